Background: an optimization exercise with open tools, aiming at small area. Do not read the settings as production practice.
Function was checked by simulation only, so behaviour that the tests miss may differ from the original.
Runs are listed by start time; runs that overlapped did not see each other's results, and the first one shown may already differ from the original design.
Not every run is shown, and edits may drop behaviour that the tests do not exercise.
No activity file was given, so power comes from the tool's default toggle rates.

File: design/flow/design.v
module sync_reset (
    input   wire    i_clk,
    input   wire    i_res_n,
    output  wire    o_res_n
);
    reg r_ff1;
    reg r_ff2;
    always @(posedge i_clk or negedge i_res_n) begin
        if (~i_res_n) begin
            r_ff1 <= 1'b0;
            r_ff2 <= 1'b0;
        end else begin
            r_ff1 <= 1'b1;
            r_ff2 <= r_ff1;
        end
    end
    assign o_res_n = r_ff2;
endmodule
module uart_rx (
    input           i_clk,
    input           i_rst_n,
    input           i_uart_mosi,
    output  [7:0]   o_data,
    output          o_dataen
    );
    parameter   DIV_WID = 10;        
    parameter   DIV_CNT = 10'd520;   
    reg     [2:0]   mosi_ff;         
    wire            start;           
    wire            fin;             
    reg             busy;
    reg     [DIV_WID-1:0]   div;     
    reg     [3:0]   bitCnt;          
    wire            dt_latch;        
    reg     [9:0]   sp;              
    reg     [7:0]   data;            
    reg             dataen;          
    reg             chk_trg;         
    always @(posedge i_clk or negedge i_rst_n) begin
        if (~i_rst_n)
            mosi_ff <= 3'b111;
        else
            mosi_ff <= { mosi_ff[1:0], i_uart_mosi };
    end
    assign start = (mosi_ff[2:1] == 2'b10) & (busy == 1'b0) ? 1'b1 : 1'b0;
    assign fin = (bitCnt == 4'd9) & (dt_latch) ? 1'b1 : 1'b0;
    always @(posedge i_clk or negedge i_rst_n) begin
        if (~i_rst_n)
            busy <= 1'b0;
        else if (start)
            busy <= 1'b1;
        else if (fin)
            busy <= 1'b0;
    end
    always @(posedge i_clk or negedge i_rst_n) begin
        if (~i_rst_n)
            div <= {DIV_WID{1'b0}};
        else if (start)
            div <= { 1'b0, DIV_CNT[DIV_WID-1:1] };   
        else if (busy) begin
            if (div == {DIV_WID{1'b0}}) begin
                div <= DIV_CNT;
            end else begin
                div <= div - {{(DIV_WID-1){1'b0}},1'b1};
            end
        end else begin
            div <= {DIV_WID{1'b0}};
        end
    end
    always @(posedge i_clk or negedge i_rst_n) begin
        if (~i_rst_n) begin
            bitCnt <= 0;
        end else if (start) begin
            bitCnt <= 0;
        end else if (dt_latch) begin
            bitCnt <= bitCnt + 4'd1;
        end
    end
    assign dt_latch = (busy) & (div == {DIV_WID{1'b0}}) ? 1'b1 : 1'b0;
    always @(posedge i_clk or negedge i_rst_n) begin
        if (~i_rst_n) begin
            sp <= 10'h3FF;
        end else if (dt_latch) begin
            sp <= { mosi_ff[2], sp[9:1] };  
        end
    end
     always @(posedge i_clk or negedge i_rst_n) begin
        if (~i_rst_n) begin
            chk_trg <= 1'b0;
        end else begin
            chk_trg <= fin;
        end
    end
    always @(posedge i_clk or negedge i_rst_n) begin
        if (~i_rst_n) begin
            data <= 8'h00;
            dataen <= 1'b0;
        end else if (chk_trg & ~sp[0] & sp[9]) begin
            data <= sp[8:1];
            dataen <= 1'b1;
        end else begin
            dataen <= 1'b0;
        end
    end
    assign o_data = data;
    assign o_dataen = dataen;
endmodule
module uart_tx (
    input           i_clk,
    input           i_rst_n,
    input   [7:0]   i_data,
    input           i_txen,
    output          o_uart_miso,
    output          o_txempty
    );
    parameter   DIV_WID = 10;        
    parameter   DIV_CNT = 10'd520;   
    reg     [9:0]       data;        
    reg                 txempty;
    reg                 miso;
    reg     [DIV_WID-1:0]   div;
    wire                start;
    wire                fin;
    wire                dt_txpls;
    reg     [3:0]       bitCnt;
    assign start = (txempty & i_txen);
    assign fin  = (bitCnt == 4'd10 & div == {DIV_WID{1'b0}});
    assign dt_txpls = (~txempty & div == DIV_CNT);
    always @(posedge i_clk or negedge i_rst_n) begin
        if (~i_rst_n)
            div <= {DIV_WID{1'b0}};
        else if (start)
            div <= DIV_CNT;
        else if (~txempty) begin
            if (div == {DIV_WID{1'b0}})
                div <= DIV_CNT;
            else
                div <= div - {{(DIV_WID-1){1'b0}},1'b1};
        end else
            div <= {DIV_WID{1'b0}};
    end
    always @(posedge i_clk or negedge i_rst_n) begin
        if (~i_rst_n)
            txempty <= 1'b1;
        else if (start)
            txempty <= 1'b0;
        else if (fin)
            txempty <= 1'b1;
    end
    always @(posedge i_clk or negedge i_rst_n) begin
        if (~i_rst_n)
            data <= 10'b1_00000000_0;
        else if (start)
            data <= { 1'b1, i_data[7:0], 1'b0 };
        else if (dt_txpls)
            data <= { 1'd0, data[9:1] };
    end
    always @(posedge i_clk or negedge i_rst_n) begin
        if (~i_rst_n)
            bitCnt <= 4'd0;
        else if (start)
            bitCnt <= 4'd0;
        else if (dt_txpls)
            bitCnt <= bitCnt + 4'd1;
    end
    always @(posedge i_clk or negedge i_rst_n) begin
        if (~i_rst_n)
            miso <= 1'b1;
        else if (dt_txpls) begin
            miso <= data[0];     
        end
    end
    assign o_uart_miso = miso;
    assign o_txempty = txempty;
endmodule
module uart2reg_if (
    input           i_clk,
    input           i_rst_n,
    input   [15:0]  i_rdata,
    input           i_uart_mosi,
    output  [15:0]  o_rwaddr,
    output  [15:0]  o_wdata,
    output          o_wen,
    output          o_uart_miso
    );
    wire    [ 7:0]  uart_rx_data;
    wire    [ 7:0]  uart_tx_data;
    wire            dataen;
    reg             ReadByteCmp;
    reg     [ 3:0]  readByteCnt;
    reg     [ 3:0]  writeByteCnt;
    reg     [47:0]  uartReadBuf;
    reg     [47:0]  uartWriteBuf;
    reg     [15:0]  rwaddr;
    reg     [15:0]  wdata;
    reg             wen;
    reg             uart_tx_ready;
    reg     [ 3:0]  read_trg;        
    wire            uartTxDataLatch_pls;
    wire            uartTxStart_pls;
    reg             uartTxBusy;
    reg             uartTxen;
    wire            tx_empty;
    always @(posedge i_clk or negedge i_rst_n) begin
        if (~i_rst_n)
            readByteCnt <= 4'd0;
        else if (dataen)
            readByteCnt <= readByteCnt + 4'd1;
        else if (ReadByteCmp)
            readByteCnt <= 4'd0;
    end
    always @(posedge i_clk or negedge i_rst_n) begin
        if (~i_rst_n) begin
            uartReadBuf <= 48'd0;
            ReadByteCmp <= 0;
        end else if (dataen) begin
            if (readByteCnt == 4'd0)
                uartReadBuf[47:40] <= uart_rx_data;
            else if (readByteCnt == 4'd1)
                uartReadBuf[39:32] <= uart_rx_data;
            else if (readByteCnt == 4'd2)
                uartReadBuf[31:24] <= uart_rx_data;
            else if (readByteCnt == 4'd3)
                uartReadBuf[23:16] <= uart_rx_data;
            else if (readByteCnt == 4'd4)
                uartReadBuf[15:8] <= uart_rx_data;
            else if (readByteCnt == 4'd5) begin
                uartReadBuf[7:0] <= uart_rx_data;
                ReadByteCmp <= 1'b1;
            end
        end else begin
            ReadByteCmp <= 1'b0;
        end
    end
    always @(posedge i_clk or negedge i_rst_n) begin
        if (~i_rst_n) begin
            wen <= 1'b0;
            rwaddr <= 16'd0;
            wdata <= 16'd0;
            read_trg <= 4'd0;
        end else if (ReadByteCmp) begin
            if (uartReadBuf[47:40] == 8'h01) begin
                wen <= 1'b1;
                rwaddr <= uartReadBuf[39:24];    
                wdata <= uartReadBuf[23:8];      
                read_trg <= 4'b0001;
            end else if (uartReadBuf[47:40] == 8'h00) begin
                wen <= 1'b0;
                rwaddr <= uartReadBuf[39:24];    
                read_trg <= 4'b0001;
            end
        end else begin
            read_trg <= { read_trg[2:0] , 1'b0 };
        end
    end
    assign uartTxDataLatch_pls = read_trg[2];
    assign uartTxStart_pls = read_trg[3];
    assign o_wen = wen;
    assign o_rwaddr = rwaddr;
    assign o_wdata = wdata;
    always @(posedge i_clk or negedge i_rst_n) begin
        if (~i_rst_n) begin
            writeByteCnt <= 4'd0;
            uartTxBusy <= 1'b0;
            uartTxen <= 1'b0;
        end else if (uartTxStart_pls) begin
            uartTxBusy <= 1'b1;
        end else if (uartTxBusy & tx_empty) begin
            uartTxen <= 1'b1;
        end else if (uartTxen) begin
            writeByteCnt <= writeByteCnt + 4'd1;
            uartTxen <= 1'b0;
            if (writeByteCnt == 4'd5) begin
                writeByteCnt <= 4'd0;
                uartTxBusy <= 1'b0;
            end
        end
    end
    always @(posedge i_clk or negedge i_rst_n) begin
        if (~i_rst_n) begin
            uartWriteBuf <= 48'd0;
        end else if (uartTxDataLatch_pls) begin
            uartWriteBuf[47:40] <= 8'hFF;    
            uartWriteBuf[39:24] <= i_rdata;  
            uartWriteBuf[23:8] <= 16'h0000;  
            uartWriteBuf[7:0] <= 8'h0;       
        end
    end
    assign uart_tx_data =   (writeByteCnt == 4'd0) ? uartWriteBuf[47:40] :
                            (writeByteCnt == 4'd1) ? uartWriteBuf[39:32] :
                            (writeByteCnt == 4'd2) ? uartWriteBuf[31:24] :
                            (writeByteCnt == 4'd3) ? uartWriteBuf[23:16] :
                            (writeByteCnt == 4'd4) ? uartWriteBuf[15:8]  :
                            uartWriteBuf[7:0];
    uart_rx uart_rx_inst (
        .i_clk ( i_clk ),
        .i_rst_n ( i_rst_n ),
        .i_uart_mosi ( i_uart_mosi ),
        .o_data ( uart_rx_data ),
        .o_dataen ( dataen )
    );
    uart_tx uart_tx_inst (
        .i_clk ( i_clk ),
        .i_rst_n ( i_rst_n ),
        .i_data ( uart_tx_data ),
        .i_txen ( uartTxen ),
        .o_uart_miso ( o_uart_miso ),
        .o_txempty ( tx_empty )
    );
endmodule
module reg_map (
    input               i_clk,
    input               i_rst_n,
    input       [15:0]  i_addr,
    input       [15:0]  i_wdata,
    input               i_wen,
    output  reg [15:0]  o_q,
    output  reg [15:0]  o_reg0000,
    output  reg [15:0]  o_reg0002,
    output  reg [15:0]  o_reg0004,
    output  reg [15:0]  o_reg0006,
    output  reg [15:0]  o_reg0008,
    output  reg [15:0]  o_reg000A,
    output  reg [15:0]  o_reg000C,
    output  reg [15:0]  o_reg000E,
    output  reg [15:0]  o_reg0010
    );
    wire        [15:0]  tmp_rdata;
    always @(posedge i_clk or negedge i_rst_n) begin
        if (~i_rst_n)
            o_reg0000 <= 16'h0000;
        else if (decode_0x0000 && i_wen)
            o_reg0000 <= i_wdata[15:0];
    end
    always @(posedge i_clk or negedge i_rst_n) begin
        if (~i_rst_n)
            o_reg0002 <= 16'h0000;
        else if (decode_0x0002 && i_wen)
            o_reg0002 <= i_wdata[15:0];
    end
    always @(posedge i_clk or negedge i_rst_n) begin
        if (~i_rst_n)
            o_reg0004 <= 16'h0000;
        else if (decode_0x0004 && i_wen)
            o_reg0004 <= i_wdata[15:0];
    end
    always @(posedge i_clk or negedge i_rst_n) begin
        if (~i_rst_n)
            o_reg0006 <= 16'h0000;
        else if (decode_0x0006 && i_wen)
            o_reg0006 <= i_wdata[15:0];
    end
    always @(posedge i_clk or negedge i_rst_n) begin
        if (~i_rst_n)
            o_reg0008 <= 16'h0000;
        else if (decode_0x0008 && i_wen)
            o_reg0008 <= i_wdata[15:0];
    end
    always @(posedge i_clk or negedge i_rst_n) begin
        if (~i_rst_n)
            o_reg000A <= 16'h0000;
        else if (decode_0x000A && i_wen)
            o_reg000A <= i_wdata[15:0];
    end
    always @(posedge i_clk or negedge i_rst_n) begin
        if (~i_rst_n)
            o_reg000C <= 16'h0000;
        else if (decode_0x000C && i_wen)
            o_reg000C <= i_wdata[15:0];
    end
    always @(posedge i_clk or negedge i_rst_n) begin
        if (~i_rst_n)
            o_reg000E <= 16'h0000;
        else if (decode_0x000E && i_wen)
            o_reg000E <= i_wdata[15:0];
    end
    always @(posedge i_clk or negedge i_rst_n) begin
        if (~i_rst_n)
            o_reg0010 <= 16'h0000;
        else if (decode_0x0010 && i_wen)
            o_reg0010 <= i_wdata[15:0];
    end
    wire    decode_0x0000 = (i_addr[15:0] == 16'h0000) ? 1'b1 : 1'b0;
    wire    decode_0x0002 = (i_addr[15:0] == 16'h0002) ? 1'b1 : 1'b0;
    wire    decode_0x0004 = (i_addr[15:0] == 16'h0004) ? 1'b1 : 1'b0;
    wire    decode_0x0006 = (i_addr[15:0] == 16'h0006) ? 1'b1 : 1'b0;
    wire    decode_0x0008 = (i_addr[15:0] == 16'h0008) ? 1'b1 : 1'b0;
    wire    decode_0x000A = (i_addr[15:0] == 16'h000A) ? 1'b1 : 1'b0;
    wire    decode_0x000C = (i_addr[15:0] == 16'h000C) ? 1'b1 : 1'b0;
    wire    decode_0x000E = (i_addr[15:0] == 16'h000E) ? 1'b1 : 1'b0;
    wire    decode_0x0010 = (i_addr[15:0] == 16'h0010) ? 1'b1 : 1'b0;
    assign  tmp_rdata[15:0] =   (decode_0x0000) ? o_reg0000 :
                                (decode_0x0002) ? o_reg0002 :
                                (decode_0x0004) ? o_reg0004 :
                                (decode_0x0006) ? o_reg0006 :
                                (decode_0x0008) ? o_reg0008 :
                                (decode_0x000A) ? o_reg000A :
                                (decode_0x000C) ? o_reg000C :
                                (decode_0x000E) ? o_reg000E :
                                (decode_0x0010) ? o_reg0010 :
                                16'd0;
    always @(posedge i_clk or negedge i_rst_n) begin
        if (~i_rst_n) begin
            o_q[15:0] <= 16'h0000;
        end else if (~i_wen) begin
            o_q[15:0] <= tmp_rdata[15:0];
        end
    end
endmodule
module period_counter (
    input   wire            i_clk,
    input   wire            i_res_n,
    input   wire    [23:0]  i_period,
    output  reg     [23:0]  o_cnt
);
    wire    w_top_en = (o_cnt == i_period);
    always @(posedge i_clk or negedge i_res_n) begin
        if (~i_res_n) begin
            o_cnt <= 24'd0;
        end else begin
            if (w_top_en) begin
                o_cnt <= 24'd0;
            end else begin
                o_cnt <= o_cnt + 24'd1;
            end
        end
    end
endmodule
module pg_oneshot (
    input   wire            i_clk,
    input   wire            i_res_n,
    input   wire    [23:0]  i_cnt,
    input   wire    [23:0]  i_st,
    input   wire    [23:0]  i_end,
    output  reg             o_pulse
);
    always @(posedge i_clk or negedge i_res_n) begin
        if (~i_res_n) begin
            o_pulse <= 1'b0;
        end else begin
            if (i_cnt == i_st) begin
                o_pulse <= 1'b1;
            end else if (i_cnt == i_end) begin
                o_pulse <= 1'b0;
            end
        end
    end
endmodule
module led_tikatika (
    input   wire    i_clk,
    input   wire    i_res_n,
    input   wire    i_en,
    output  reg     o_led
);
    reg     [23:0]  r_cnt;
    wire            w_cnt_top = (r_cnt == 24'd4999999);     
    always @(posedge i_clk or negedge i_res_n) begin
        if (~i_res_n) begin
            r_cnt <= 24'd0;
            o_led <= 1'b0;
        end else begin
            if (~i_en) begin
                r_cnt <= 24'd0;
                o_led <= 1'b0;
            end else if (w_cnt_top) begin
                r_cnt <= 24'd0;
                o_led <= ~o_led;
            end else begin
                r_cnt <= r_cnt + 24'd1;
            end
        end
    end
endmodule
module pg_top
(
    input   wire            clk,         
    input   wire            res_n,       
    input   wire            btn_b_n,     
    input   wire            uart_rx,     
    output  wire            uart_tx,     
    output  wire    [2:0]   led_rgb_n,   
    output  wire            pout0,       
    output  wire            pout1,       
    output  wire            pout2,       
    output  wire            pout3        
);
    wire            w_sync_res_n;
    wire    [23:0]  w_period_cnt;
    wire    [15:0]  w_regmap_addr;
    wire    [15:0]  w_regmap_rdata;
    wire    [15:0]  w_regmap_wdata;
    wire            w_regmap_wen;
    wire    [15:0]  w_reg0000;
    wire    [15:0]  w_reg0002;
    wire    [15:0]  w_reg0004;
    wire    [15:0]  w_reg0006;
    wire    [15:0]  w_reg0008;
    wire    [15:0]  w_reg000A;
    wire    [15:0]  w_reg000C;
    wire    [15:0]  w_reg000E;
    wire    [15:0]  w_reg0010;
    sync_reset sync_reset (
        .i_clk          ( clk                   ),
        .i_res_n        ( res_n                 ),
        .o_res_n        ( w_sync_res_n          )
    );
    led_tikatika l_tika (
        .i_clk          ( clk                   ),
        .i_res_n        ( w_sync_res_n          ),
        .i_en           ( 1'b1                  ),
        .o_led          ( led_rgb_n[1]          )
    );
    assign led_rgb_n[0] = 1'b1;
    assign led_rgb_n[2] = 1'b1;
    uart2reg_if uart2reg (
        .i_clk          ( clk                   ),
        .i_rst_n        ( w_sync_res_n          ),
        .i_rdata        ( w_regmap_rdata[15:0]  ),
        .i_uart_mosi    ( uart_rx               ),
        .o_rwaddr       ( w_regmap_addr[15:0]   ),
        .o_wdata        ( w_regmap_wdata[15:0]  ),
        .o_wen          ( w_regmap_wen          ),
        .o_uart_miso    ( uart_tx               )
    );
    reg_map reg_map (
        .i_clk          ( clk                   ),
        .i_rst_n        ( w_sync_res_n          ),
        .i_addr         ( w_regmap_addr[15:0]   ),
        .i_wdata        ( w_regmap_wdata[15:0]  ),
        .i_wen          ( w_regmap_wen          ),
        .o_q            ( w_regmap_rdata[15:0]  ),
        .o_reg0000      ( w_reg0000[15:0]       ),
        .o_reg0002      ( w_reg0002[15:0]       ),
        .o_reg0004      ( w_reg0004[15:0]       ),
        .o_reg0006      ( w_reg0006[15:0]       ),
        .o_reg0008      ( w_reg0008[15:0]       ),
        .o_reg000A      ( w_reg000A[15:0]       ),
        .o_reg000C      ( w_reg000C[15:0]       ),
        .o_reg000E      ( w_reg000E[15:0]       ),
        .o_reg0010      ( w_reg0010[15:0]       )
    );
    period_counter period_counter (
        .i_clk          ( clk                   ),
        .i_res_n        ( w_sync_res_n          ),
        .i_period       ( {8'd0, w_reg0000[15:0]} ),
        .o_cnt          ( w_period_cnt[23:0]    )
    );
    pg_oneshot pgo0 (
        .i_clk          ( clk                   ),
        .i_res_n        ( w_sync_res_n          ),
        .i_cnt          ( w_period_cnt[23:0]    ),
        .i_st           ( {8'd0, w_reg0002[15:0]} ),
        .i_end          ( {8'd0, w_reg0004[15:0]} ),
        .o_pulse        ( pout0                 )
    );
    pg_oneshot pgo1 (
        .i_clk          ( clk                   ),
        .i_res_n        ( w_sync_res_n          ),
        .i_cnt          ( w_period_cnt[23:0]    ),
        .i_st           ( {8'd0, w_reg0006[15:0]} ),
        .i_end          ( {8'd0, w_reg0008[15:0]} ),
        .o_pulse        ( pout1                 )
    );
    pg_oneshot pgo2 (
        .i_clk          ( clk                   ),
        .i_res_n        ( w_sync_res_n          ),
        .i_cnt          ( w_period_cnt[23:0]    ),
        .i_st           ( {8'd0, w_reg000A[15:0]} ),
        .i_end          ( {8'd0, w_reg000C[15:0]} ),
        .o_pulse        ( pout2                 )
    );
    pg_oneshot pgo3 (
        .i_clk          ( clk                   ),
        .i_res_n        ( w_sync_res_n          ),
        .i_cnt          ( w_period_cnt[23:0]    ),
        .i_st           ( {8'd0, w_reg000E[15:0]} ),
        .i_end          ( {8'd0, w_reg0010[15:0]} ),
        .o_pulse        ( pout3                 )
    );
endmodule
File: design/flow/config.mk
export PLATFORM = sky130hd
export DESIGN_NAME = pg_top
export DESIGN_NICKNAME = pg_top
export VERILOG_FILES = /design/flow/design.v
export SDC_FILE = /design/flow/constraint.sdc
export NUM_CORES = 4
export LEC_CHECK = 0
export CAP_MARGIN = 20
export CORE_MARGIN = 2
export CORE_UTILIZATION = 40
export SLEW_MARGIN = 20
File: design/flow/constraint.sdc
create_clock -name core_clock -period 10.0 [get_ports {clk}]
set_input_delay 2.0000 -clock core_clock [delete_from_list [all_inputs] [get_ports {clk}]]
set_output_delay 2.0000 -clock core_clock [all_outputs]
set_load 0.01 [all_outputs]
File: design/flow/run.sh
#!/bin/bash
# synth_recipe.tcl (not shown) runs the flow's synth.tcl, then flattens the netlist and writes it again
# the make line also repeats each setting of config.mk as NAME=value (left out here)
make -C /OpenROAD-flow-scripts/flow DESIGN_CONFIG=/design/flow/config.mk WORK_HOME=/design/flow/orfs CLKGATE_MAP_FILE= SYNTH_SCRIPT=/design/flow/synth_recipe.tcl finish
==> metrics.md, run 1 <==
| Metric | Value |
|---|---|
| Outcome | complete, no violations |
| Reg power frac | 48.6% |
| Crit. End Element | output pin |
| TritonCTS Buffers | between 40 and 50 |
| Finish-stage setup viols | 0 |
| Clock Sinks | 384 |
| Final Skew | about 21 ps |
| Post-route worst setup slack | around 6400 ps |
| Cells after synthesis | 1585 |
| Row count | between 70 and 80 |
| Synthesized area per cell | approximately 12 um2 |
| Share of the synthesized area in the top cell type | ~50% |
| DR WL/cell | about 20 um |
| Fin cells | 2206 |
| Async set-reset flop share out of synthesis | 100.0% |
| Die width | approximately 220 um |
| EDFF count, synth | 0 |
| First-pass GRT wire length | a little over 70 mm |
| Clock latency (worst-skew pair) | 570 ps |
| Via Count | approximately 12k |
| WL met3 | between 2 and 2.5 mm |
| Worst slew pin tran | approximately 1100 ps |
| H-Tree Depth | 2 |
| Fin. max-slew vios | 0 |
| Area growth, synth to finish | 11.43% |
| Period minus WS final | roughly 3600 ps |
| Highest metal used | met4 |
| Drt drc | 0 |
| Critical path class | reg2out |
| Initial DRC Count | between 700 and 800 |
| Hold Fails Final Rpt | 0 |
| Max FO, Critical Path | 2 |
| Layout cells sized above 1 | a little under a quarter |
| Initial Utilization | 40.57% |
| Largest net degree at the start of global routing | 165 |
| Worst Path Required | 8000 ps |
| Slew HR | ~27% |
| DRT Wirelength | 45.00 mm |
| CTS tree | yes |
| Post-Synthesis Cell Area | approximately 18000 um2 |
| Gr ovfl total | 0 |
| Final net count | between 1.5k and 2k |
| Reg clk slew, reported paths | 60 ps |
| Initial antenna violation count | 2 |
| Post-DR vias/cell | ~5.5 |
| Maximum vdd drop | 0.1445 mV |
| Area leader, netlist | dfrtp_1 |
| Post-Route Setup TNS | 0 ps |
| N_diodes | 0 |
| DP Cell Count | roughly 2.1k |
| CP max-delay cell | clkdlybuf4s50_1 |
| CP startpoint kind | flop |
| Sw Pwr | about 730 uW |
| Max clock buf depth | 3 |
| Top cells by area, synth | dfrtp_1 50%, mux2_2 14%, xor2_1 6.2% |
| Hold-fix buffers, CTS | 0 |
| Met1 WL | about 21 mm |
| Synth warn | 8 |
| Input/output buffers | 8 |
| Net Sw Frac | a little over a fifth |
| Cell-internal power | approximately 2600 uW |
| Part of the power in the clock network | between 40% and 50% |
| Post_cts resized | 0 |
| Pleak | between 0.01 and 0.015 uW |
| Die Span Y | 218.5 um |
| Distinct cells, synth | 70 |
| Post-DRT Antenna Nets | 0 |
| Root Buffer Master | clkbuf_16 |
| First-pass DRT Iterations | 5 |
| Die area | around 48000 um2 |
| RSZ-0062 raised after global routing | false |
| Top delay family on crit path | buffers and inverters |
| Total GRT Usage | about 20% |
| Post-CTS Setup Inserts | 0 |
| Logic gate share of total power | 2.9% |
| Core Area | around 45000 um2 |
| Register area share after synthesis | a little over half |
| I/O pin total | 12 |
| Vias in the first global route | between 10k and 15k |
| Min-Delay Path Class | reg2async |
| CP bufs+invs | 1 |
| PD cells | 162.2 nW/um2 |
| Routed length on met2 | about 20 mm |
| Slowest stage delay, CP | between 500 and 600 ps |
| GP Congestion | a little under 0.9 |
| Worst slack at placement | ~6500 ps |
| Number of max-cap violations | 0 |
| Max Freq | 276.5 MHz |
| Register bit total from synthesis | 384 |
| Cells along the critical path | clkdlybuf4s50_1 |
| Detailed placement HPWL | slightly below 30 mm |
| Post-synth top flop | dfrtp_1 |
| Tcrit/Tclk final | a little over a third |
| Crit path arrival time | between 1500 and 2000 ps |
[stage by stage]
stage / cell area, um2 / hold slack (ps) / util (%) / total power (uW)
floorplan: 18420 / 331.1 / - / 1717
global route: 20520 / 242.0 / 45.21 / 3456
CTS: 20500 / 221.5 / 45.18 / 3375
detailed placement: 19060 / 218.6 / 42.00 / 1746
finish: 20520 / 211.3 / 45.21 / 3327
global placement: 19040 / 213.8 / 41.97 / 1740
[cells in the final DEF (no fill, tap or decap), drive strengths merged, types with 7 or more instances in the layout]
| cell type | instances |
|---|---|
| a21o | 10 |
| a21oi | 38 |
| a221o | 9 |
| a221oi | 7 |
| and2 | 7 |
| and3 | 17 |
| and4 | 10 |
| buf | 26 |
| clkbuf | 68 |
| clkdlybuf4s50 | 8 |
| dfrtp | 368 |
| dfstp | 16 |
| ha | 13 |
| inv | 24 |
| mux2 | 234 |
| mux2i | 26 |
| nand2 | 133 |
| nand3 | 45 |
| nand4 | 21 |
| nor2 | 67 |
| nor2b | 8 |
| nor3 | 30 |
| nor4 | 37 |
| o21a | 10 |
| o21ai | 40 |
| o22ai | 23 |
| o2bb2ai | 9 |
| o31ai | 10 |
| or3 | 13 |
| xnor2 | 69 |
| xor2 | 131 |
[per-layer routing]
layer | track usage, % | vias up
met1 | 27.81 | 6235
met5 | 0 | -
li1 | - | 5574
met3 | 3.535 | 74
met2 | 30.00 | 292
met4 | 5.692 | 0
[flip-flops by register name (all words and copies together), names as in the netlist, 17 cells and up]
signal	count
uart2reg.uartReadBuf	40
l_tika.r_cnt	24
period_counter.o_cnt	24
uart2reg.uartWriteBuf	17
[cell usage after synthesis, drive strengths merged, types with 4 or more instances]
master and n:
dfrtp 368, mux2 234, nand2 133, xor2 131, xnor2 69, nor2 67
buf 53, nand3 45, clkbuf 41, o21ai 40, a21oi 38, nor4 37
nor3 30, mux2i 26, o22ai 23, inv 22, nand4 21, and3 17
dfstp 16, ha 13, or3 13, a21o 10, and4 10, o21a 10
o31ai 10, a221o 9, o2bb2ai 9, nor2b 8, a221oi 7, and2 7
a22oi 6, nand2b 6, o22a 6, o32ai 6, or2 6, or4 5
nand3b 4, nor3b 4
[final timing paths]
check                                           startpoint                              end  slack (ps)  cells after the start
max in group asynchronous                 sync_reset.r_ff2  uart2reg.uart_tx_inst.bitCnt[1]        7620                      2
worst max-delay path            uart2reg.uart_tx_inst.miso                          uart_tx        6380                      1
worst max register to register         uart2reg.rwaddr[14]                   reg_map.o_q[5]        6570                      6
min in group core_clock                   sync_reset.r_ff1                 sync_reset.r_ff2         350                      0
worst min register to register            sync_reset.r_ff2     uart2reg.uart_rx_inst.div[5]         210                      0
worst min-delay path                      sync_reset.r_ff2     uart2reg.uart_rx_inst.div[5]         210                      0
[cell type report]
class | instances | area (um2)
well taps | 600 | 750.7
inverters | 23 | 86.33
clock buffers | 68 | 1303
multi-input cells | 1086 | 8300
fillers | 4187 | 24870
clock inverters | 11 | 142.6
repair buffers | 34 | 299.0
flip-flops and latches | 384 | 9634
[power groups by stage]
stage	Combinational, uW	Sequential, uW	Clock [uW]
3_5_place_dp	100	1650	0
6_report	96.4	1620	1610
4_1_cts	101	1620	1660
5_1_grt	117	1620	1720
2_1_floorplan	58.6	1660	0
3_3_place_gp	97.0	1640	0
[kinds of logic (layout without fill, tap and decap cells)]
group           count (synthesis)  count (layout)  synth area share [%]
simple gates                  424             424                 12.12
flops                         384             384                 52.30
mux                           260             260                 15.73
xor+xnor                      200             200                 9.514
compound gates                186             186                 6.714
buf+inv                       117             136                 2.718
fa+ha+maj                      13              13                0.8835
other cells                     1               3               0.02037
==> inputs of run 2 (changes only) <==
==> design/flow/design.v (replaced) <==
module pg_top
(
    input   wire            clk,
    input   wire            res_n,
    input   wire            btn_b_n,
    input   wire            uart_rx,
    output  wire            uart_tx,
    output  wire    [2:0]   led_rgb_n,
    output  wire            pout0,
    output  wire            pout1,
    output  wire            pout2,
    output  wire            pout3
);
    reg r_ff1, r_ff2;
    always @(posedge clk or negedge res_n) begin
        if (~res_n) begin
            r_ff1 <= 1'b0;
            r_ff2 <= 1'b0;
        end else begin
            r_ff1 <= 1'b1;
            r_ff2 <= r_ff1;
        end
    end
    wire rst_n = r_ff2;
    reg  [22:0] led_lfsr;
    reg         led;
    wire        led_top = (led_lfsr == 23'h209829);    
    always @(posedge clk) begin
        if (~rst_n | led_top)
            led_lfsr <= 23'd0;
        else
            led_lfsr <= {led_lfsr[21:0], ~(led_lfsr[22] ^ led_lfsr[17])};
    end
    always @(posedge clk or negedge rst_n) begin
        if (~rst_n)
            led <= 1'b0;
        else if (led_top)
            led <= ~led;
    end
    assign led_rgb_n = {1'b1, led, 1'b1};
    reg  [15:0] reg_q [0:8];
    reg         wr_en;           
    reg  [3:0]  cmd_idx;         
    reg  [15:0] cmd_data;        
    wire [15:0] wr_data = rst_n ? cmd_data : 16'd0;
    genvar gi;
    generate
        for (gi = 0; gi < 9; gi = gi + 1) begin : g_reg
            always @(posedge clk) begin
                if (~rst_n | (wr_en & (cmd_idx == gi)))
                    reg_q[gi] <= wr_data;
            end
        end
    endgenerate
    reg  [23:0] cnt;
    wire        cnt_hz = (cnt[23:16] == 8'd0);
    wire        cnt_top = cnt_hz & (cnt[15:0] == reg_q[0]);
    always @(posedge clk) begin
        if (~rst_n | cnt_top)
            cnt <= 24'd0;
        else
            cnt <= cnt + 24'd1;
    end
    reg [3:0] pout;
    generate
        for (gi = 0; gi < 4; gi = gi + 1) begin : g_pout
            always @(posedge clk or negedge rst_n) begin
                if (~rst_n)
                    pout[gi] <= 1'b0;
                else if (cnt_hz & (cnt[15:0] == reg_q[2*gi+1]))
                    pout[gi] <= 1'b1;
                else if (cnt_hz & (cnt[15:0] == reg_q[2*gi+2]))
                    pout[gi] <= 1'b0;
            end
        end
    endgenerate
    assign pout0 = pout[0];
    assign pout1 = pout[1];
    assign pout2 = pout[2];
    assign pout3 = pout[3];
    reg  [2:0]  mosi_ff;
    always @(posedge clk or negedge rst_n) begin
        if (~rst_n)
            mosi_ff <= 3'b111;
        else
            mosi_ff <= {mosi_ff[1:0], uart_rx};
    end
    reg         rx_busy;
    reg  [9:0]  rx_div;          
    reg  [9:0]  rx_sr;           
    wire        rx_start = mosi_ff[2] & ~mosi_ff[1] & ~rx_busy;
    wire        rx_zero  = (rx_div == 10'd1000);
    wire        rx_smp   = rx_busy & rx_zero;
    wire        rx_fin   = rx_smp & rx_sr[9];
    wire        rx_byte  = rx_fin & ~rx_sr[8] & mosi_ff[2];
    wire [7:0]  rx_data  = {rx_sr[0], rx_sr[1], rx_sr[2], rx_sr[3],
                            rx_sr[4], rx_sr[5], rx_sr[6], rx_sr[7]};
    always @(posedge clk or negedge rst_n) begin
        if (~rst_n)
            rx_busy <= 1'b0;
        else if (rx_start)
            rx_busy <= 1'b1;
        else if (rx_fin)
            rx_busy <= 1'b0;
    end
    always @(posedge clk) begin
        if (rx_start)
            rx_div <= 10'd496;
        else if (rx_zero)
            rx_div <= 10'd368;
        else
            rx_div <= {rx_div[8:0], ~(rx_div[9] ^ rx_div[6])};
    end
    always @(posedge clk) begin
        if (rx_start)
            rx_sr <= 10'd1;
        else if (rx_smp)
            rx_sr <= {rx_sr[8:0], mosi_ff[2]};
    end
    reg  [3:0]  byte_cnt;
    reg         cmd_rd, cmd_wr, cmd_av;
    wire        pipe = byte_cnt[3] | (byte_cnt[2] & byte_cnt[1]);
    always @(posedge clk) begin
        if (~rst_n | (byte_cnt == 4'd12))
            byte_cnt <= 4'd0;
        else if (rx_byte | pipe)
            byte_cnt <= byte_cnt + 4'd1;
    end
    always @(posedge clk) begin
        if (rx_byte) begin
            case (byte_cnt)
                4'd0: begin
                    cmd_rd <= (rx_data == 8'h00);
                    cmd_wr <= (rx_data == 8'h01);
                end
                4'd1: cmd_av <= (rx_data == 8'h00);
                4'd2: begin
                    cmd_av  <= cmd_av & (rx_data[7:5] == 3'd0) & ~rx_data[0]
                               & (~rx_data[4] | (rx_data[3:1] == 3'd0));
                    cmd_idx <= rx_data[4:1];
                end
                4'd3: cmd_data[15:8] <= rx_data;
                4'd4: cmd_data[7:0]  <= rx_data;
                default: ;
            endcase
        end
    end
    always @(posedge clk or negedge rst_n) begin
        if (~rst_n)
            wr_en <= 1'b0;
        else
            wr_en <= (byte_cnt == 4'd8) & cmd_wr & cmd_av;
    end
    reg  [15:0] resp;
    wire        resp_ld = (byte_cnt == 4'd11) & cmd_rd;
    wire [15:0] rd_data = (cmd_av & rst_n) ? reg_q[cmd_idx] : 16'd0;
    always @(posedge clk) begin
        if (~rst_n | resp_ld)
            resp <= rd_data;
    end
    wire        tx_req = (byte_cnt == 4'd12) & (cmd_rd | cmd_wr);
    reg  [2:0]  wbc;
    reg         tx_busy;
    reg         tx_en;
    reg         txempty;
    always @(posedge clk or negedge rst_n) begin
        if (~rst_n) begin
            wbc     <= 3'd0;
            tx_busy <= 1'b0;
            tx_en   <= 1'b0;
        end else if (tx_req) begin
            tx_busy <= 1'b1;
        end else if (tx_busy & txempty) begin
            tx_en <= 1'b1;
        end else if (tx_en) begin
            tx_en <= 1'b0;
            if (wbc == 3'd5) begin
                wbc     <= 3'd0;
                tx_busy <= 1'b0;
            end else begin
                wbc <= wbc + 3'd1;
            end
        end
    end
    reg  [9:0]  tx_div;          
    reg  [9:0]  tx_sr;           
    reg         miso;
    wire        tx_start = txempty & tx_en;
    wire        tx_term  = (tx_div == 10'd99);
    wire        tx_last  = (tx_sr[9:1] == 9'd0);
    wire        tx_done  = tx_last & ~tx_sr[0];
    wire        tx_stop  = tx_last & tx_sr[0];
    wire        tx_shift = ~txempty & tx_term & ~tx_done;
    reg  [7:0]  tx_byte;
    always @(*) begin
        case (wbc)
            3'd0:    tx_byte = 8'hFF;
            3'd1:    tx_byte = resp[15:8];
            3'd2:    tx_byte = resp[7:0];
            default: tx_byte = 8'h00;
        endcase
    end
    always @(posedge clk) begin
        if (tx_start)
            tx_div <= 10'd99;
        else if (tx_term)
            tx_div <= tx_stop ? 10'd1 : 10'd0;
        else
            tx_div <= {tx_div[8:0], ~(tx_div[9] ^ tx_div[6])};
    end
    always @(posedge clk) begin
        if (tx_start)
            tx_sr <= {1'b1, tx_byte, 1'b0};
        else if (tx_shift)
            tx_sr <= {1'b0, tx_sr[9:1]};
    end
    always @(posedge clk or negedge rst_n) begin
        if (~rst_n)
            txempty <= 1'b1;
        else if (tx_start)
            txempty <= 1'b0;
        else if (tx_term & tx_done)
            txempty <= 1'b1;
    end
    always @(posedge clk or negedge rst_n) begin
        if (~rst_n)
            miso <= 1'b1;
        else if (tx_shift)
            miso <= tx_sr[0];
    end
    assign uart_tx = miso;
endmodule
==> run 2 against run 1 <==
- design area fell by 28%
- setup slack got worse by 3.7 ps
- utilization rose by 0.36 points
- synthesized cell count fell by 32%
- routed wire length fell by 22%
- sequential share of layout area rose by 6.3 points
- count of clock-buffer cells in the layout fell by 32
- critical path type unchanged
- critical endpoint unchanged
- largest power group unchanged
==> metrics.md, run 2 <==
| Metric | Value |
|---|---|
| H-Tree Depth | 1 (was 2) |
| Detailed placement HPWL | 23.89 mm (was 29.79 mm) |
| Area leader, netlist | edfxtp_1 (was dfrtp_1) |
| Post-CTS Setup Inserts | 0 (unchanged) |
| Register area share after synthesis | 59.99% (was 52.30%) |
| First-pass DRT Iterations | 5 (unchanged) |
| N_diodes | 0 (unchanged) |
| Tcrit/Tclk final | 36.20% (was 36.16%) |
| Via Count | 8617 (was 12.18k) |
| Total GRT Usage | 20.78% (was 19.42%) |
| Synth warn | 2 (was 8) |
| Maximum vdd drop | 0.1474 mV (was 0.1445 mV) |
| Crit path arrival time | 1620 ps (about the same) |
| Min-Delay Path Class | reg2reg (was reg2async) |
| Post-DR vias/cell | 5.567 (was 5.519) |
| Core Area | 32450 um2 (was 45380 um2) |
| Crit. End Element | output pin (unchanged) |
| Finish-stage setup viols | 0 (unchanged) |
| RSZ-0062 raised after global routing | false (unchanged) |
| Number of max-cap violations | 0 (unchanged) |
| Gr ovfl total | 0 (unchanged) |
| Worst slew pin tran | 1023 ps (was 1096 ps) |
| Most frequent cell after synthesis | edfxtp_1 (was dfrtp_1) |
| DRT Wirelength | 34.92 mm (was 45.00 mm) |
| Share of the synthesized area in the top cell type | 43.67% (was 50.02%) |
| Clock Sinks | 293 (was 384) |
| Vias in the first global route | 8370 (was 12.53k) |
| Largest reg by FF count | reg_q (was uart2reg.uartReadBuf) |
| Critical path class | reg2out (unchanged) |
| Slowest stage delay, CP | 530 ps (was 540 ps) |
| Largest net degree at the start of global routing | 55 (was 165) |
| Post-Route Setup TNS | 0 ps (unchanged) |
| Register bit total from synthesis | 293 (was 384) |
| Max FO, Critical Path | 2 (unchanged) |
| Initial DRC Count | 849 (was 763) |
| Die Span Y | 185.2 um (was 218.5 um) |
| Max FFs per register | 144 (was 40) |
| Row count | 66 (was 78) |
| Async set-reset flop share out of synthesis | 6.485% (was 100.0%) |
| Pleak | 0.005644 uW (was 0.01019 uW) |
| Cells after synthesis | 1076 (was 1585) |
| Post_cts resized | 0 (unchanged) |
| CTS tree | yes (unchanged) |
| Period minus WS final | 3620 ps (was 3616 ps) |
| Max Freq | 276.2 MHz (was 276.5 MHz) |
| Fin. max-slew vios | 0 (unchanged) |
| GP Congestion | 0.8756 (was 0.8679) |
| Placed inst area | 13710 um2 (was 19060 um2) |
| Largest regs | reg_q (144), cnt (24), led_lfsr (23) (was uart2reg.uartReadBuf (40), l_tika.r_cnt (24), period_counter.o_cnt (24)) |
| Outcome | complete, no violations (unchanged) |
| I/O pin total | 12 (unchanged) |
| Final net count | 1094 (was 1590) |
| Final Cell Area | 14790 um2 (was 20520 um2) |
| Top cells by area, synth | edfxtp_1 44%, dfxtp_1 13%, xor2_1 8.0% (was dfrtp_1 50%, mux2_2 14%, xor2_1 6.2%) |
| Commonest cells in the netlist | 191 x edfxtp_1, 120 x xor2_1, 83 x dfxtp_1, 64 x nand2_1, 62 x nor2_1 (was 368 x dfrtp_1, 232 x mux2_2, 132 x nand2_1, 131 x xor2_1, 69 x xnor2_1) |
| Layout cells sized above 1 | 10.40% (was 22.85%) |
| TritonCTS Buffers | 31 (was 44) |
| Post-DRT Antenna Nets | 0 (unchanged) |
| Initial antenna violation count | 0 (was 2) |
| PD cells | 184.1 nW/um2 (was 162.2 nW/um2) |
| Commonest non-fill, non-tap cells in the layout | 191 x edfxtp_1, 120 x xor2_1, 83 x dfxtp_1 (was 366 x dfrtp_1, 232 x mux2_2, 132 x nand2_1) |
| Area growth, synth to finish | 12.61% (was 11.43%) |
| CP max-delay cell | dfstp_2 (was clkdlybuf4s50_1) |
| Top delay family on crit path | flip-flops (was buffers and inverters) |
| EDFF count, synth | 191 (was 0) |
| Reg clk slew, reported paths | 60 ps (about the same) |
| Die area | 34300 um2 (was 47760 um2) |
| DR WL/cell | 22.56 um (was 20.40 um) |
| CP startpoint kind | flop (unchanged) |
| Clock latency (worst-skew pair) | 570 ps (about the same) |
| Cells along the critical path | clkdlybuf4s50_1 (unchanged) |
| Post-Synthesis Cell Area | 13130 um2 (was 18410 um2) |
| Max clock buf depth | 3 (unchanged) |
| Root Buffer Master | clkbuf_16 (unchanged) |
| Worst Path Required | 8000 ps (about the same) |
| Slew HR | 31.80% (was 26.88%) |
| Initial Utilization | 40.47% (was 40.57%) |
| Hold-fix buffers, CTS | 0 (unchanged) |
| Distinct cells, synth | 75 (was 70) |
| Hold Fails Final Rpt | 0 (unchanged) |
| First-pass GRT wire length | 52.75 mm (was 72.17 mm) |
| Drt drc | 0 (unchanged) |
| Leading cell type in the layout, fill and taps excluded | edfxtp_1 (was dfrtp_1) |
| Final Skew | 16.32 ps (was 21.39 ps) |
| Post-synth top flop | edfxtp_1 (was dfrtp_1) |
| Synthesized area per cell | 12.21 um2 (was 11.62 um2) |
| Die width | 185.2 um (was 218.5 um) |
| Input/output buffers | 8 (unchanged) |
| CP bufs+invs | 1 (unchanged) |
==> run 2: cell count changes after synthesis, sizes merged, moves of 19 or more <==
cell / before / now
nand2: 133 / 65
mux2: 234 / 12
dfxtp: 0 / 83
buf: 53 / 34
and2: 7 / 47
dfrtp: 368 / 14
edfxtp: 0 / 191
o22ai: 23 / 4
==> run 2: worst paths after layout <==
kind | endpoint | slack [ps] | from | cells past startpoint
max in group asynchronous | r_ff2 | 8270 | res_n | 1
worst min-delay path | mosi_ff[1] | 360 | mosi_ff[0] | 0
worst max-delay path | uart_tx | 6380 | miso | 1
worst min register to register | mosi_ff[1] | 360 | mosi_ff[0] | 0
worst max register to register | resp[10] | 7040 | cmd_idx[0] | 7
min in group asynchronous | tx_busy | 370 | r_ff2 | 1
==> run 2: final cells by class <==
type / instances / area, um2
Clock buffer: 36 / 814.5
Clock inverter: 22 / 254.0
Fill cell: 2921 / 17660
Inverter: 22 / 82.58
Multi-Input combinational cell: 704 / 4964
Sequential cell: 293 / 7880
Tap cell: 442 / 553.0
Timing Repair Buffer: 29 / 241.5
==> run 2: cell families (layout without fill, tap and decap cells) <==
group	Yosys count	count (layout)	share of synthesized area, %
muxes	35	35	2.877
xor gates and xnor gates	172	172	11.47
DFF	293	293	59.99
buffers and inverters	81	109	2.744
AOI/OAI and AO/OA	147	147	7.956
adders and majority gates	9	9	0.8575
other	1	3	0.02855
and+or+nand+nor	338	338	14.07
==> run 2: routing by layer <==
metal,up-vias,GRT usage (%),part of all wire (%)
met5,-,0,0
met4,0,9.365,4.8
met3,82,3.225,8.1
met2,409,31.90,44
met1,4210,29.10,43
li1,3916,-,-
==> run 2: metrics by stage <==
stage	power (uW)	hold WS (ps)	util [%]	instances	setup WS, ps
final	2723	356.6	45.57	1548	6380
after global routing	2805	358.3	45.57	1548	6337
after CTS	2742	357.8	45.53	1548	6352
after detailed placement	1549	347.0	42.24	1490	6950
after global placement	1546	336.7	42.16	1489	6949
after floorplan	1496	217.4	-	1078	7251
==> run 2: where the power goes <==
part | internal [uW] | total (uW) | switching (uW) | leakage [uW]
combinational | 53.1 | 136 | 83.1 | 0.00232
clock | 713 | 1200 | 484 | 0.000512
sequential | 1350 | 1390 | 39.1 | 0.00281
==> inputs of run 3 (changes only) <==
--- a/design/flow/design.v
+++ b/design/flow/design.v
@@ -154,2 +154,3 @@
     reg  [15:0] resp;
+    reg         txempty;
     wire        resp_ld = (byte_cnt == 4'd11) & cmd_rd;
@@ -164,3 +165,2 @@
     reg         tx_en;
-    reg         txempty;
     always @(posedge clk or negedge rst_n) begin
@@ -185,3 +185,3 @@
     reg  [9:0]  tx_div;          
-    reg  [9:0]  tx_sr;           
+    reg  [3:0]  tx_bit;
     reg         miso;
@@ -189,15 +189,9 @@
     wire        tx_term  = (tx_div == 10'd99);
-    wire        tx_last  = (tx_sr[9:1] == 9'd0);
-    wire        tx_done  = tx_last & ~tx_sr[0];
-    wire        tx_stop  = tx_last & tx_sr[0];
+    wire        tx_stop  = ~tx_bit[3] & ~tx_bit[0];
+    wire        tx_done  = ~tx_bit[3] & tx_bit[0] & ~tx_bit[1];
     wire        tx_shift = ~txempty & tx_term & ~tx_done;
-    reg  [7:0]  tx_byte;
-    always @(*) begin
-        case (wbc)
-            3'd0:    tx_byte = 8'hFF;
-            3'd1:    tx_byte = resp[15:8];
-            3'd2:    tx_byte = resp[7:0];
-            default: tx_byte = 8'h00;
-        endcase
-    end
+    wire [7:0]  tx_rbyte = (wbc == 3'd2) ? resp[15:8] : resp[7:0];
+    wire        tx_dbit  = (wbc == 3'd1) |
+                           (((wbc == 3'd2) | (wbc == 3'd3)) & tx_rbyte[tx_bit[2:0]]);
+    wire        tx_nbit  = tx_bit[3] ? tx_dbit : ~tx_bit[0];
     always @(posedge clk) begin
@@ -212,5 +206,5 @@
         if (tx_start)
-            tx_sr <= {1'b1, tx_byte, 1'b0};
+            tx_bit <= 4'd7;
         else if (tx_shift)
-            tx_sr <= {1'b0, tx_sr[9:1]};
+            tx_bit <= tx_bit + 4'd1;
     end
@@ -228,3 +222,3 @@
         else if (tx_shift)
-            miso <= tx_sr[0];
+            miso <= tx_nbit;
     end
--- a/design/flow/config.mk
+++ b/design/flow/config.mk
@@ -9,3 +9,6 @@
 export CORE_MARGIN = 2
-export CORE_UTILIZATION = 40
+export CORE_UTILIZATION = 60
+export CTS_BUF_LIST = sky130_fd_sc_hd__clkbuf_16
+export CTS_CLUSTER_DIAMETER = 150
+export CTS_CLUSTER_SIZE = 30
 export SLEW_MARGIN = 20
==> run 3 against run 2 <==
- count of clock-buffer cells in the layout decreased by 23
- combinational power about the same
- synthesized area is 2.7% lower
- hold slack improved by 5.8 ps
- critical path depth unchanged
- global-route usage up 8.9 points
- still clean on timing, DRC and antenna
==> metrics.md, run 3 <==
| Metric | Value |
|---|---|
| Root Buffer Master | clkbuf_16 (unchanged) |
| CP bufs+invs | 1 (unchanged) |
| Finish-stage setup viols | 0 (unchanged) |
| Initial Utilization | 60.96% (was 40.47%) |
| Post-CTS Setup Inserts | 0 (unchanged) |
| Most frequent cell after synthesis | edfxtp_1 (unchanged) |
| Largest reg by FF count | reg_q (unchanged) |
| Post-DRT Antenna Nets | 0 (unchanged) |
| DR WL/cell | 24.81 um (was 22.56 um) |
| Top delay family on crit path | flip-flops (unchanged) |
| Max FFs per register | 144 (unchanged) |
| Layout cells sized above 1 | 7.094% (was 10.40%) |
| N_diodes | 0 (unchanged) |
| Leading cell type in the layout, fill and taps excluded | edfxtp_1 (unchanged) |
| Initial antenna violation count | 1 (was 0) |
| Max Freq | 279.9 MHz (was 276.2 MHz) |
| Post_cts resized | 0 (unchanged) |
| Worst slew pin tran | 1001 ps (was 1023 ps) |
| Fillers | 1604 (was 2921) |
| Top cells by area, synth | edfxtp_1 43%, dfxtp_1 13%, xor2_1 8.7% (was edfxtp_1 44%, dfxtp_1 13%, xor2_1 8.0%) |
| Gr ovfl total | 0 (unchanged) |
| Max clock buf depth | 3 (unchanged) |
| PD cells | 156.3 nW/um2 (was 184.1 nW/um2) |
| Crit path depth | 1 (unchanged) |
| Reg clk slew, reported paths | 110 ps (was 60 ps) |
| Final Skew | 32.31 ps (was 16.32 ps) |
| H-Tree Depth | 1 (unchanged) |
| Input/output buffers | 8 (unchanged) |
| Fin. max-slew vios | 0 (unchanged) |
| Worst r2r src | cmd_idx[1] (was cmd_idx[0]) |
| Via Count | 8235 (was 8617) |
| Worst Path Required | 8000 ps (about the same) |
| Crit. End Element | output pin (unchanged) |
| I/O pin total | 12 (unchanged) |
| Clock latency (worst-skew pair) | 510 ps (was 570 ps) |
| Crit path arrival time | 1570 ps (was 1620 ps) |
| Register bit total from synthesis | 287 (was 293) |
| Die Span Y | 149.9 um (was 185.2 um) |
| Slowest stage delay, CP | 550 ps (was 530 ps) |
| Die width | 149.9 um (was 185.2 um) |
| Commonest cells in the netlist | 183 x edfxtp_1, 127 x xor2_1, 85 x dfxtp_1, 62 x nor2_1, 54 x nand2_1 (was 191 x edfxtp_1, 120 x xor2_1, 83 x dfxtp_1, 64 x nand2_1, 62 x nor2_1) |
| Post-synth top flop | edfxtp_1 (unchanged) |
| Largest regs | reg_q (144), cnt (24), led_lfsr (23) (unchanged) |
| Hold-fix buffers, CTS | 0 (unchanged) |
| CP max-delay cell | dfstp_2 (unchanged) |
| First-pass GRT wire length | 49.24 mm (was 52.75 mm) |
| Total GRT Usage | 29.66% (was 20.78%) |
| Hold Fails Final Rpt | 0 (unchanged) |
| Tcrit/Tclk final | 35.73% (was 36.20%) |
| Post-Route Setup TNS | 0 ps (unchanged) |
| Maximum vdd drop | 0.1413 mV (was 0.1474 mV) |
| Initial DRC Count | 869 (was 849) |
| First-pass DRT Iterations | 6 (was 5) |
| Period minus WS final | 3573 ps (was 3620 ps) |
| Critical path class | reg2out (unchanged) |
| Post-Synthesis Cell Area | 12770 um2 (was 13130 um2) |
| Max FO, Critical Path | 2 (unchanged) |
| Post-DR vias/cell | 6.315 (was 5.567) |
| Drt drc | 0 (unchanged) |
| Detailed placement HPWL | 22.69 mm (was 23.89 mm) |
| R2R setup slack | 7190 ps (was 7040 ps) |
| RSZ-0062 raised after global routing | false (unchanged) |
| Cells along the critical path | clkdlybuf4s50_1 (unchanged) |
| Commonest non-fill, non-tap cells in the layout | 183 x edfxtp_1, 127 x xor2_1, 85 x dfxtp_1 (was 191 x edfxtp_1, 120 x xor2_1, 83 x dfxtp_1) |
| Clock Sinks | 287 (was 293) |
| Register area share after synthesis | 60.11% (was 59.99%) |
| Number of max-cap violations | 0 (unchanged) |
| DRT Wirelength | 32.35 mm (was 34.92 mm) |
| Critical R2R Capture | reg_q[3][4] (was resp[10]) |
| Die area | 22470 um2 (was 34300 um2) |
| Min-Delay Path Class | reg2async (was reg2reg) |
| GP Congestion | 1.016 (was 0.8756) |
| Slew HR | 33.12% (was 31.80%) |
| Worst slack at placement | 6965 ps (was 6950 ps) |
| Largest net degree at the start of global routing | 55 (unchanged) |
| Async set-reset flop share out of synthesis | 6.620% (was 6.485%) |
| Cells after synthesis | 1037 (was 1076) |
| Row count | 53 (was 66) |
| Area growth, synth to finish | 5.269% (was 12.61%) |
| Outcome | complete, no violations (unchanged) |
| Distinct cells, synth | 66 (was 75) |
| Final net count | 1033 (was 1094) |
| Reg2Reg Depth | 5 (was 7) |
| Share of the synthesized area in the top cell type | 43.02% (was 43.67%) |
| Synth warn | 2 (unchanged) |
| CP startpoint kind | flop (unchanged) |
| Vias in the first global route | 7967 (was 8370) |
| Core Area | 20960 um2 (was 32450 um2) |
| Post-route worst setup slack | 6427 ps (was 6380 ps) |
| Area leader, netlist | edfxtp_1 (unchanged) |
| Pleak | 0.005137 uW (was 0.005644 uW) |
| TritonCTS Buffers | 13 (was 31) |
| CTS tree | yes (unchanged) |
| EDFF count, synth | 183 (was 191) |
| Synthesized area per cell | 12.32 um2 (was 12.21 um2) |
[run 3: per-layer routing]
metal / share of wire, % / track usage, %
met1: 41 / 41.64
met2: 46 / 45.89
met3: 10 / 6.860
met4: 3.4 / 9.953
met5: 0 / 0
[run 3: worst max-delay path by stage]
stage	startpoint	endpoint	slack, ps
final	miso	uart_tx	6430
after global routing	miso	uart_tx	6370
after CTS	miso	uart_tx	6410
after detailed placement	miso	uart_tx	6970
after global placement	cmd_idx[1]	reg_q[3][13]	6890
after floorplan	cmd_idx[2]	reg_q[4][0]	7140
[run 3: power breakdown]
group | total [uW] | internal [uW] | switching (uW)
sequential | 1360 | 1320 | 42.5
combinational | 133 | 52.4 | 80.3
clock | 607 | 244 | 363
[run 3: cells by family after synthesis]
family | synth area share [%]
AOI/OAI and AO/OA | 7.454
xor gates and xnor gates | 11.93
adders and majority gates | 0.5877
buffers and inverters | 2.762
DFF | 60.11
muxes | 2.743
other | 0.02936
and+or+nand+nor | 14.38
[run 3: stage by stage]
| step | total power [uW] | utilization, % | hold WS (ps) | area, um2 | cells |
|---|---|---|---|---|---|
| final | 2102 | 64.17 | 362.4 | 13450 | 1304 |
| after global routing | 2166 | 64.17 | 370.2 | 13450 | 1304 |
| after CTS | 2109 | 64.17 | 364.8 | 13450 | 1304 |
| after detailed placement | 1520 | 62.41 | 348.5 | 13080 | 1283 |
| after global placement | 1514 | 62.39 | 338.9 | 13070 | 1283 |
| after floorplan | 1469 | - | 217.4 | 12780 | 1039 |
[run 3: layout make-up]
type	count	area, um2	area share (%)
Multi-Input combinational cell	680	4765	35.43
Timing Repair Buffer	31	252.7	1.880
Clock inverter	8	42.54	0.3164
Clock buffer	13	325.3	2.419
Sequential cell	287	7680	57.11
Inverter	10	37.54	0.2791
Tap cell	275	344.1	2.559
==> inputs of run 4 (changes only) <==
--- a/design/flow/design.v
+++ b/design/flow/design.v
@@ -41,6 +41,7 @@
     reg  [15:0] reg_q [0:8];
-    reg         wr_en;           
+    wire        wr_en;           
+    wire [8:0]  sel;             
     reg  [3:0]  cmd_idx;         
-    reg  [15:0] cmd_data;        
-    wire [15:0] wr_data = rst_n ? cmd_data : 16'd0;
+    reg  [7:0]  cmd_data;        
+    wire [15:0] wr_data = rst_n ? {cmd_data, rx_d} : 16'd0;
     genvar gi;
@@ -49,3 +50,3 @@
             always @(posedge clk) begin
-                if (~rst_n | (wr_en & (cmd_idx == gi)))
+                if (~rst_n | (wr_en & sel[gi]))
                     reg_q[gi] <= wr_data;
@@ -89,3 +90,5 @@
     reg  [9:0]  rx_div;          
-    reg  [9:0]  rx_sr;           
+    reg  [3:0]  rx_bit;          
+    reg  [7:0]  rx_d;            
+    reg         rx_s0;           
     wire        rx_start = mosi_ff[2] & ~mosi_ff[1] & ~rx_busy;
@@ -93,6 +96,7 @@
     wire        rx_smp   = rx_busy & rx_zero;
-    wire        rx_fin   = rx_smp & rx_sr[9];
-    wire        rx_byte  = rx_fin & ~rx_sr[8] & mosi_ff[2];
-    wire [7:0]  rx_data  = {rx_sr[0], rx_sr[1], rx_sr[2], rx_sr[3],
-                            rx_sr[4], rx_sr[5], rx_sr[6], rx_sr[7]};
+    wire        rx_fin   = rx_smp & ~rx_bit[3] & ~rx_bit[0];
+    wire        rx_byte  = rx_fin & ~rx_s0 & mosi_ff[2];
+    wire [7:0]  rx_data  = rx_d;
+    reg  [3:0]  byte_cnt;
+    wire        rx_dsmp  = rx_smp & rx_bit[3] & (byte_cnt != 4'd5);
     always @(posedge clk or negedge rst_n) begin
@@ -115,7 +119,14 @@
         if (rx_start)
-            rx_sr <= 10'd1;
+            rx_bit <= 4'd7;
         else if (rx_smp)
-            rx_sr <= {rx_sr[8:0], mosi_ff[2]};
-    end
-    reg  [3:0]  byte_cnt;
+            rx_bit <= rx_bit + 4'd1;
+    end
+    always @(posedge clk) begin
+        if (rx_smp & ~rx_bit[3] & rx_bit[0])
+            rx_s0 <= mosi_ff[2];
+    end
+    always @(posedge clk) begin
+        if (rx_dsmp)
+            rx_d <= {mosi_ff[2], rx_d[7:1]};
+    end
     reg         cmd_rd, cmd_wr, cmd_av;
@@ -141,4 +152,3 @@
                 end
-                4'd3: cmd_data[15:8] <= rx_data;
-                4'd4: cmd_data[7:0]  <= rx_data;
+                4'd3: cmd_data <= rx_data;
                 default: ;
@@ -147,8 +157,8 @@
     end
-    always @(posedge clk or negedge rst_n) begin
-        if (~rst_n)
-            wr_en <= 1'b0;
-        else
-            wr_en <= (byte_cnt == 4'd8) & cmd_wr & cmd_av;
-    end
+    assign wr_en = (byte_cnt == 4'd9) & cmd_wr;
+    generate
+        for (gi = 0; gi < 9; gi = gi + 1) begin : g_sel
+            assign sel[gi] = cmd_av & (cmd_idx == gi);
+        end
+    endgenerate
     reg  [15:0] resp;
@@ -156,3 +166,9 @@
     wire        resp_ld = (byte_cnt == 4'd11) & cmd_rd;
-    wire [15:0] rd_data = (cmd_av & rst_n) ? reg_q[cmd_idx] : 16'd0;
+    reg  [15:0] rd_data;
+    integer ri;
+    always @(*) begin
+        rd_data = 16'd0;
+        for (ri = 0; ri < 9; ri = ri + 1)
+            rd_data = rd_data | ({16{sel[ri] & rst_n}} & reg_q[ri]);
+    end
     always @(posedge clk) begin
==> run 4 against run 3 <==
- sequential cell count fell by 6
- combinational power is 5% lower
- setup slack lost 3.1 ps
- critical path depth stayed put
==> metrics.md, run 4 <==
| Metric | Value |
|---|---|
| Post-DR vias/cell | 6.173 (was 6.315) |
| First-pass GRT wire length | 46.51 mm (was 49.24 mm) |
| Sw Pwr | 474.6 uW (was 485.6 uW) |
| Top delay family on crit path | flip-flops (unchanged) |
| Cell-internal power | 1589 uW (was 1616 uW) |
| EDFF count, synth | 184 (was 183) |
| GP Congestion | 0.9503 (was 1.016) |
| Part of the power in the clock network | 29.2% (was 28.9%) |
| Maximum vdd drop | 0.1215 mV (was 0.1413 mV) |
| Max FFs per register | 144 (unchanged) |
| Top cells by area, synth | edfxtp_1 44%, dfxtp_1 13%, xor2_1 9.1% (was edfxtp_1 43%, dfxtp_1 13%, xor2_1 8.7%) |
| Worst Path Required | 8000 ps (about the same) |
| Slowest stage delay, CP | 550 ps (about the same) |
| Total GRT Usage | 28.36% (was 29.66%) |
| Commonest cells in the netlist | 184 x edfxtp_1, 130 x xor2_1, 84 x nand2_1, 79 x dfxtp_1, 50 x and2_1 (was 183 x edfxtp_1, 127 x xor2_1, 85 x dfxtp_1, 62 x nor2_1, 54 x nand2_1) |
| Fin. max-slew vios | 0 (unchanged) |
| Crit. End Element | output pin (unchanged) |
| Input/output buffers | 8 (unchanged) |
| Cells along the critical path | clkdlybuf4s50_1 (unchanged) |
| Final net count | 1013 (was 1033) |
| Vias in the first global route | 7740 (was 7967) |
| Distinct cells, synth | 57 (was 66) |
| Clock latency (worst-skew pair) | 500 ps (was 510 ps) |
| Core Area | 20360 um2 (was 20960 um2) |
| Post-Route Setup TNS | 0 ps (unchanged) |
| Crit path arrival time | 1580 ps (was 1570 ps) |
| Register bit total from synthesis | 281 (was 287) |
| Pleak | 0.005014 uW (was 0.005137 uW) |
| Initial DRC Count | 949 (was 869) |
| PD cells | 155.9 nW/um2 (was 156.3 nW/um2) |
| Cells after synthesis | 1015 (was 1037) |
| Async set-reset flop share out of synthesis | 6.406% (was 6.620%) |
| Die area | 22040 um2 (was 22470 um2) |
| Outcome | complete, no violations (unchanged) |
| Area growth, synth to finish | 5.676% (was 5.269%) |
| Commonest non-fill, non-tap cells in the layout | 184 x edfxtp_1, 130 x xor2_1, 84 x nand2_1 (was 183 x edfxtp_1, 127 x xor2_1, 85 x dfxtp_1) |
| Synth warn | 2 (unchanged) |
| Post-CTS Setup Inserts | 0 (unchanged) |
| Post-DRT Antenna Nets | 0 (unchanged) |
| Logic gate share of total power | 6.1% (was 6.3%) |
| Reg2Reg Depth | 5 (unchanged) |
| Clock Sinks | 281 (was 287) |
| CTS tree | yes (unchanged) |
| Placed inst area | 12850 um2 (was 13080 um2) |
| Net Sw Frac | 23.00% (was 23.10%) |
| Worst slew pin tran | 1105 ps (was 1001 ps) |
| Drt drc | 0 (unchanged) |
| Largest net degree at the start of global routing | 52 (was 55) |
| Reg clk slew, reported paths | 120 ps (was 110 ps) |
| Crit path depth | 1 (unchanged) |
| Row count | 52 (was 53) |
| N_diodes | 0 (unchanged) |
| Hold-fix buffers, CTS | 0 (unchanged) |
| Max Freq | 279.6 MHz (was 279.9 MHz) |
| Period minus WS final | 3576 ps (was 3573 ps) |
| Post-synth top flop | edfxtp_1 (unchanged) |
| Final Cell Area | 13230 um2 (was 13450 um2) |
| Die Span Y | 148.5 um (was 149.9 um) |
| Final Skew | 32.77 ps (was 32.31 ps) |
| Register area share after synthesis | 60.40% (was 60.11%) |
| DP Cell Count | 1256 (was 1283) |
| Fin cells | 1277 (was 1304) |
| Initial antenna violation count | 0 (was 1) |
| Min-Delay Path Class | reg2async (unchanged) |
| H-Tree Depth | 1 (unchanged) |
| TritonCTS Buffers | 13 (unchanged) |
| CP startpoint kind | flop (unchanged) |
| CP max-delay cell | dfstp_2 (unchanged) |
| Die width | 148.5 um (was 149.9 um) |
| Max clock buf depth | 3 (unchanged) |
| Detailed placement HPWL | 21.22 mm (was 22.69 mm) |
| CP bufs+invs | 1 (unchanged) |
| Leading cell type in the layout, fill and taps excluded | edfxtp_1 (unchanged) |
| Via Count | 7883 (was 8235) |
| Gr ovfl total | 0 (unchanged) |
| Most frequent cell after synthesis | edfxtp_1 (unchanged) |
| Largest reg by FF count | reg_q (unchanged) |
| RSZ-0062 raised after global routing | false (unchanged) |
| Finish-stage setup viols | 0 (unchanged) |
| Largest regs | reg_q (144), cnt (24), led_lfsr (23) (unchanged) |
| Slew HR | 25.85% (was 33.12%) |
| Tcrit/Tclk final | 35.76% (was 35.73%) |
| Hold Fails Final Rpt | 0 (unchanged) |
| Root Buffer Master | clkbuf_16 (unchanged) |
| Synthesized area per cell | 12.34 um2 (was 12.32 um2) |
| Share of the synthesized area in the top cell type | 44.12% (was 43.02%) |
| Post_cts resized | 0 (unchanged) |
| Max FO, Critical Path | 3 (was 2) |
| Initial Utilization | 61.49% (was 60.96%) |
| DR WL/cell | 24.00 um (was 24.81 um) |
| Reg power frac | 64.7% (was 64.8%) |
| Post-Synthesis Cell Area | 12520 um2 (was 12770 um2) |
| DRT Wirelength | 30.65 mm (was 32.35 mm) |
| Layout cells sized above 1 | 6.653% (was 7.094%) |
| First-pass DRT Iterations | 5 (was 6) |
| Area leader, netlist | edfxtp_1 (unchanged) |
| Number of max-cap violations | 0 (unchanged) |
| I/O pin total | 12 (unchanged) |
| Critical path class | reg2out (unchanged) |
## run 4: power by group through the flow
stage                     sequential, uW  clock (uW)  combinational [uW]
after detailed placement            1360           0                 124
final                               1340         602                 126
after floorplan                     1350           0                87.8
after CTS                           1340         612                 125
after global routing                1340         650                 136
after global placement              1360           0                 121
## run 4: worst register-to-register path, stage by stage (launching register included)
cell      delay, ps
dfrtp_2         350
buf_4           480
inv_1           310
nor2_2          890
a22oi_1         220
o211ai_1        250
## run 4: path summary, 6_finish.rpt
path,slack [ps],start,end
worst max-delay path,6420,miso,uart_tx
worst min-delay path,350,r_ff2,pout[2]
worst max register to register,7250,r_ff2,resp[3]
worst min register to register,350,r_ff2,pout[2]
max in group asynchronous,8220,res_n,r_ff2
min in group core_clock,370,mosi_ff[1],mosi_ff[2]
## run 4: final cells by class
| type | instances | area (um2) |
|---|---|---|
| clock buffer | 13 | 325.3 |
| inverter | 15 | 56.30 |
| fill | 1554 | 7132 |
| sequential | 281 | 7565 |
| clock inverter | 8 | 46.29 |
| multi-input combinational | 665 | 4695 |
| tap | 270 | 337.8 |
| timing repair buffer | 25 | 207.7 |
## run 4: cell families (layout without fill, tap and decap cells)
| family | Yosys count | after routing | share of synthesized area (%) |
|---|---|---|---|
| AO/OA/AOI/OAI | 119 | 119 | 6.345 |
| XOR/XNOR | 175 | 175 | 12.24 |
| adder cells (fa/ha/maj) | 8 | 8 | 0.7994 |
| buffers and inverters | 71 | 61 | 2.348 |
| flip-flops | 281 | 281 | 60.40 |
| multiplexers | 40 | 40 | 4.047 |
| other | 1 | 3 | 0.02995 |
| AND/OR/NAND/NOR | 320 | 320 | 13.79 |
## run 4: per-layer routing
metal  vias to the layer above  part of all wire [%]  GRT usage, %
met2                       319                    46         44.61
met5                         -                     0             0
met3                        48                   7.8         3.834
li1                       3608                     -             -
met4                         0                   2.8         8.095
met1                      3908                    44         41.89
## run 4: through the flow
stage	utilization [%]	hold WS [ps]	total power, uW	worst slack [ps]
finish	64.98	350.0	2063	6424
CTS	64.95	372.7	2072	6408
global route	64.98	378.9	2128	6389
floorplan	-	265.5	1435	7149
global placement	63.11	344.7	1478	6955
detailed placement	63.12	341.6	1485	6956
==> inputs of run 5 (changes only) <==
--- a/design/flow/design.v
+++ b/design/flow/design.v
@@ -131,3 +131,3 @@
     end
-    reg         cmd_rd, cmd_wr, cmd_av;
+    reg         cmd_rd, cmd_wr;
     wire        pipe = byte_cnt[3] | (byte_cnt[2] & byte_cnt[1]);
@@ -146,8 +146,5 @@
                 end
-                4'd1: cmd_av <= (rx_data == 8'h00);
-                4'd2: begin
-                    cmd_av  <= cmd_av & (rx_data[7:5] == 3'd0) & ~rx_data[0]
-                               & (~rx_data[4] | (rx_data[3:1] == 3'd0));
-                    cmd_idx <= rx_data[4:1];
-                end
+                4'd1: cmd_idx <= (rx_data == 8'h00) ? 4'd0 : 4'd15;
+                4'd2: cmd_idx <= ((cmd_idx == 4'd15) | (rx_data[7:5] != 3'd0) | rx_data[0])
+                                 ? 4'd15 : rx_data[4:1];
                 4'd3: cmd_data <= rx_data;
@@ -160,3 +157,3 @@
         for (gi = 0; gi < 9; gi = gi + 1) begin : g_sel
-            assign sel[gi] = cmd_av & (cmd_idx == gi);
+            assign sel[gi] = (cmd_idx == gi);
         end
--- a/design/flow/config.mk
+++ b/design/flow/config.mk
@@ -12,3 +12,3 @@
 export CTS_CLUSTER_DIAMETER = 150
-export CTS_CLUSTER_SIZE = 30
+export CTS_CLUSTER_SIZE = 25
 export SLEW_MARGIN = 20
==> run 5 against run 4 <==
- setup slack improved by 14 ps
- sequential cell count decreased by 1
- register-to-register slack worse by 220 ps
- utilization is 0.43 points lower
- design area fell by 1.9%
- maximum frequency rose by 0.38%
- combinational power barely moved
- total power rose by 2.1%
- clock power grew 6.8%
- synthesized area down 2.4%
- critical path type unchanged
- critical endpoint unchanged
- largest cell class unchanged
- highest routed layer unchanged
==> metrics.md, run 5 <==
| Metric | Value |
|---|---|
| Outcome | complete, no violations (unchanged) |
| Synth warn | 2 (unchanged) |
| Die Span Y | 146.7 um (was 148.5 um) |
| Area share of and/or/nand/nor cells after synthesis | 14.26% (was 13.79%) |
| Total GRT Usage | 28.18% (was 28.36%) |
| I/O pin total | 12 (unchanged) |
| Sw Pwr | 482.1 uW (was 474.6 uW) |
| Synth Area in Compound Gates | 6.882% (was 6.345%) |
| Drt drc | 0 (unchanged) |
| Leading cell type in the layout, fill and taps excluded | edfxtp_1 (unchanged) |
| Tcrit/Tclk final | 35.63% (was 35.76%) |
| Reg clk slew, reported paths | 100 ps (was 120 ps) |
| RSZ-0062 raised after global routing | false (unchanged) |
| Worst Path Required | 8000 ps (about the same) |
| Root Buffer Master | clkbuf_16 (unchanged) |
| Via Count | 7776 (was 7883) |
| Finish-stage setup viols | 0 (unchanged) |
| Worst setup endpoint | uart_tx (unchanged) |
| Initial antenna violation count | 0 (unchanged) |
| DR WL/cell | 24.47 um (was 24.00 um) |
| Max FO, Critical Path | 2 (was 3) |
| GP Congestion | 0.9133 (was 0.9503) |
| Area leader, netlist | edfxtp_1 (unchanged) |
| Area growth, synth to finish | 6.227% (was 5.676%) |
| Crit. End Element | output pin (unchanged) |
| Initial DRC Count | 922 (was 949) |
| Critical path class | reg2out (unchanged) |
| Synth Area in Adders | 0.8193% (was 0.7994%) |
| Input/output buffers | 8 (unchanged) |
| Initial Utilization | 60.77% (was 61.49%) |
| DRT Wirelength | 30.02 mm (was 30.65 mm) |
| Post-DR vias/cell | 6.337 (was 6.173) |
| PD cells | 162.3 nW/um2 (was 155.9 nW/um2) |
| Share of the synthesized area in the top cell type | 44.98% (was 44.12%) |
| Layout cells sized above 1 | 6.897% (was 6.653%) |
| Crit path arrival time | 1560 ps (was 1580 ps) |
| Cells after synthesis | 954 (was 1015) |
| Fin cells | 1227 (was 1277) |
| Core Area | 20100 um2 (was 20360 um2) |
| Largest reg by FF count | reg_q (unchanged) |
| Post_cts resized | 0 (unchanged) |
| Max clock buf depth | 3 (unchanged) |
| Post-Route Setup TNS | 0 ps (unchanged) |
| Top cells by area, synth | edfxtp_1 45%, dfxtp_1 13%, xor2_1 8.9% (was edfxtp_1 44%, dfxtp_1 13%, xor2_1 9.1%) |
| First-pass DRT Iterations | 5 (unchanged) |
| Slew HR | 25.33% (was 25.85%) |
| CP bufs+invs | 1 (unchanged) |
| Post-synth top flop | edfxtp_1 (unchanged) |
| EDFF count, synth | 183 (was 184) |
| Gr ovfl total | 0 (unchanged) |
| Post-synthesis xor/xnor area fraction | 12.55% (was 12.24%) |
| Min-Delay Path Class | reg2async (unchanged) |
| Largest family of logic cells by synthesized area | simple AND/OR/NAND/NOR gates (unchanged) |
| Max FFs per register | 144 (unchanged) |
| Fillers | 1534 (was 1554) |
| Post-Synthesis Cell Area | 12220 um2 (was 12520 um2) |
| Die area | 21520 um2 (was 22040 um2) |
| Crit path depth | 1 (unchanged) |
| Cell-internal power | 1624 uW (was 1589 uW) |
| Reg power frac | 63.4% (was 64.7%) |
| Post-DRT Antenna Nets | 0 (unchanged) |
| Clock latency (worst-skew pair) | 500 ps (about the same) |
| Register area share after synthesis | 61.67% (was 60.40%) |
| Hold Fails Final Rpt | 0 (unchanged) |
| Largest regs | reg_q (144), cnt (24), led_lfsr (23) (unchanged) |
| Maximum vdd drop | 0.1331 mV (was 0.1215 mV) |
| Critical R2R Capture | resp[1] (was resp[3]) |
| Max Freq | 280.7 MHz (was 279.6 MHz) |
| Clock Sinks | 280 (was 281) |
| Distinct cells, synth | 69 (was 57) |
| Slowest stage delay, CP | 540 ps (was 550 ps) |
| Part of the power in the clock network | 30.5% (was 29.2%) |
| Net Sw Frac | 22.89% (was 23.00%) |
| CTS tree | yes (unchanged) |
| Detailed placement HPWL | 20.92 mm (was 21.22 mm) |
| Fin. max-slew vios | 0 (unchanged) |
| N_diodes | 0 (unchanged) |
| Async set-reset flop share out of synthesis | 6.429% (was 6.406%) |
| CP max-delay cell | dfstp_2 (unchanged) |
| CP startpoint kind | flop (unchanged) |
| H-Tree Depth | 1 (unchanged) |
| Commonest cells in the netlist | 183 x edfxtp_1, 124 x xor2_1, 79 x dfxtp_1 (was 184 x edfxtp_1, 130 x xor2_1, 84 x nand2_1, 79 x dfxtp_1, 50 x and2_1) |
| Hold-fix buffers, CTS | 0 (unchanged) |
| Final Skew | 26.72 ps (was 32.77 ps) |
| Worst slew pin tran | 1119 ps (was 1105 ps) |
| TritonCTS Buffers | 15 (was 13) |
| Post-synthesis mux area share | 1.383% (was 4.047%) |
| Commonest non-fill, non-tap cells in the layout | 183 x edfxtp_1, 124 x xor2_1, 79 x dfxtp_1 (was 184 x edfxtp_1, 130 x xor2_1, 84 x nand2_1) |
| Number of max-cap violations | 0 (unchanged) |
| Row count | 52 (unchanged) |
| Cells along the critical path | clkdlybuf4s50_1 (unchanged) |
| Worst Setup SP | miso (unchanged) |
| Pleak | 0.004889 uW (was 0.005014 uW) |
| Final net count | 961 (was 1013) |
| First-pass GRT wire length | 46.04 mm (was 46.51 mm) |
| DP Cell Count | 1202 (was 1256) |
| R2R setup slack | 7030 ps (was 7250 ps) |
| Register bit total from synthesis | 280 (was 281) |
| Synthesized area per cell | 12.81 um2 (was 12.34 um2) |
| Die width | 146.7 um (was 148.5 um) |
| Reg2Reg Depth | 7 (was 5) |
| Largest net degree at the start of global routing | 56 (was 52) |
| Period minus WS final | 3563 ps (was 3576 ps) |
| Logic gate share of total power | 6.1% (about the same) |
| Vias in the first global route | 7621 (was 7740) |
| Worst r2r src | r_ff2 (unchanged) |
| Overall power | 2106 uW (was 2063 uW) |
| Top delay family on crit path | flip-flops (unchanged) |
| Post-CTS Setup Inserts | 0 (unchanged) |
| Most frequent cell after synthesis | edfxtp_1 (unchanged) |
==> run 5: cell types whose count changed after synthesis, moves of 5 or more <==
cell and delta:
nand2_1 -33, o21ai_0 -25, mux2i_1 -24, a22oi_1 +18, and3_1 +17, clkbuf_1 -15
a222oi_1 +14, o211ai_1 -13, xnor2_1 +6, xor2_1 -6, a21oi_1 -5, inv_1 -5
==> run 5: final cells by class <==
cell class	count	area (um2)	area share, %
multi-input combinational	616	4423	34.08
inverter	10	37.54	0.2892
clock buffer	15	375.4	2.892
timing repair buffer	26	215.2	1.658
tap	270	337.8	2.603
sequential	280	7535	58.06
clock inverter	10	53.80	0.4146
==> run 5: power by group through the flow <==
stage          clock [uW]  sequential (uW)  combinational [uW]
6_report              643             1330                 129
5_1_grt               692             1340                 140
2_1_floorplan           0             1340                91.5
3_5_place_dp            0             1360                 127
3_3_place_gp            0             1350                 122
4_1_cts               650             1330                 128
==> run 5: cells by family (layout without fill, tap and decap cells) <==
group,after synthesis,count (layout)
other cells,1,3
xor+xnor,175,175
fa+ha+maj,8,8
flops,280,280
compound gates,111,111
buf+inv,60,61
mux,10,10
simple gates,309,309
==> run 5: through the flow <==
step	cell area [um2]	setup WS [ps]	utilization, %	hold WS (ps)
floorplan	12220	7237	-	225.4
global placement	12540	6967	62.39	340.4
detailed placement	12540	6967	62.39	346.4
CTS	12970	6427	64.53	368.9
global route	12980	6403	64.55	376.6
finish	12980	6437	64.55	355.9
==> run 5: worst min-delay path by stage <==
stage                 end  slack [ps]  cells after the start
6_report           wbc[2]         360                      1
3_5_place_dp        r_ff2         350                      0
3_3_place_gp        r_ff2         340                      0
2_1_floorplan         led         230                      0
5_1_grt        mosi_ff[1]         380                      0
4_1_cts             r_ff2         370                      0
==> run 5: routing by layer <==
| layer | GRT usage [%] | wire (um) | vias up |
|---|---|---|---|
| li1 | - | - | 3469 |
| met1 | 41.83 | 12540 | 3825 |
| met2 | 44.27 | 13880 | 416 |
| met3 | 3.478 | 2687 | 66 |
| met4 | 8.350 | 904 | 0 |
| met5 | 0 | 0 | - |
==> inputs of run 6 (changes only) <==
==> design/flow/flow/run.sh (new file) <==
#!/bin/bash
# Standard layout (standard.sh: standard synthesis, floorplan, placement,
# CTS, routing), with only the clock tree settings changed: 8x clock buffers,
# clusters of at most 15 sinks within 100 um, and no dummy balancing loads.
set -euo pipefail
export CTS_ARGS="-sink_clustering_enable -repair_clock_nets -buf_list sky130_fd_sc_hd__clkbuf_8 -sink_clustering_size 15 -sink_clustering_max_diameter 100 -dont_use_dummy_load"
bash standard.sh finish > standard.log 2>&1
==> design/flow/standard.sh (new file) <==
#!/bin/bash
# synth_recipe.tcl (not shown) runs the flow's synth.tcl, then flattens the netlist and writes it again
# the make line also repeats each setting of config.mk as NAME=value (left out here)
make -C /OpenROAD-flow-scripts/flow DESIGN_CONFIG=/design/flow/config.mk WORK_HOME=/design/flow/orfs CLKGATE_MAP_FILE= SYNTH_SCRIPT=/design/flow/synth_recipe.tcl "${@:-finish}"
--- a/design/flow/config.mk
+++ b/design/flow/config.mk
@@ -10,5 +10,2 @@
 export CORE_UTILIZATION = 60
-export CTS_BUF_LIST = sky130_fd_sc_hd__clkbuf_16
-export CTS_CLUSTER_DIAMETER = 150
-export CTS_CLUSTER_SIZE = 25
 export SLEW_MARGIN = 20
removed: design/flow/run.sh
==> run 6 against run 5 <==
- critical path depth unchanged
- maximum frequency shrank 0.30%
- combinational power about the same
- still clean
- total power shrank 5.1%
- register-to-register slack got worse by 50 ps
- clock power down 17%
- setup slack got worse by 11 ps
- utilization down 0.63 points
- first-iteration DRC count fell by 13%
==> metrics.md, run 6 <==
| Metric | Value |
|---|---|
| DR WL/cell | 24.59 um (was 24.47 um) |
| Pleak | 0.004805 uW (was 0.004889 uW) |
| Final net count | 968 (was 961) |
| Share of the synthesized area in the top cell type | 44.98% (unchanged) |
| CP startpoint kind | flop (unchanged) |
| Fin cells | 1224 (was 1227) |
| CP bufs+invs | 1 (unchanged) |
| DRT Wirelength | 30.10 mm (was 30.02 mm) |
| Worst Path Required | 8000 ps (about the same) |
| Synthesized area per cell | 12.81 um2 (unchanged) |
| Post-route worst setup slack | 6426 ps (was 6437 ps) |
| Hold Fails Final Rpt | 0 (unchanged) |
| Final Cell Area | 12850 um2 (was 12980 um2) |
| Outcome | complete, no violations (unchanged) |
| Initial DRC Count | 803 (was 922) |
| GP Congestion | 0.9133 (unchanged) |
| Input/output buffers | 8 (unchanged) |
| Die width | 146.7 um (unchanged) |
| Top cells by area, synth | edfxtp_1 45%, dfxtp_1 13%, xor2_1 8.9% (unchanged) |
| Vias in the first global route | 7699 (was 7621) |
| Area growth, synth to finish | 5.193% (was 6.227%) |
| CP max-delay cell | dfstp_2 (unchanged) |
| Clock Sinks | 280 (unchanged) |
| Worst slack at placement | 6967 ps (unchanged) |
| Cells after synthesis | 954 (unchanged) |
| Period minus WS final | 3574 ps (was 3563 ps) |
| Maximum vdd drop | 0.1154 mV (was 0.1331 mV) |
| Row count | 52 (unchanged) |
| Post_cts resized | 0 (unchanged) |
| Die Span Y | 146.7 um (unchanged) |
| H-Tree Depth | 1 (unchanged) |
| TritonCTS Buffers | 22 (was 15) |
| N_diodes | 0 (unchanged) |
| Hold-fix buffers, CTS | 0 (unchanged) |
| Layout cells sized above 1 | 7.547% (was 6.897%) |
| CTS tree | yes (unchanged) |
| Drt drc | 0 (unchanged) |
| I/O pin total | 12 (unchanged) |
| Largest regs | reg_q (144), cnt (24), led_lfsr (23) (unchanged) |
| Final Skew | 65.70 ps (was 26.72 ps) |
| Area leader, netlist | edfxtp_1 (unchanged) |
| EDFF count, synth | 183 (unchanged) |
| Max FFs per register | 144 (unchanged) |
| Initial Utilization | 60.77% (unchanged) |
| Register area share after synthesis | 61.67% (unchanged) |
| Root Buffer Master | clkbuf_8 (was clkbuf_16) |
| Distinct cells, synth | 69 (unchanged) |
| Crit path arrival time | 1570 ps (was 1560 ps) |
| Post-Synthesis Cell Area | 12220 um2 (unchanged) |
| Post-DRT Antenna Nets | 0 (unchanged) |
| Synth warn | 2 (unchanged) |
| Reg clk slew, reported paths | 100 ps (about the same) |
| Max FO, Critical Path | 2 (unchanged) |
| Initial antenna violation count | 0 (unchanged) |
| Finish-stage setup viols | 0 (unchanged) |
| Cells along the critical path | clkdlybuf4s50_1 (unchanged) |
| Top delay family on crit path | flip-flops (unchanged) |
| Total GRT Usage | 28.31% (was 28.18%) |
| Overall power | 1998 uW (was 2106 uW) |
| PD cells | 155.5 nW/um2 (was 162.3 nW/um2) |
| Slew HR | 28.00% (was 25.33%) |
| Post-synth top flop | edfxtp_1 (unchanged) |
| Most frequent cell after synthesis | edfxtp_1 (unchanged) |
| Gr ovfl total | 0 (unchanged) |
| Largest reg by FF count | reg_q (unchanged) |
| Min-Delay Path Class | reg2reg (was reg2async) |
| RSZ-0062 raised after global routing | false (unchanged) |
| Leading cell type in the layout, fill and taps excluded | edfxtp_1 (unchanged) |
| Placed inst area | 12540 um2 (unchanged) |
| Critical path class | reg2out (unchanged) |
| Slowest stage delay, CP | 540 ps (about the same) |
| Clock latency (worst-skew pair) | 580 ps (was 500 ps) |
| First-pass DRT Iterations | 6 (was 5) |
| Crit. End Element | output pin (unchanged) |
| Detailed placement HPWL | 20.92 mm (unchanged) |
| Max Freq | 279.8 MHz (was 280.7 MHz) |
| Commonest cells in the netlist | 183 x edfxtp_1, 124 x xor2_1, 79 x dfxtp_1 (unchanged) |
| Number of max-cap violations | 0 (unchanged) |
| Post-Route Setup TNS | 0 ps (unchanged) |
| Core Area | 20100 um2 (unchanged) |
| Max clock buf depth | 3 (unchanged) |
| Post-CTS Setup Inserts | 0 (unchanged) |
| Commonest non-fill, non-tap cells in the layout | 183 x edfxtp_1, 124 x xor2_1, 79 x dfxtp_1 (unchanged) |
| Fin. max-slew vios | 0 (unchanged) |
| Async set-reset flop share out of synthesis | 6.429% (unchanged) |
| Post-DR vias/cell | 6.343 (was 6.337) |
| First-pass GRT wire length | 46.08 mm (was 46.04 mm) |
| Tcrit/Tclk final | 35.74% (was 35.63%) |
| Largest net degree at the start of global routing | 56 (unchanged) |
| Via Count | 7764 (was 7776) |
| Die area | 21520 um2 (unchanged) |
| DP Cell Count | 1202 (unchanged) |
| Worst slew pin tran | 1079 ps (was 1119 ps) |
| Register bit total from synthesis | 280 (unchanged) |
## run 6: cell counts after synthesis
Identical to the previous run, type by type.
## run 6: area by class of cell
cell class	instances	area [um2]
Sequential cell	280	7535
Inverter	10	37.54
Fill cell	1552	7253
Timing Repair Buffer	26	215.2
Clock buffer	22	302.8
Tap cell	270	337.8
Multi-Input combinational cell	616	4423
## run 6: per-stage QoR
stage,utilization (%),hold WS (ps)
after global routing,63.92,375.1
final,63.92,362.2
after detailed placement,62.39,346.4
after global placement,62.39,340.4
after floorplan,-,225.4
after CTS,63.90,368.4
## run 6: report_power, final
group | internal, uW | switching, uW | total (uW)
Clock | 198 | 338 | 536
Combinational | 53.5 | 74.8 | 128
Sequential | 1290 | 45.0 | 1330
## run 6: worst paths after layout
check	start	end	slack [ps]	depth (start not counted)
min in group asynchronous	r_ff2	rx_busy	400	1
max reg2reg	r_ff2	resp[4]	6980	7
min reg2reg	r_ff1	r_ff2	360	0
max	miso	uart_tx	6430	1
max in group asynchronous	res_n	r_ff2	8300	1
min	r_ff1	r_ff2	360	0
## run 6: logic make-up (layout without fill, tap and decap cells)
logic type | Yosys count | in the layout | share of synthesized area [%]
and+or+nand+nor | 309 | 309 | 14.26
adders and majority gates | 8 | 8 | 0.8194
buffers and inverters | 60 | 58 | 2.417
DFF | 280 | 280 | 61.67
xor gates and xnor gates | 175 | 175 | 12.55
muxes | 10 | 10 | 1.383
other | 1 | 3 | 0.03070
AOI/OAI and AO/OA | 111 | 111 | 6.883
## run 6: per-layer routing
| metal | up-vias | wire (um) | global-route usage [%] |
|---|---|---|---|
| li1 | 3471 | - | - |
| met4 | 0 | 825 | 8.350 |
| met3 | 57 | 2604 | 3.696 |
| met2 | 421 | 13960 | 44.84 |
| met5 | - | 0 | 0 |
| met1 | 3815 | 12710 | 41.56 |
==> inputs of run 7 (changes only) <==
==> design/flow/flow/run.sh (replaced) <==
#!/bin/bash
# Standard layout (standard.sh: standard synthesis, floorplan, placement,
# CTS, routing) with two settings changed:
#  - clock tree: 8x clock buffers, clusters of at most 15 sinks within 100 um,
#    no dummy balancing loads
#  - port buffers: every input and output port still gets a buffer, of the
#    library's smallest buffer cell
set -euo pipefail
export CTS_ARGS="-sink_clustering_enable -repair_clock_nets -buf_list sky130_fd_sc_hd__clkbuf_8 -sink_clustering_size 15 -sink_clustering_max_diameter 100 -dont_use_dummy_load"
export BUFFER_PORTS_ARGS="-buffer_cell sky130_fd_sc_hd__buf_1"
bash standard.sh finish > standard.log 2>&1
==> run 7 against run 6 <==
- sequential share of layout area rose by 0.23 points
- die area did not move
- still clean
- utilization fell by 0.25 points
- sequential cell count did not move
- clock power barely moved
- count of clock-buffer cells in the layout did not move
- total power barely moved
- critical path type unchanged
- largest cell class unchanged
==> metrics.md, run 7 <==
| Metric | Value |
|---|---|
| Share of the synthesized area in the top cell type | 44.98% (unchanged) |
| Worst slew pin tran | 1137 ps (was 1079 ps) |
| Initial antenna violation count | 0 (unchanged) |
| Area of the multi-input gates | 4423 um2 (unchanged) |
| RSZ-0062 raised after global routing | false (unchanged) |
| Tcrit/Tclk final | 32.28% (was 35.74%) |
| Fillers | 1556 (was 1552) |
| Die Span Y | 146.7 um (unchanged) |
| CP max-delay cell | dfstp_2 (unchanged) |
| Post-DRT Antenna Nets | 0 (unchanged) |
| PD cells | 156.2 nW/um2 (was 155.5 nW/um2) |
| Outcome | complete, no violations (unchanged) |
| Largest regs | reg_q (144), cnt (24), led_lfsr (23) (unchanged) |
| Clock latency (worst-skew pair) | 540 ps (was 580 ps) |
| Max Freq | 309.8 MHz (was 279.8 MHz) |
| Core Area | 20100 um2 (unchanged) |
| First-pass GRT wire length | 45.28 mm (was 46.08 mm) |
| Distinct cells, synth | 69 (unchanged) |
| Final net count | 968 (unchanged) |
| Max FO, Critical Path | 2 (unchanged) |
| Largest family of logic cells by synthesized area | simple AND/OR/NAND/NOR gates (unchanged) |
| Worst r2r src | r_ff2 (unchanged) |
| Max FFs per register | 144 (unchanged) |
| Post-Route Setup TNS | 0 ps (unchanged) |
| Post_cts resized | 0 (unchanged) |
| Die width | 146.7 um (unchanged) |
| Synth Area in Adders | 0.8193% (unchanged) |
| Drt drc | 0 (unchanged) |
| Synth warn | 2 (unchanged) |
| H-Tree Depth | 1 (unchanged) |
| CTS tree | yes (unchanged) |
| Top cells by area, synth | edfxtp_1 45%, dfxtp_1 13%, xor2_1 8.9% (unchanged) |
| Via Count | 7691 (was 7764) |
| Area share of and/or/nand/nor cells after synthesis | 14.26% (unchanged) |
| Row count | 52 (unchanged) |
| Slowest stage delay, CP | 540 ps (about the same) |
| Initial DRC Count | 976 (was 803) |
| Area leader, netlist | edfxtp_1 (unchanged) |
| N_diodes | 0 (unchanged) |
| Crit path arrival time | 1230 ps (was 1570 ps) |
| Hold Fails Final Rpt | 0 (unchanged) |
| Maximum vdd drop | 0.1020 mV (was 0.1154 mV) |
| Post-DR vias/cell | 6.283 (was 6.343) |
| DRT Wirelength | 29.65 mm (was 30.10 mm) |
| Register area share after synthesis | 61.67% (unchanged) |
| Critical path class | reg2out (unchanged) |
| EDFF count, synth | 183 (unchanged) |
| Crit. End Element | output pin (unchanged) |
| Max clock buf depth | 3 (unchanged) |
| Commonest non-fill, non-tap cells in the layout | 183 x edfxtp_1, 124 x xor2_1, 79 x dfxtp_1 (unchanged) |
| Largest net degree at the start of global routing | 56 (unchanged) |
| Final core occ | 63.67% (was 63.92%) |
| DR WL/cell | 24.22 um (was 24.59 um) |
| TritonCTS Buffers | 22 (unchanged) |
| First-pass DRT Iterations | 6 (unchanged) |
| Leading cell type in the layout, fill and taps excluded | edfxtp_1 (unchanged) |
| Register bit total from synthesis | 280 (unchanged) |
| Cells along the critical path | buf_1 (was clkdlybuf4s50_1) |
| Root Buffer Master | clkbuf_8 (unchanged) |
| Clock Sinks | 280 (unchanged) |
| Hold-fix buffers, CTS | 0 (unchanged) |
| Vias in the first global route | 7662 (was 7699) |
| Input/output buffers | 8 (unchanged) |
| CP startpoint kind | flop (unchanged) |
| Synthesized area per cell | 12.81 um2 (unchanged) |
| Post-Synthesis Cell Area | 12220 um2 (unchanged) |
| Post-synthesis mux area share | 1.383% (unchanged) |
| Synth Area in Compound Gates | 6.882% (unchanged) |
| Gr ovfl total | 0 (unchanged) |
| Fin. max-slew vios | 0 (unchanged) |
| Initial Utilization | 60.77% (unchanged) |
| Layout cells sized above 1 | 7.547% (unchanged) |
| Slew HR | 24.14% (was 28.00%) |
| Post-CTS Setup Inserts | 0 (unchanged) |
| Worst Path Required | 8000 ps (about the same) |
| Post-synth top flop | edfxtp_1 (unchanged) |
| Number of max-cap violations | 0 (unchanged) |
| Register area | 7535 um2 (unchanged) |
| Detailed placement HPWL | 20.69 mm (was 20.92 mm) |
| Commonest cells in the netlist | 183 x edfxtp_1, 124 x xor2_1, 79 x dfxtp_1 (unchanged) |
| Min-Delay Path Class | reg2async (was reg2reg) |
| Final Skew | 20.02 ps (was 65.70 ps) |
| Reg clk slew, reported paths | 90 ps (was 100 ps) |
| Period minus WS final | 3228 ps (was 3574 ps) |
| Cells after synthesis | 954 (unchanged) |
| Finish-stage setup viols | 0 (unchanged) |
| Largest reg by FF count | reg_q (unchanged) |
| I/O pin total | 12 (unchanged) |
| CP bufs+invs | 1 (unchanged) |
| Async set-reset flop share out of synthesis | 6.429% (unchanged) |
| Pleak | 0.004782 uW (was 0.004805 uW) |
| GP Congestion | 0.9194 (was 0.9133) |
| Top delay family on crit path | flip-flops (unchanged) |
| Post-synthesis xor/xnor area fraction | 12.55% (unchanged) |
| Worst Setup SP | miso (unchanged) |
| Die area | 21520 um2 (unchanged) |
| Area growth, synth to finish | 4.783% (was 5.193%) |
| Most frequent cell after synthesis | edfxtp_1 (unchanged) |
| Total GRT Usage | 27.85% (was 28.31%) |
[run 7: cell type report]
cell class | count | area share, %
Tap cell | 270 | 2.639
Multi-Input combinational cell | 616 | 34.55
Clock buffer | 22 | 2.365
Inverter | 10 | 0.2932
Timing Repair Buffer | 26 | 1.290
Sequential cell | 280 | 58.86
[run 7: power breakdown]
part | switching (uW) | internal (uW) | total (uW)
clock network | 341 | 198 | 539
registers | 44.3 | 1290 | 1330
logic | 74.6 | 52.2 | 127
[run 7: path summary, 6_finish.rpt]
| path | to | slack [ps] | cells past startpoint |
|---|---|---|---|
| max | uart_tx | 6770 | 1 |
| min | wbc[2] | 360 | 1 |
| max reg2reg | resp[9] | 7060 | 7 |
| min reg2reg | wbc[2] | 360 | 1 |
| max in group asynchronous | r_ff2 | 8640 | 1 |
| min in group core_clock | r_ff2 | 370 | 0 |
[run 7: cell families after synthesis]
logic type	count (synthesis)
AND/OR/NAND/NOR	309
buffers and inverters	60
adder cells (fa/ha/maj)	8
XOR/XNOR	175
other	1
AO/OA/AOI/OAI	111
flip-flops	280
multiplexers	10
[run 7: metal layers]
| metal | share of wire [%] | track usage, % | up-vias |
|---|---|---|---|
| met5 | 0 | 0 | - |
| li1 | - | - | 3473 |
| met3 | 8.5 | 4.472 | 65 |
| met1 | 41 | 39.36 | 3813 |
| met2 | 47 | 44.77 | 340 |
| met4 | 3.4 | 8.981 | 0 |
[run 7: stage by stage]
stage / hold slack [ps] / power [uW] / instance area (um2) / setup WS, ps / instances
global placement: 340.1 / 1476 / 12490 / 7136 / 1202
detailed placement: 336.2 / 1485 / 12490 / 7109 / 1202
CTS: 368.1 / 2013 / 12800 / 6747 / 1224
global route: 367.6 / 2070 / 12800 / 6716 / 1224
floorplan: 225.4 / 1434 / 12220 / 7237 / 956
finish: 355.5 / 1999 / 12800 / 6772 / 1224
==> inputs of run 8 (changes only) <==
--- a/design/flow/design.v
+++ b/design/flow/design.v
@@ -162,3 +162,3 @@
     reg         txempty;
-    wire        resp_ld = (byte_cnt == 4'd11) & cmd_rd;
+    wire        resp_ld = (byte_cnt == 4'd9) & cmd_rd;
     reg  [15:0] rd_data;
==> run 8 against run 7 <==
- still clean
- synthesized area shrank 0.90%
- clock skew up 21 ps
- clock power about the same
- combinational power barely moved
- count of clock-buffer cells in the layout unchanged
- global-route usage up 0.84 points
- routed wire length up 3.5%
- critical endpoint unchanged
==> metrics.md, run 8 <==
| Metric | Value |
|---|---|
| Synth warn | 2 (unchanged) |
| Largest net degree at the start of global routing | 55 (was 56) |
| Synthesized area per cell | 12.95 um2 (was 12.81 um2) |
| Slew HR | 18.58% (was 24.14%) |
| Period minus WS final | 3211 ps (was 3228 ps) |
| Top cells by area, synth | edfxtp_1 45%, dfxtp_1 13%, xor2_1 9.4% (was edfxtp_1 45%, dfxtp_1 13%, xor2_1 8.9%) |
| Core Area | 19650 um2 (was 20100 um2) |
| Max FFs per register | 144 (unchanged) |
| Root Buffer Master | clkbuf_8 (unchanged) |
| CP bufs+invs | 1 (unchanged) |
| Initial Utilization | 61.60% (was 60.77%) |
| Most frequent cell after synthesis | edfxtp_1 (unchanged) |
| Outcome | complete, no violations (unchanged) |
| Met2 Resource Use GR | 45.02% (was 44.77%) |
| Logic gate share of total power | 6.3% (about the same) |
| Drt drc | 0 (unchanged) |
| Fillers | 1543 (was 1556) |
| Distinct cells, synth | 67 (was 69) |
| Max FO, Critical Path | 2 (unchanged) |
| Final Skew | 41.34 ps (was 20.02 ps) |
| Critical path class | reg2out (unchanged) |
| Max Freq | 311.4 MHz (was 309.8 MHz) |
| Worst slew pin tran | 1220 ps (was 1137 ps) |
| Cell-internal power | 1536 uW (was 1539 uW) |
| Vias in the first global route | 7653 (was 7662) |
| Finish-stage setup viols | 0 (unchanged) |
| Initial antenna violation count | 0 (unchanged) |
| Async set-reset flop share out of synthesis | 6.429% (unchanged) |
| Area leader, netlist | edfxtp_1 (unchanged) |
| TritonCTS Buffers | 22 (unchanged) |
| I/O pin total | 12 (unchanged) |
| Top delay family on crit path | flip-flops (unchanged) |
| Commonest non-fill, non-tap cells in the layout | 183 x edfxtp_1, 130 x xor2_1, 79 x dfxtp_1 (was 183 x edfxtp_1, 124 x xor2_1, 79 x dfxtp_1) |
| Min-Delay Path Class | reg2async (unchanged) |
| Die width | 146.1 um (was 146.7 um) |
| Via Count | 7800 (was 7691) |
| Hold Fails Final Rpt | 0 (unchanged) |
| GP Congestion | 0.9727 (was 0.9194) |
| Number of max-cap violations | 0 (unchanged) |
| Pleak | 0.004762 uW (was 0.004782 uW) |
| EDFF count, synth | 183 (unchanged) |
| Hold-fix buffers, CTS | 0 (unchanged) |
| Max clock buf depth | 3 (unchanged) |
| Share of the synthesized area in the top cell type | 45.39% (was 44.98%) |
| Post-CTS Setup Inserts | 0 (unchanged) |
| H-Tree Depth | 1 (unchanged) |
| Reg clk slew, reported paths | 90 ps (about the same) |
| Slowest stage delay, CP | 530 ps (was 540 ps) |
| Maximum vdd drop | 0.1254 mV (was 0.1020 mV) |
| Register area share after synthesis | 62.23% (was 61.67%) |
| First-pass GRT wire length | 46.06 mm (was 45.28 mm) |
| Final net count | 945 (was 968) |
| Detailed placement HPWL | 20.93 mm (was 20.69 mm) |
| Commonest cells in the netlist | 183 x edfxtp_1, 130 x xor2_1, 79 x dfxtp_1, 48 x nor2_1, 47 x and2_1 (was 183 x edfxtp_1, 124 x xor2_1, 79 x dfxtp_1) |
| Largest regs | reg_q (144), cnt (24), led_lfsr (23) (unchanged) |
| Die Span Y | 146.1 um (was 146.7 um) |
| Clock Sinks | 280 (unchanged) |
| Net Sw Frac | 23.28% (was 23.01%) |
| PD cells | 157.8 nW/um2 (was 156.2 nW/um2) |
| Register bit total from synthesis | 280 (unchanged) |
| RSZ-0062 raised after global routing | false (unchanged) |
| DRT Wirelength | 30.68 mm (was 29.65 mm) |
| Clock latency (worst-skew pair) | 560 ps (was 540 ps) |
| DR WL/cell | 25.65 um (was 24.22 um) |
| Fin. max-slew vios | 0 (unchanged) |
| CTS tree | yes (unchanged) |
| Reg power frac | 66.7% (about the same) |
| Area growth, synth to finish | 4.837% (was 4.783%) |
| Post-Route Setup TNS | 0 ps (unchanged) |
| Met1 global-route usage | 40.92% (was 39.36%) |
| Leading cell type in the layout, fill and taps excluded | edfxtp_1 (unchanged) |
| Worst Path Required | 8000 ps (about the same) |
| Post-synth top flop | edfxtp_1 (unchanged) |
| Tcrit/Tclk final | 32.11% (was 32.28%) |
| Gr busiest metal | met2 (unchanged) |
| Sw Pwr | 466.2 uW (was 460.0 uW) |
| Initial DRC Count | 1165 (was 976) |
| Layout cells sized above 1 | 6.982% (was 7.547%) |
| N_diodes | 0 (unchanged) |
| CP startpoint kind | flop (unchanged) |
| Cells after synthesis | 935 (was 954) |
| Post-DRT Antenna Nets | 0 (unchanged) |
| Post-Synthesis Cell Area | 12110 um2 (was 12220 um2) |
| Row count | 51 (was 52) |
| CP max-delay cell | dfstp_2 (unchanged) |
| Part of the power in the clock network | 27.1% (was 26.9%) |
| Total GRT Usage | 28.69% (was 27.85%) |
| Cells along the critical path | buf_1 (unchanged) |
| Largest reg by FF count | reg_q (unchanged) |
| Met3 usage | 4.438% (was 4.472%) |
| Final core occ | 64.58% (was 63.67%) |
| Die area | 21330 um2 (was 21520 um2) |
| Crit path arrival time | 1210 ps (was 1230 ps) |
| Post_cts resized | 0 (unchanged) |
| Input/output buffers | 8 (unchanged) |
| First-pass DRT Iterations | 6 (unchanged) |
| Gr ovfl total | 0 (unchanged) |
| Crit. End Element | output pin (unchanged) |
| Post-DR vias/cell | 6.522 (was 6.283) |
## run 8: changes by cell type in the layout (fill, tap and decap cells not counted), sizes merged, moves of 4 or more
cell / delta
a22oi: -29
nand2: -20
and3: -18
nand3: +16
a22o: +15
a221oi: +14
buf: -6
xor2: +6
xnor2: -5
a211oi: +4
mux4: -4
nand2b: -4
## run 8: power groups by stage
stage | Clock (uW) | Sequential (uW) | Combinational, uW
final | 542 | 1330 | 126
after detailed placement | 0 | 1360 | 124
after CTS | 553 | 1330 | 125
after floorplan | 0 | 1340 | 87.8
after global routing | 596 | 1340 | 136
after global placement | 0 | 1350 | 121
## run 8: area by class of cell
type / instances / area, um2 / share of cell area, %
clock buffer: 22 / 302.8 / 2.386
tap: 265 / 331.6 / 2.612
timing repair buffer: 20 / 120.1 / 0.9464
inverter: 13 / 48.80 / 0.3845
sequential: 280 / 7535 / 59.37
multi-input combinational: 596 / 4354 / 34.31
## run 8: worst paths after layout
check	from	cells after the start	endpoint	slack [ps]
hold / removal	r_ff2	1	tx_busy	360
setup / recovery	miso	1	uart_tx	6790
setup reg to reg	r_ff2	5	resp[11]	6870
min in group core_clock	r_ff1	0	r_ff2	360
max in group asynchronous	res_n	1	r_ff2	8660
hold reg to reg	r_ff2	1	tx_busy	360
## run 8: routing by layer
layer,part of all wire [%],vias to the layer above
li1,-,3432
met1,40,3848
met2,46,432
met3,9.3,88
met4,4.0,0
met5,0,-
## run 8: cell families after synthesis
kind of cell             Yosys count  synth area share [%]
AO/OA/AOI/OAI                    119                 7.844
buffers and inverters             61                 2.201
XOR/XNOR                         176                 12.73
adder cells (fa/ha/maj)            8                0.8268
other                              1               0.03097
AND/OR/NAND/NOR                  284                 13.53
multiplexers                       6                0.6097
flip-flops                       280                 62.23
## run 8: per-stage QoR
stage | worst slack, ps | hold WS (ps) | area, um2 | instances | total power, uW
final | 6789 | 359.2 | 12690 | 1196 | 2002
after global routing | 6748 | 366.6 | 12690 | 1196 | 2071
after CTS | 6766 | 364.4 | 12690 | 1196 | 2011
after detailed placement | 7042 | 344.8 | 12380 | 1174 | 1482
after global placement | 7106 | 339.3 | 12380 | 1174 | 1476
after floorplan | 7218 | 208.5 | 12110 | 937 | 1430
==> inputs of run 9 (changes only) <==
==> design/flow/flow/run.sh (replaced) <==
#!/bin/bash
# Standard layout (standard.sh: standard synthesis, floorplan, placement,
# CTS, routing) with two settings changed:
#  - clock tree: 8x clock buffers, clusters of at most 18 sinks within 100 um,
#    no dummy balancing loads
#  - port buffers: every input and output port still gets a buffer, of the
#    library's smallest buffer cell
set -euo pipefail
export CTS_ARGS="-sink_clustering_enable -repair_clock_nets -buf_list sky130_fd_sc_hd__clkbuf_8 -sink_clustering_size 18 -sink_clustering_max_diameter 100 -dont_use_dummy_load"
export BUFFER_PORTS_ARGS="-buffer_cell sky130_fd_sc_hd__buf_1"
bash standard.sh finish > standard.log 2>&1
==> run 9 against run 8 <==
- sequential share of layout area up 0.19 points
- highest routed layer unchanged
- still clean on timing, DRC and antenna
- final cell count shrank 0.25%
- sequential cell count did not move
- critical endpoint unchanged
- critical path type unchanged
==> metrics.md, run 9 <==
| Metric | Value |
|---|---|
| Outcome | complete, no violations (unchanged) |
| Commonest non-fill, non-tap cells in the layout | 183 x edfxtp_1, 130 x xor2_1, 79 x dfxtp_1 (unchanged) |
| CP bufs+invs | 1 (unchanged) |
| Synth Area in Adders | 0.8268% (unchanged) |
| Sw Pwr | 459.4 uW (was 466.2 uW) |
| Share of the synthesized area in the top cell type | 45.39% (unchanged) |
| Crit path arrival time | 1240 ps (was 1210 ps) |
| Cells along the critical path | buf_1 (unchanged) |
| Max clock buf depth | 3 (unchanged) |
| Slowest stage delay, CP | 540 ps (was 530 ps) |
| N_diodes | 0 (unchanged) |
| Post-CTS Setup Inserts | 0 (unchanged) |
| First-pass DRT Iterations | 6 (unchanged) |
| Post-Route Setup TNS | 0 ps (unchanged) |
| Final net count | 942 (was 945) |
| Gr ovfl total | 0 (unchanged) |
| Root Buffer Master | clkbuf_8 (unchanged) |
| H-Tree Depth | 1 (unchanged) |
| Distinct cells, synth | 67 (unchanged) |
| PD cells | 155.7 nW/um2 (was 157.8 nW/um2) |
| Commonest cells in the netlist | 183 x edfxtp_1, 130 x xor2_1, 79 x dfxtp_1, 48 x nor2_1, 47 x and2_1 (unchanged) |
| Max FO, Critical Path | 2 (unchanged) |
| EDFF count, synth | 183 (unchanged) |
| Top delay family on crit path | flip-flops (unchanged) |
| Min-Delay Path Class | reg2async (unchanged) |
| Most frequent cell after synthesis | edfxtp_1 (unchanged) |
| Async set-reset flop share out of synthesis | 6.429% (unchanged) |
| Area growth, synth to finish | 4.496% (was 4.837%) |
| Die area | 21330 um2 (unchanged) |
| Part of the power in the clock network | 25.9% (was 27.1%) |
| Drt drc | 0 (unchanged) |
| Area share of and/or/nand/nor cells after synthesis | 13.53% (unchanged) |
| First-pass GRT wire length | 45.93 mm (was 46.06 mm) |
| Post-DR vias/cell | 6.524 (was 6.522) |
| Hold-fix buffers, CTS | 0 (unchanged) |
| Clock latency (worst-skew pair) | 550 ps (was 560 ps) |
| Crit. End Element | output pin (unchanged) |
| Reg power frac | 67.7% (was 66.7%) |
| Die width | 146.1 um (unchanged) |
| Final Cell Area | 12650 um2 (was 12690 um2) |
| Worst slew pin tran | 1174 ps (was 1220 ps) |
| Initial Utilization | 61.60% (unchanged) |
| Reg clk slew, reported paths | 110 ps (was 90 ps) |
| Largest net degree at the start of global routing | 55 (unchanged) |
| CTS tree | yes (unchanged) |
| Synthesized area per cell | 12.95 um2 (unchanged) |
| Net Sw Frac | 23.32% (was 23.28%) |
| Post-synthesis mux area share | 0.6098% (unchanged) |
| DR WL/cell | 25.59 um (was 25.65 um) |
| Logic gate share of total power | 6.4% (was 6.3%) |
| Post-Synthesis Cell Area | 12110 um2 (unchanged) |
| Worst Path Required | 8000 ps (about the same) |
| Via Count | 7783 (was 7800) |
| Hold Fails Final Rpt | 0 (unchanged) |
| Register bit total from synthesis | 280 (unchanged) |
| Tcrit/Tclk final | 32.38% (was 32.11%) |
| Fin. max-slew vios | 0 (unchanged) |
| Leading cell type in the layout, fill and taps excluded | edfxtp_1 (unchanged) |
| Largest family of logic cells by synthesized area | simple AND/OR/NAND/NOR gates (unchanged) |
| CP startpoint kind | flop (unchanged) |
| CP max-delay cell | dfstp_2 (unchanged) |
| RSZ-0062 raised after global routing | false (unchanged) |
| Max Freq | 308.8 MHz (was 311.4 MHz) |
| Synth Area in Compound Gates | 7.844% (unchanged) |
| Area leader, netlist | edfxtp_1 (unchanged) |
| Finish-stage setup viols | 0 (unchanged) |
| Row count | 51 (unchanged) |
| Critical path class | reg2out (unchanged) |
| Input/output buffers | 8 (unchanged) |
| Period minus WS final | 3238 ps (was 3211 ps) |
| Initial DRC Count | 1145 (was 1165) |
| Maximum vdd drop | 0.1496 mV (was 0.1254 mV) |
| Detailed placement HPWL | 20.93 mm (unchanged) |
| Pleak | 0.004740 uW (was 0.004762 uW) |
| Core Area | 19650 um2 (unchanged) |
| Largest reg by FF count | reg_q (unchanged) |
| Initial antenna violation count | 0 (unchanged) |
| Number of max-cap violations | 0 (unchanged) |
| Cell-internal power | 1511 uW (was 1536 uW) |
| Clock Sinks | 280 (unchanged) |
| DRT Wirelength | 30.52 mm (was 30.68 mm) |
| Fillers | 1543 (unchanged) |
| Max FFs per register | 144 (unchanged) |
| Largest regs | reg_q (144), cnt (24), led_lfsr (23) (unchanged) |
| Total GRT Usage | 28.54% (was 28.69%) |
| Vias in the first global route | 7594 (was 7653) |
| Post_cts resized | 0 (unchanged) |
| Layout cells sized above 1 | 6.681% (was 6.982%) |
| Post-DRT Antenna Nets | 0 (unchanged) |
| Top cells by area, synth | edfxtp_1 45%, dfxtp_1 13%, xor2_1 9.4% (unchanged) |
| GP Congestion | 0.9727 (unchanged) |
| Synth warn | 2 (unchanged) |
| Post-synthesis xor/xnor area fraction | 12.73% (unchanged) |
| Cells after synthesis | 935 (unchanged) |
| Die Span Y | 146.1 um (unchanged) |
| Register area share after synthesis | 62.23% (unchanged) |
| I/O pin total | 12 (unchanged) |
| Placed inst area | 12380 um2 (unchanged) |
| Post-synth top flop | edfxtp_1 (unchanged) |
| Final Skew | 41.45 ps (was 41.34 ps) |
| TritonCTS Buffers | 19 (was 22) |
| Slew HR | 21.64% (was 18.58%) |
==> run 9: path summary, 6_finish.rpt <==
kind                            start          to  slack (ps)  depth (start not counted)
min reg2reg                     r_ff2      wbc[2]         360                          1
min in group core_clock    mosi_ff[0]  mosi_ff[1]         360                          0
max in group asynchronous       res_n       r_ff2        8650                          1
max                              miso     uart_tx        6760                          1
max reg2reg                     r_ff2    resp[11]        6900                          5
min                             r_ff2      wbc[2]         360                          1
==> run 9: per-layer routing <==
layer  global-route usage (%)  wire length, um
met2                    45.07            14240
met3                    5.000             2654
met4                    9.515             1057
met1                    40.65            12570
met5                        0                0
==> run 9: area by class of cell <==
| cell class | instances | area [um2] | share of cell area (%) |
|---|---|---|---|
| Multi-Input combinational cell | 596 | 4354 | 34.42 |
| Sequential cell | 280 | 7535 | 59.56 |
| Inverter | 13 | 48.80 | 0.3857 |
| Clock buffer | 19 | 261.5 | 2.067 |
| Tap cell | 265 | 331.6 | 2.621 |
| Timing Repair Buffer | 20 | 120.1 | 0.9495 |
==> run 9: cells by family after synthesis <==
| group | Yosys count |
|---|---|
| fa+ha+maj | 8 |
| other cells | 1 |
| flops | 280 |
| mux | 6 |
| simple gates | 284 |
| xor+xnor | 176 |
| compound gates | 119 |
| buf+inv | 61 |
==> run 9: power by group through the flow <==
stage	Sequential, uW	Combinational, uW	Clock, uW
after global routing	1340	135	563
after CTS	1330	125	520
after floorplan	1340	87.8	0
after global placement	1350	121	0
after detailed placement	1360	124	0
final	1330	126	510
==> run 9: metrics by stage <==
stage | worst slack [ps] | utilization (%) | hold WS, ps | power, uW | cells
after floorplan | 7218 | - | 208.5 | 1430 | 937
after global placement | 7106 | 62.97 | 339.3 | 1476 | 1174
after detailed placement | 7042 | 63.01 | 344.8 | 1482 | 1174
after CTS | 6727 | 64.34 | 365.6 | 1978 | 1193
after global routing | 6709 | 64.37 | 368.2 | 2038 | 1193
final | 6762 | 64.37 | 359.4 | 1970 | 1193

## re-timing with driven ports
The flow's constraints put no driver on any port. The routed layouts listed below were extracted and timed again, unchanged, in two steps. Step 1, drivers: a clkbuf_16 drives clk and a buf_2 each remaining input, both assumed. Step 2 adds t to the input delays and takes it off the output delays; t is the mean of the earliest and latest rising clock arrival at the registers after step 1. Input paths then give back, and output paths get back, about the clock's delay inside the block. Slacks: ideal / step 1 / step 2; pairs: ideal / step 1.
| run | shift t [ns] | slack for setup (ns) | worst setup path at the end | latest minus earliest clock arrival (ns) |
|---|---|---|---|---|
| run 1 | 0.613 | 6.384 / 6.331 / 6.568 | register to register | 0.023 / 0.022 |
| run 2 | 0.613 | 6.380 / 6.330 / 6.944 | register to output | 0.017 / 0.017 |
| run 3 | 0.541 | 6.427 / 6.376 / 6.917 | register to output | 0.033 / 0.032 |
| run 4 | 0.533 | 6.424 / 6.376 / 6.909 | register to output | 0.033 / 0.032 |
| run 5 | 0.531 | 6.437 / 6.392 / 6.923 | register to output | 0.032 / 0.032 |
| run 6 | 0.586 | 6.426 / 6.382 / 6.967 | register to output | 0.069 / 0.069 |
| run 7 | 0.579 | 6.772 / 6.732 / 7.059 | register to register | 0.029 / 0.029 |
| run 8 | 0.584 | 6.789 / 6.745 / 6.874 | register to register | 0.042 / 0.042 |
| run 9 | 0.573 | 6.762 / 6.718 / 6.898 | register to register | 0.046 / 0.046 |
After both steps every run listed still meets setup and hold.
